What follows belongs to an exercise in optimizing a design on an open flow for small area, a short achievable clock period and few clock cycles; a production flow would make more cautious choices.
Only simulation tests tie the RTL to the original design; equivalence was not proved.
The runs stand in the order in which they began. Some may have run side by side, so a run need not build on the results above it, and the first need not be the original design.
Not every run is shown, and edits may drop behaviour that the tests do not exercise.

[flow/run.sh]
#!/bin/bash
# synth_recipe.tcl (not shown) runs the flow's synth.tcl, then flattens the netlist and writes it again
# the make line also repeats each setting of config.mk as NAME=value (left out here)
make -C /OpenROAD-flow-scripts/flow DESIGN_CONFIG=/design/flow/config.mk WORK_HOME=/design/flow/orfs CLKGATE_MAP_FILE= SYNTH_SCRIPT=/design/flow/synth_recipe.tcl finish
[flow/config.mk]
export PLATFORM = sky130hd
export DESIGN_NAME = pagerank16
export DESIGN_NICKNAME = pagerank16
export VERILOG_FILES = /design/flow/design.v
export SDC_FILE = /design/flow/constraint.sdc
export NUM_CORES = 8
export LEC_CHECK = 0
export CAP_MARGIN = 20
export CORE_MARGIN = 2
export CORE_UTILIZATION = 30
export PLACE_DENSITY = 0.45
export SLEW_MARGIN = 20
[flow/constraint.sdc]
create_clock -name core_clock -period 23.0 [get_ports {clk}]
set_input_delay 4.6000 -clock core_clock [delete_from_list [all_inputs] [get_ports {clk}]]
set_output_delay 4.6000 -clock core_clock [all_outputs]
set_load 0.01 [all_outputs]
[flow/design.v]
module pagerank16 #(parameter N=16, WIDTH=16)
(
input clk,
input reset,
input start,
input [5:0] iters,
input [N*N-1:0] adjacency,
input [N*WIDTH-1:0] weights,
output [10*WIDTH-1:0] top_vals,
output [10*4-1:0] top_ids,
output reg done
);
localparam base = 17'h10000;
localparam d    = 16'h2666;           
localparam dn   = d/N;                
localparam db   = base-d;             
localparam n_1  = base/N;             
localparam S_IDLE = 2'd0, S_RUN = 2'd1, S_SORT = 2'd2;
reg [1:0] state;
reg [WIDTH-1:0] nodeVal [N-1:0];       
reg [WIDTH-1:0] nodeVal_next [N-1:0];  
reg [3:0] ID [N-1:0];                  
reg [3:0] page;       
reg [3:0] ref_page;   
reg [5:0] iter;       
reg [WIDTH-1:0] acc;  
reg [3:0] head, p, max;
wire [WIDTH-1:0] w_k = weights[ref_page*WIDTH +: WIDTH];
wire [WIDTH-1:0] v_k = nodeVal[ref_page];
wire [3*WIDTH-1:0] temp = db * w_k * v_k;
wire link = adjacency[{page, ref_page}];
wire [WIDTH-1:0] acc_base = (ref_page == 4'd0) ? dn[WIDTH-1:0] : acc;
wire [WIDTH-1:0] acc_new = acc_base + (link ? temp[3*WIDTH-1:2*WIDTH] : {WIDTH{1'b0}});
wire better = (nodeVal[p] > nodeVal[max]) ||
              ((nodeVal[p] == nodeVal[max]) && (ID[p] < ID[max]));
wire [3:0] max_sel = better ? p : max;
integer i;
always @(posedge clk or posedge reset) begin
	if (reset) begin
		state <= S_IDLE;
		done <= 1'b0;
		page <= 0;
		ref_page <= 0;
		iter <= 0;
		acc <= 0;
		head <= 0;
		p <= 0;
		max <= 0;
		for (i=0; i<N; i=i+1) begin
			nodeVal[i] <= n_1[WIDTH-1:0];
			nodeVal_next[i] <= 0;
			ID[i] <= i;
		end
	end
	else begin
		case (state)
		S_IDLE: begin
			if (start) begin
				done <= 1'b0;
				page <= 0;
				ref_page <= 0;
				iter <= 0;
				head <= 0;
				p <= 1;
				max <= 0;
				for (i=0; i<N; i=i+1) begin
					nodeVal[i] <= n_1[WIDTH-1:0];
					ID[i] <= i;
				end
				state <= (iters == 6'd0) ? S_SORT : S_RUN;
			end
		end
		S_RUN: begin
			acc <= acc_new;
			ref_page <= ref_page + 1'b1;
			if (ref_page == N-1) begin
				nodeVal_next[page] <= acc_new;
				page <= page + 1'b1;
				if (page == N-1) begin
					for (i=0; i<N-1; i=i+1)
						nodeVal[i] <= nodeVal_next[i];
					nodeVal[N-1] <= acc_new;
					iter <= iter + 1'b1;
					if (iter + 6'd1 == iters)
						state <= S_SORT;
				end
			end
		end
		S_SORT: begin
			if (p == N-1) begin
				nodeVal[head] <= nodeVal[max_sel];
				nodeVal[max_sel] <= nodeVal[head];
				ID[head] <= ID[max_sel];
				ID[max_sel] <= ID[head];
				if (head == 4'd9) begin
					state <= S_IDLE;
					done <= 1'b1;
				end
				else begin
					head <= head + 1'b1;
					p <= head + 4'd2;
					max <= head + 1'b1;
				end
			end
			else begin
				max <= max_sel;
				p <= p + 1'b1;
			end
		end
		default: state <= S_IDLE;
		endcase
	end
end
generate
	genvar g;
	for (g=0; g<10; g=g+1) begin : outs
		assign top_vals[g*WIDTH +: WIDTH] = nodeVal[g];
		assign top_ids[g*4 +: 4] = ID[g];
	end
endgenerate
endmodule
==> flow_summary.ini, run 1 <==
[timing]
hold_violations = 0
tightestPinTransition_ns = 1.389
timing.fmax_ghz = 0.04766
rsz0062_at_grt = no
finalMaxSlewViolations = 0
finalCriticalPeriod_ns = 20.98
fin_skew_ns = 0.05298
maxSlewHeadroom_pct = 7.404
tns_ns = 0
finalCritPeriodShare_pct = 91.22
setup_viol = 0

[critical_path]
reg2regPathDepth = 59
rrSetupSlack_ns = 5.05
crit_fanout = 16
cp_common_cell = fa_1
crit_slowest_cell = xor2_2
crit_start = weights[19]
reg2reg_to = nodeVal[15][15]$_DFFE_PP0P_
cp-end-kind = flip-flop
arrival_ns = 21.53
path_class = in2reg
cp-start-kind = input pin
worst_path_largest_cell_delay_ns = 0.71
r2r-start = ref_page[0]$_DFFE_PP0P_
worstPathRequired_ns = 23.55

[status]
outcome = complete, no violations

[finish]
syn2layout_area_growth_pct = 22.57
fin_cells = 10780
layout.cells.most_common = nand2_1
num-nets-final = 9195
postLayoutCoreUtil_pct = 37.00
drive_above_1_share_pct = 11.83
final_cell_mix = nand2_1, clkdlybuf4s50_1, o21ai_0

[routing]
drt_iter0_drc = 10870
dr.pass1.iters = 13
post-route-drc-count = 0
ant_nets = 0
wl_um = 435600
vias = 69760
vias_per_cell = 6.471
wl_per_cell_um = 40.42

[floorplan]
die_h_um = 463.4
initial_core_util_pct = 30.18
num_io_pins = 722
std_cell_rows = 168
coreArea_mm2 = 0.2098
die_w_um = 463.4
dieArea_mm2 = 0.2148

[yosys]
synth_ff_type = dfrtp_1
ys_seq_area_share_pct = 24.00
async_reset_ff_share_pct = 100.0
ys_ff_latch = 605
synth-xor-area-share_pct = 1.037
synth-simple-area-share_pct = 14.72
synthMuxAreaShare_pct = 8.097
synth_area_mm2 = 0.06332
synthCells = 7330
synthAdderAreaFrac_pct = 21.33
postSynthAreaPerCell_um2 = 8.639
synth_compound_area_share_pct = 23.20
synth-edff-count = 0
synth.distinct_cells = 92
synth_top_family_by_area = compound AO/OA/AOI/OAI gates
ys_warn_count = 4

[grt]
grt_pass1_vias = 67930
antenna_found_initial = 54
grt_pass1_wl_um = 587500
grt_start_max_net_pins = 107
gr-total-overflow = 0
track_usage_pct = 39.38

[clock_network]
path_clk_slew_ns = 0.06
cts_made_buffers = 77
post-cts-setup-buffer-count = 0
root_buffer = clkbuf_16
cts_tree = done
cts_sinks = 605
clk_latency_ns = 0.74
cts_resized = 0
ctsLongestPathBuffers = 3
h-tree-depth = 3
hold_buffers = 0

[min_path]
min_to = acc[14]$_DFFE_PP0P_
min_path_cells = 1
min-delay-start = acc[14]$_DFFE_PP0P_
hold_path.class = reg2reg

[place]
dp_hpwl_um = 314400
port_buffers = 721
place_congestion = 1.074
place_inst = 10610

[run]
cap_violations = 0
## synth_stat cells, drive strengths merged, types with 30 or more instances
master,number,share of area (%)
o22a,39,0.54
mux2i,51,0.81
a22oi,276,3.3
a21oi,186,1.5
ha,302,6.0
or2,45,0.45
nor2b,31,0.31
a221oi,123,1.7
nor3,43,0.34
a21o,36,0.43
fa,486,15
nor2,284,1.7
a22o,137,1.9
o21ai,817,6.5
xor2,32,0.44
and2,147,1.5
dfrtp,557,22
nand4,61,0.61
clkbuf,493,2.9
inv,646,3.8
buf,100,0.85
and3,83,0.84
nand2,1178,7.0
dfstp,48,2.0
o22ai,48,0.47
a31oi,273,2.7
xnor2,43,0.59
a222oi,62,0.98
nand3,139,1.1
mux4,164,5.8
a221o,41,0.65
mux2,82,1.5
nand2b,30,0.30
## metrics by stage
| step | worst slack, ns | hold slack (ns) | instance area [um2] |
|---|---|---|---|
| floorplan | 1.543 | 0.4418 | 63320 |
| global placement | 1.377 | 0.4593 | 74830 |
| detailed placement | 1.361 | 0.4621 | 74870 |
| CTS | 2.046 | 0.4752 | 77500 |
| global route | 1.111 | 0.4974 | 77560 |
| finish | 2.020 | 0.4752 | 77610 |
## cells by family after synthesis
family | count (synthesis)
AO/OA/AOI/OAI | 2236
AND/OR/NAND/NOR | 2089
buffers and inverters | 1240
adder cells (fa/ha/maj) | 788
flip-flops | 605
multiplexers | 297
XOR/XNOR | 75
## layer usage
layer | vias up | track usage (%) | routed length [um]
met5 | - | 0 | 248
met4 | 34 | 28.26 | 40390
met3 | 1695 | 14.40 | 51620
met2 | 5462 | 58.47 | 183800
met1 | 35280 | 46.88 | 159600
li1 | 27280 | - | -
## worst max path at each step
stage | depth (start not counted) | endpoint
after floorplan | 1 | ID[0][0]$_DFFE_PP0P_
after global placement | 61 | nodeVal_next[3][14]$_DFFE_PP0P_
after detailed placement | 58 | nodeVal_next[7][14]$_DFFE_PP0P_
after CTS | 58 | nodeVal_next[0][14]$_DFFE_PP0P_
after global routing | 58 | nodeVal_next[10][14]$_DFFE_PP0P_
final | 59 | nodeVal[15][15]$_DFFE_PP0P_
## area by class of cell
cell class                      instances  area (um2)
Clock inverter                         31       420.4
Clock buffer                          109        2207
Antenna cell                           27       67.56
Tap cell                             2805        3510
Multi-Input combinational cell       5485       43860
Inverter                              647        2437
Timing Repair Buffer                 1070        9898
Fill cell                           21800      132200
Sequential cell                       605       15210
## critical path: cells and delay by family
kind	cells	cell delay (ns)
adder cells (fa/ha/maj)	15	6.59
AO/OA/AOI/OAI	23	5.42
XOR/XNOR	4	1.53
multiplexers	2	1.27
buffers and inverters	10	1.11
AND/OR/NAND/NOR	5	0.98
## flip-flops by register name (all words and copies together) (netlist names)
| name | cells |
|---|---|
| ID | 64 |
| p | 4 |
| nodeVal_next | 240 |
| page | 4 |
| acc | 16 |
| iter | 6 |
| max | 4 |
| done | 1 |
| state | 2 |
| head | 4 |
| nodeVal | 256 |
| ref_page | 4 |
Testbench counts, summed over its fixed seeds: cycles 250,848.
Power of run 1 is not shown: default switching activity piles up to over one toggle a cycle in this logic, so the estimate is an artifact.
==> run 2: too many edits to list; what changed since run 1 <==
flow/design.v: 121 -> 3732 lines; modules unchanged: 0
  pagerank16: edited, 121 -> 106 lines
  pr_x3: new, 237 lines
  pr_term: new, 1158 lines, not shown
  pr_pair: new, 280 lines
  pr_row: new, 612 lines, not shown
  pr_rank: new, 1083 lines, not shown
  pr_out: new, 202 lines, shown in part
  pr_hit: new, 12 lines
  pr_cmp: new, 11 lines
  pr_fa: new, 4 lines
  pr_ha: new, 4 lines
  pr_lc15: new, 3 lines
  pr_lc16: new, 3 lines
  pr_xnor2: new, 3 lines
  pr_or2: new, 3 lines
  pr_nor2: new, 3 lines
  pr_dec4: new, 5 lines
  pr_maj: new, 3 lines
==> module pagerank16 as of run 2 <==
module pagerank16 #(parameter N=16, WIDTH=16)
(
input clk,
input reset,
input start,
input [5:0] iters,
input [N*N-1:0] adjacency,
input [N*WIDTH-1:0] weights,
output [10*WIDTH-1:0] top_vals,
output [10*4-1:0] top_ids,
output reg done
);
localparam [31:0] DB12  = 32'h0D99A000;    
localparam [33:0] DB12x3 = 34'h028CCE000;  
reg busy;         
reg first;        
reg [5:0] left;   
reg zero;         
reg [31:1] A  [0:N-1];    
reg [33:1] A3 [0:N-1];
reg [15:0] fin [0:N-1];   
reg [7:0] sel1 [0:N-1];
reg [7:0] sel2 [0:N-1];
reg [7:0] sel3 [0:N-1];
function [23:0] digits;   
	input [15:0] x;
	integer j;
	begin
		for (j=0; j<8; j=j+1) begin
			digits[j]    = x[2*j] & ~x[2*j+1];
			digits[8+j]  = ~x[2*j] & x[2*j+1];
			digits[16+j] = x[2*j] & x[2*j+1];
		end
	end
endfunction
wire go = start & ~busy;
wire [19:0] Dl [0:N-1];
wire [33:0] D3 [0:N-1];
wire [N*16-1:0] T, Xh, Yh;
wire [N-1:0] c32;
wire [8*16-1:0] Q;
wire [15:0] S [0:N-1];
genvar k;
generate
	for (k=0; k<N; k=k+1) begin : mk
		pr_term u_term (.A({A[k], 1'b0}), .A3({A3[k], 1'b0}), .s1(sel1[k]), .s2(sel2[k]), .s3(sel3[k]), .T(T[k*16 +: 16]),
			.Xh(Xh[k*16 +: 16]), .Yh(Yh[k*16 +: 16]), .c32(c32[k]), .Dl(Dl[k]));
		pr_x3 u_x3 (.a({T[k*16 +: 12], Dl[k]}), .s(D3[k]));
		pr_row u_row (.T(T), .Q(Q), .adj(adjacency[k*N +: N]), .S(S[k]));
	end
	for (k=0; k<N/2; k=k+1) begin : mp
		pr_pair u_pair (.Xa(Xh[32*k +: 16]), .Ya(Yh[32*k +: 16]), .Xb(Xh[32*k+16 +: 16]), .Yb(Yh[32*k+16 +: 16]),
			.ca(c32[2*k]), .cb(c32[2*k+1]), .Q(Q[16*k +: 16]));
	end
endgenerate
always @(posedge clk or posedge reset) begin
	if (reset) begin
		busy <= 1'b0;
		first <= 1'b0;
		left <= 6'd0;
		zero <= 1'b0;
		done <= 1'b0;
	end else if (go) begin
		busy <= 1'b1;
		first <= 1'b1;
		left <= iters;
		zero <= (iters == 6'd0);
		done <= 1'b0;
	end else if (busy) begin
		first <= 1'b0;
		left <= left - 1'b1;
		if (left <= 6'd1) begin
			busy <= 1'b0;
			done <= 1'b1;
		end
	end
end
integer i;
always @(posedge clk) begin
	for (i=0; i<N; i=i+1) begin
		if (go) begin
			A[i] <= DB12[31:1];
			A3[i] <= DB12x3[33:1];
			{sel3[i], sel2[i], sel1[i]} <= digits(iters == 6'd0 ? 16'h1000 : weights[i*WIDTH +: WIDTH]);
		end else if (busy) begin
			if (!zero)
				{sel3[i], sel2[i], sel1[i]} <= digits(S[i]);
			if (left <= 6'd1)
				fin[i] <= zero ? 16'h1000 : S[i];
			if (first) begin
				A[i] <= {T[i*16 +: 12], Dl[i][19:1]};
				A3[i] <= D3[i][33:1];
			end
		end
	end
end
wire [N*16-1:0] vals;
generate
	for (k=0; k<N; k=k+1) begin : mv
		assign vals[k*16 +: 16] = fin[k];
	end
endgenerate
wire [N*10-1:0] hit;   
pr_rank u_rank (.v(vals), .hit(hit));
pr_out u_out (.v(vals), .hit(hit), .top_vals(top_vals), .top_ids(top_ids));
endmodule
==> module pr_x3 as of run 2 <==
module pr_x3(input [31:0] a, output [33:0] s);
wire n1 = a[0] & 1'b0;
wire n2 = a[0] ^ 1'b0;
wire n3 = a[1] & a[0];
wire n4 = a[1] ^ a[0];
wire n5 = a[2] & a[1];
wire n6 = a[2] ^ a[1];
wire n7 = a[3] & a[2];
wire n8 = a[3] ^ a[2];
wire n9 = a[4] & a[3];
wire n10 = a[4] ^ a[3];
wire n11 = a[5] & a[4];
wire n12 = a[5] ^ a[4];
wire n13 = a[6] & a[5];
wire n14 = a[6] ^ a[5];
wire n15 = a[7] & a[6];
wire n16 = a[7] ^ a[6];
wire n17 = a[8] & a[7];
wire n18 = a[8] ^ a[7];
wire n19 = a[9] & a[8];
wire n20 = a[9] ^ a[8];
wire n21 = a[10] & a[9];
wire n22 = a[10] ^ a[9];
wire n23 = a[11] & a[10];
wire n24 = a[11] ^ a[10];
wire n25 = a[12] & a[11];
wire n26 = a[12] ^ a[11];
wire n27 = a[13] & a[12];
wire n28 = a[13] ^ a[12];
wire n29 = a[14] & a[13];
wire n30 = a[14] ^ a[13];
wire n31 = a[15] & a[14];
wire n32 = a[15] ^ a[14];
wire n33 = a[16] & a[15];
wire n34 = a[16] ^ a[15];
wire n35 = a[17] & a[16];
wire n36 = a[17] ^ a[16];
wire n37 = a[18] & a[17];
wire n38 = a[18] ^ a[17];
wire n39 = a[19] & a[18];
wire n40 = a[19] ^ a[18];
wire n41 = a[20] & a[19];
wire n42 = a[20] ^ a[19];
wire n43 = a[21] & a[20];
wire n44 = a[21] ^ a[20];
wire n45 = a[22] & a[21];
wire n46 = a[22] ^ a[21];
wire n47 = a[23] & a[22];
wire n48 = a[23] ^ a[22];
wire n49 = a[24] & a[23];
wire n50 = a[24] ^ a[23];
wire n51 = a[25] & a[24];
wire n52 = a[25] ^ a[24];
wire n53 = a[26] & a[25];
wire n54 = a[26] ^ a[25];
wire n55 = a[27] & a[26];
wire n56 = a[27] ^ a[26];
wire n57 = a[28] & a[27];
wire n58 = a[28] ^ a[27];
wire n59 = a[29] & a[28];
wire n60 = a[29] ^ a[28];
wire n61 = a[30] & a[29];
wire n62 = a[30] ^ a[29];
wire n63 = a[31] & a[30];
wire n64 = a[31] ^ a[30];
wire n65 = 1'b0 & a[31];
wire n66 = 1'b0 ^ a[31];
wire n67 = 1'b0 & 1'b0;
wire n68 = 1'b0 ^ 1'b0;
wire n69 = n3 | (n4 & n1);
wire n70 = n7 | (n8 & n5);
wire n71 = n8 & n6;
wire n72 = n11 | (n12 & n9);
wire n73 = n12 & n10;
wire n74 = n15 | (n16 & n13);
wire n75 = n16 & n14;
wire n76 = n19 | (n20 & n17);
wire n77 = n20 & n18;
wire n78 = n23 | (n24 & n21);
wire n79 = n24 & n22;
wire n80 = n27 | (n28 & n25);
wire n81 = n28 & n26;
wire n82 = n31 | (n32 & n29);
wire n83 = n32 & n30;
wire n84 = n35 | (n36 & n33);
wire n85 = n36 & n34;
wire n86 = n39 | (n40 & n37);
wire n87 = n40 & n38;
wire n88 = n43 | (n44 & n41);
wire n89 = n44 & n42;
wire n90 = n47 | (n48 & n45);
wire n91 = n48 & n46;
wire n92 = n51 | (n52 & n49);
wire n93 = n52 & n50;
wire n94 = n55 | (n56 & n53);
wire n95 = n56 & n54;
wire n96 = n59 | (n60 & n57);
wire n97 = n60 & n58;
wire n98 = n63 | (n64 & n61);
wire n99 = n64 & n62;
wire n100 = n67 | (n68 & n65);
wire n101 = n68 & n66;
wire n102 = n5 | (n6 & n69);
wire n103 = n70 | (n71 & n69);
wire n104 = n13 | (n14 & n72);
wire n105 = n14 & n73;
wire n106 = n74 | (n75 & n72);
wire n107 = n75 & n73;
wire n108 = n21 | (n22 & n76);
wire n109 = n22 & n77;
wire n110 = n78 | (n79 & n76);
wire n111 = n79 & n77;
wire n112 = n29 | (n30 & n80);
wire n113 = n30 & n81;
wire n114 = n82 | (n83 & n80);
wire n115 = n83 & n81;
wire n116 = n37 | (n38 & n84);
wire n117 = n38 & n85;
wire n118 = n86 | (n87 & n84);
wire n119 = n87 & n85;
wire n120 = n45 | (n46 & n88);
wire n121 = n46 & n89;
wire n122 = n90 | (n91 & n88);
wire n123 = n91 & n89;
wire n124 = n53 | (n54 & n92);
wire n125 = n54 & n93;
wire n126 = n94 | (n95 & n92);
wire n127 = n95 & n93;
wire n128 = n61 | (n62 & n96);
wire n129 = n62 & n97;
wire n130 = n98 | (n99 & n96);
wire n131 = n99 & n97;
wire n132 = n9 | (n10 & n103);
wire n133 = n72 | (n73 & n103);
wire n134 = n104 | (n105 & n103);
wire n135 = n106 | (n107 & n103);
wire n136 = n25 | (n26 & n110);
wire n137 = n26 & n111;
wire n138 = n80 | (n81 & n110);
wire n139 = n81 & n111;
wire n140 = n112 | (n113 & n110);
wire n141 = n113 & n111;
wire n142 = n114 | (n115 & n110);
wire n143 = n115 & n111;
wire n144 = n41 | (n42 & n118);
wire n145 = n42 & n119;
wire n146 = n88 | (n89 & n118);
wire n147 = n89 & n119;
wire n148 = n120 | (n121 & n118);
wire n149 = n121 & n119;
wire n150 = n122 | (n123 & n118);
wire n151 = n123 & n119;
wire n152 = n57 | (n58 & n126);
wire n153 = n58 & n127;
wire n154 = n96 | (n97 & n126);
wire n155 = n97 & n127;
wire n156 = n128 | (n129 & n126);
wire n157 = n129 & n127;
wire n158 = n130 | (n131 & n126);
wire n159 = n131 & n127;
wire n160 = n17 | (n18 & n135);
wire n161 = n76 | (n77 & n135);
wire n162 = n108 | (n109 & n135);
wire n163 = n110 | (n111 & n135);
wire n164 = n136 | (n137 & n135);
wire n165 = n138 | (n139 & n135);
wire n166 = n140 | (n141 & n135);
wire n167 = n142 | (n143 & n135);
wire n168 = n49 | (n50 & n150);
wire n169 = n50 & n151;
wire n170 = n92 | (n93 & n150);
wire n171 = n93 & n151;
wire n172 = n124 | (n125 & n150);
wire n173 = n125 & n151;
wire n174 = n126 | (n127 & n150);
wire n175 = n127 & n151;
wire n176 = n152 | (n153 & n150);
wire n177 = n153 & n151;
wire n178 = n154 | (n155 & n150);
wire n179 = n155 & n151;
wire n180 = n156 | (n157 & n150);
wire n181 = n157 & n151;
wire n182 = n158 | (n159 & n150);
wire n183 = n159 & n151;
wire n184 = n33 | (n34 & n167);
wire n185 = n84 | (n85 & n167);
wire n186 = n116 | (n117 & n167);
wire n187 = n118 | (n119 & n167);
wire n188 = n144 | (n145 & n167);
wire n189 = n146 | (n147 & n167);
wire n190 = n148 | (n149 & n167);
wire n191 = n150 | (n151 & n167);
wire n192 = n168 | (n169 & n167);
wire n193 = n170 | (n171 & n167);
wire n194 = n172 | (n173 & n167);
wire n195 = n174 | (n175 & n167);
wire n196 = n176 | (n177 & n167);
wire n197 = n178 | (n179 & n167);
wire n198 = n180 | (n181 & n167);
wire n199 = n182 | (n183 & n167);
wire n200 = n65 | (n66 & n199);
wire n201 = n100 | (n101 & n199);
assign s[0] = a[0];
assign s[1] = n4 ^ n1;
assign s[2] = n6 ^ n69;
assign s[3] = n8 ^ n102;
assign s[4] = n10 ^ n103;
assign s[5] = n12 ^ n132;
assign s[6] = n14 ^ n133;
assign s[7] = n16 ^ n134;
assign s[8] = n18 ^ n135;
assign s[9] = n20 ^ n160;
assign s[10] = n22 ^ n161;
assign s[11] = n24 ^ n162;
assign s[12] = n26 ^ n163;
assign s[13] = n28 ^ n164;
assign s[14] = n30 ^ n165;
assign s[15] = n32 ^ n166;
assign s[16] = n34 ^ n167;
assign s[17] = n36 ^ n184;
assign s[18] = n38 ^ n185;
assign s[19] = n40 ^ n186;
assign s[20] = n42 ^ n187;
assign s[21] = n44 ^ n188;
assign s[22] = n46 ^ n189;
assign s[23] = n48 ^ n190;
assign s[24] = n50 ^ n191;
assign s[25] = n52 ^ n192;
assign s[26] = n54 ^ n193;
assign s[27] = n56 ^ n194;
assign s[28] = n58 ^ n195;
assign s[29] = n60 ^ n196;
assign s[30] = n62 ^ n197;
assign s[31] = n64 ^ n198;
assign s[32] = n66 ^ n199;
assign s[33] = n68 ^ n200;
endmodule
==> module pr_pair as of run 2 <==
module pr_pair(input [15:0] Xa, input [15:0] Ya, input [15:0] Xb, input [15:0] Yb, input ca, input cb, output [15:0] Q);
wire n1;
wire n2;
pr_fa f1 (.a(Xa[0]), .b(Ya[0]), .c(Xb[0]), .s(n1), .co(n2));
wire n3;
wire n4;
pr_fa f2 (.a(n1), .b(Yb[0]), .c(1'b1), .s(n3), .co(n4));
wire n5;
wire n6;
pr_fa f3 (.a(Xa[1]), .b(Ya[1]), .c(Xb[1]), .s(n5), .co(n6));
wire n7;
wire n8;
pr_xnor2 x4 (.a(Xa[2]), .b(Ya[2]), .y(n7));
pr_or2 o4 (.a(Xa[2]), .b(Ya[2]), .y(n8));
wire n9;
wire n10;
pr_xnor2 x5 (.a(Xa[3]), .b(Ya[3]), .y(n9));
pr_or2 o5 (.a(Xa[3]), .b(Ya[3]), .y(n10));
wire n11;
wire n12;
pr_xnor2 x6 (.a(Xa[4]), .b(Ya[4]), .y(n11));
pr_or2 o6 (.a(Xa[4]), .b(Ya[4]), .y(n12));
wire n13;
wire n14;
pr_xnor2 x7 (.a(Xa[5]), .b(Ya[5]), .y(n13));
pr_or2 o7 (.a(Xa[5]), .b(Ya[5]), .y(n14));
wire n15;
wire n16;
pr_xnor2 x8 (.a(Xa[6]), .b(Ya[6]), .y(n15));
pr_or2 o8 (.a(Xa[6]), .b(Ya[6]), .y(n16));
wire n17;
wire n18;
pr_xnor2 x9 (.a(Xa[7]), .b(Ya[7]), .y(n17));
pr_or2 o9 (.a(Xa[7]), .b(Ya[7]), .y(n18));
wire n19;
wire n20;
pr_xnor2 x10 (.a(Xa[8]), .b(Ya[8]), .y(n19));
pr_or2 o10 (.a(Xa[8]), .b(Ya[8]), .y(n20));
wire n21;
wire n22;
pr_xnor2 x11 (.a(Xa[9]), .b(Ya[9]), .y(n21));
pr_or2 o11 (.a(Xa[9]), .b(Ya[9]), .y(n22));
wire n23;
wire n24;
pr_xnor2 x12 (.a(Xa[10]), .b(Ya[10]), .y(n23));
pr_or2 o12 (.a(Xa[10]), .b(Ya[10]), .y(n24));
wire n25;
wire n26;
pr_xnor2 x13 (.a(Xa[11]), .b(Ya[11]), .y(n25));
pr_or2 o13 (.a(Xa[11]), .b(Ya[11]), .y(n26));
wire n27;
wire n28;
pr_xnor2 x14 (.a(Xa[12]), .b(Ya[12]), .y(n27));
pr_or2 o14 (.a(Xa[12]), .b(Ya[12]), .y(n28));
wire n29;
wire n30;
pr_xnor2 x15 (.a(Xa[13]), .b(Ya[13]), .y(n29));
pr_or2 o15 (.a(Xa[13]), .b(Ya[13]), .y(n30));
wire n31;
wire n32;
pr_xnor2 x16 (.a(Xa[14]), .b(Ya[14]), .y(n31));
pr_or2 o16 (.a(Xa[14]), .b(Ya[14]), .y(n32));
wire n33;
wire n34;
pr_xnor2 x17 (.a(Xa[15]), .b(Ya[15]), .y(n33));
pr_or2 o17 (.a(Xa[15]), .b(Ya[15]), .y(n34));
wire n35;
wire n36;
pr_xnor2 x18 (.a(Yb[1]), .b(n2), .y(n35));
pr_or2 o18 (.a(Yb[1]), .b(n2), .y(n36));
wire n37;
wire n38;
pr_fa f19 (.a(Xb[2]), .b(Yb[2]), .c(n7), .s(n37), .co(n38));
wire n39;
wire n40;
pr_fa f20 (.a(Xb[3]), .b(Yb[3]), .c(n9), .s(n39), .co(n40));
wire n41;
wire n42;
pr_fa f21 (.a(Xb[4]), .b(Yb[4]), .c(n11), .s(n41), .co(n42));
wire n43;
wire n44;
pr_fa f22 (.a(Xb[5]), .b(Yb[5]), .c(n13), .s(n43), .co(n44));
wire n45;
wire n46;
pr_fa f23 (.a(Xb[6]), .b(Yb[6]), .c(n15), .s(n45), .co(n46));
wire n47;
wire n48;
pr_fa f24 (.a(Xb[7]), .b(Yb[7]), .c(n17), .s(n47), .co(n48));
wire n49;
wire n50;
pr_fa f25 (.a(Xb[8]), .b(Yb[8]), .c(n19), .s(n49), .co(n50));
wire n51;
wire n52;
pr_fa f26 (.a(Xb[9]), .b(Yb[9]), .c(n21), .s(n51), .co(n52));
wire n53;
wire n54;
pr_fa f27 (.a(Xb[10]), .b(Yb[10]), .c(n23), .s(n53), .co(n54));
wire n55;
wire n56;
pr_fa f28 (.a(Xb[11]), .b(Yb[11]), .c(n25), .s(n55), .co(n56));
wire n57;
wire n58;
pr_fa f29 (.a(Xb[12]), .b(Yb[12]), .c(n27), .s(n57), .co(n58));
wire n59;
wire n60;
pr_fa f30 (.a(Xb[13]), .b(Yb[13]), .c(n29), .s(n59), .co(n60));
wire n61;
wire n62;
pr_fa f31 (.a(Xb[14]), .b(Yb[14]), .c(n31), .s(n61), .co(n62));
wire n63;
wire n64;
pr_fa f32 (.a(Xb[15]), .b(Yb[15]), .c(n33), .s(n63), .co(n64));
wire n65;
wire n66;
pr_xnor2 x33 (.a(n4), .b(n5), .y(n65));
pr_or2 o33 (.a(n4), .b(n5), .y(n66));
wire n67;
wire n68;
pr_fa f34 (.a(n6), .b(n37), .c(n36), .s(n67), .co(n68));
wire n69;
wire n70;
pr_fa f35 (.a(n8), .b(n39), .c(n38), .s(n69), .co(n70));
wire n71;
wire n72;
pr_fa f36 (.a(n10), .b(n41), .c(n40), .s(n71), .co(n72));
wire n73;
wire n74;
pr_fa f37 (.a(n12), .b(n43), .c(n42), .s(n73), .co(n74));
wire n75;
wire n76;
pr_fa f38 (.a(n14), .b(n45), .c(n44), .s(n75), .co(n76));
wire n77;
wire n78;
pr_fa f39 (.a(n16), .b(n47), .c(n46), .s(n77), .co(n78));
wire n79;
wire n80;
pr_fa f40 (.a(n18), .b(n49), .c(n48), .s(n79), .co(n80));
wire n81;
wire n82;
pr_fa f41 (.a(n20), .b(n51), .c(n50), .s(n81), .co(n82));
wire n83;
wire n84;
pr_fa f42 (.a(n22), .b(n53), .c(n52), .s(n83), .co(n84));
wire n85;
wire n86;
pr_fa f43 (.a(n24), .b(n55), .c(n54), .s(n85), .co(n86));
wire n87;
wire n88;
pr_fa f44 (.a(n26), .b(n57), .c(n56), .s(n87), .co(n88));
wire n89;
wire n90;
pr_fa f45 (.a(n28), .b(n59), .c(n58), .s(n89), .co(n90));
wire n91;
wire n92;
pr_fa f46 (.a(n30), .b(n61), .c(n60), .s(n91), .co(n92));
wire n93;
wire n94;
pr_fa f47 (.a(n32), .b(n63), .c(n62), .s(n93), .co(n94));
wire n95 = ~n3;
assign Q[0] = n95 ^ ca ^ cb;
wire n97 = (n95 & ca) | (n95 & cb) | (ca & cb);
wire n98;
pr_nor2 g98 (.a(n35), .b(n65), .y(n98));
wire n99 = n35 ^ n65;
wire n100;
pr_nor2 g100 (.a(n67), .b(n66), .y(n100));
wire n101 = n67 ^ n66;
wire n102;
pr_nor2 g102 (.a(n69), .b(n68), .y(n102));
wire n103 = n69 ^ n68;
wire n104;
pr_nor2 g104 (.a(n71), .b(n70), .y(n104));
wire n105 = n71 ^ n70;
wire n106;
pr_nor2 g106 (.a(n73), .b(n72), .y(n106));
wire n107 = n73 ^ n72;
wire n108;
pr_nor2 g108 (.a(n75), .b(n74), .y(n108));
wire n109 = n75 ^ n74;
wire n110;
pr_nor2 g110 (.a(n77), .b(n76), .y(n110));
wire n111 = n77 ^ n76;
wire n112;
pr_nor2 g112 (.a(n79), .b(n78), .y(n112));
wire n113 = n79 ^ n78;
wire n114;
pr_nor2 g114 (.a(n81), .b(n80), .y(n114));
wire n115 = n81 ^ n80;
wire n116;
pr_nor2 g116 (.a(n83), .b(n82), .y(n116));
wire n117 = n83 ^ n82;
wire n118;
pr_nor2 g118 (.a(n85), .b(n84), .y(n118));
wire n119 = n85 ^ n84;
wire n120;
pr_nor2 g120 (.a(n87), .b(n86), .y(n120));
wire n121 = n87 ^ n86;
wire n122;
pr_nor2 g122 (.a(n89), .b(n88), .y(n122));
wire n123 = n89 ^ n88;
wire n124;
pr_nor2 g124 (.a(n91), .b(n90), .y(n124));
wire n125 = n91 ^ n90;
wire n126;
pr_nor2 g126 (.a(n93), .b(n92), .y(n126));
wire n127 = n93 ^ n92;
wire n128 = n100 | (n101 & n98);
wire n129 = n101 & n99;
wire n130 = n104 | (n105 & n102);
wire n131 = n105 & n103;
wire n132 = n108 | (n109 & n106);
wire n133 = n109 & n107;
wire n134 = n112 | (n113 & n110);
wire n135 = n113 & n111;
wire n136 = n116 | (n117 & n114);
wire n137 = n117 & n115;
wire n138 = n120 | (n121 & n118);
wire n139 = n121 & n119;
wire n140 = n124 | (n125 & n122);
wire n141 = n125 & n123;
wire n142 = n102 | (n103 & n128);
wire n143 = n103 & n129;
wire n144 = n130 | (n131 & n128);
wire n145 = n131 & n129;
wire n146 = n110 | (n111 & n132);
wire n147 = n111 & n133;
wire n148 = n134 | (n135 & n132);
wire n149 = n135 & n133;
wire n150 = n118 | (n119 & n136);
wire n151 = n119 & n137;
wire n152 = n138 | (n139 & n136);
wire n153 = n139 & n137;
wire n154 = n126 | (n127 & n140);
wire n155 = n127 & n141;
wire n156 = n106 | (n107 & n144);
wire n157 = n107 & n145;
wire n158 = n132 | (n133 & n144);
wire n159 = n133 & n145;
wire n160 = n146 | (n147 & n144);
wire n161 = n147 & n145;
wire n162 = n148 | (n149 & n144);
wire n163 = n149 & n145;
wire n164 = n122 | (n123 & n152);
wire n165 = n123 & n153;
wire n166 = n140 | (n141 & n152);
wire n167 = n141 & n153;
wire n168 = n154 | (n155 & n152);
wire n169 = n155 & n153;
wire n170 = n114 | (n115 & n162);
wire n171 = n115 & n163;
wire n172 = n136 | (n137 & n162);
wire n173 = n137 & n163;
wire n174 = n150 | (n151 & n162);
wire n175 = n151 & n163;
wire n176 = n152 | (n153 & n162);
wire n177 = n153 & n163;
wire n178 = n164 | (n165 & n162);
wire n179 = n165 & n163;
wire n180 = n166 | (n167 & n162);
wire n181 = n167 & n163;
wire n182 = n168 | (n169 & n162);
wire n183 = n169 & n163;
wire [14:0] n184;
pr_lc15 lc (.p({n127, n125, n123, n121, n119, n117, n115, n113, n111, n109, n107, n105, n103, n101, n99}), .G({n180, n178, n176, n174, n172, n170, n162, n160, n158, n156, n144, n142, n128, n98}), .P({n181, n179, n177, n175, n173, n171, n163, n161, n159, n157, n145, n143, n129, n99}), .ci(n97), .s(n184));
assign Q[1] = n184[0];
assign Q[2] = n184[1];
assign Q[3] = n184[2];
assign Q[4] = n184[3];
assign Q[5] = n184[4];
assign Q[6] = n184[5];
assign Q[7] = n184[6];
assign Q[8] = n184[7];
assign Q[9] = n184[8];
assign Q[10] = n184[9];
assign Q[11] = n184[10];
assign Q[12] = n184[11];
assign Q[13] = n184[12];
assign Q[14] = n184[13];
assign Q[15] = n184[14];
endmodule
==> module pr_out as of run 2, first 5 of 202 lines <==
module pr_out(input [255:0] v, input [159:0] hit, output [159:0] top_vals, output [39:0] top_ids);
assign top_vals[0] = (hit[0] & v[0]) | (hit[10] & v[16]) | (hit[20] & v[32]) | (hit[30] & v[48]) | (hit[40] & v[64]) | (hit[50] & v[80]) | (hit[60] & v[96]) | (hit[70] & v[112]) | (hit[80] & v[128]) | (hit[90] & v[144]) | (hit[100] & v[160]) | (hit[110] & v[176]) | (hit[120] & v[192]) | (hit[130] & v[208]) | (hit[140] & v[224]) | (hit[150] & v[240]);
assign top_vals[1] = (hit[0] & v[1]) | (hit[10] & v[17]) | (hit[20] & v[33]) | (hit[30] & v[49]) | (hit[40] & v[65]) | (hit[50] & v[81]) | (hit[60] & v[97]) | (hit[70] & v[113]) | (hit[80] & v[129]) | (hit[90] & v[145]) | (hit[100] & v[161]) | (hit[110] & v[177]) | (hit[120] & v[193]) | (hit[130] & v[209]) | (hit[140] & v[225]) | (hit[150] & v[241]);
assign top_vals[2] = (hit[0] & v[2]) | (hit[10] & v[18]) | (hit[20] & v[34]) | (hit[30] & v[50]) | (hit[40] & v[66]) | (hit[50] & v[82]) | (hit[60] & v[98]) | (hit[70] & v[114]) | (hit[80] & v[130]) | (hit[90] & v[146]) | (hit[100] & v[162]) | (hit[110] & v[178]) | (hit[120] & v[194]) | (hit[130] & v[210]) | (hit[140] & v[226]) | (hit[150] & v[242]);
assign top_vals[3] = (hit[0] & v[3]) | (hit[10] & v[19]) | (hit[20] & v[35]) | (hit[30] & v[51]) | (hit[40] & v[67]) | (hit[50] & v[83]) | (hit[60] & v[99]) | (hit[70] & v[115]) | (hit[80] & v[131]) | (hit[90] & v[147]) | (hit[100] & v[163]) | (hit[110] & v[179]) | (hit[120] & v[195]) | (hit[130] & v[211]) | (hit[140] & v[227]) | (hit[150] & v[243]);
==> module pr_hit as of run 2 <==
module pr_hit(input [3:0] a, input [3:0] b, output [9:0] h);
genvar k, j;
generate
	for (k=0; k<10; k=k+1) begin : gk
		wire [k:0] t;
		for (j=0; j<=k; j=j+1) begin : gj
			assign t[j] = (a == j) & (b == k-j);
		end
		assign h[k] = |t;
	end
endgenerate
endmodule
==> module pr_cmp as of run 2 <==
module pr_cmp(input [15:0] a, input [15:0] nb, output y);
wire [16:0] c;
assign c[0] = 1'b1;
genvar i;
generate
	for (i=0; i<16; i=i+1) begin : g
		assign c[i+1] = (a[i] & nb[i]) | (a[i] & c[i]) | (nb[i] & c[i]);
	end
endgenerate
assign y = c[16];
endmodule
==> module pr_fa as of run 2 <==
module pr_fa(input a, input b, input c, output s, output co);
assign s = a ^ b ^ c;
assign co = (a & b) | (a & c) | (b & c);
endmodule
==> module pr_ha as of run 2 <==
module pr_ha(input a, input b, output s, output co);
assign s = a ^ b;
assign co = a & b;
endmodule
==> module pr_lc15 as of run 2 <==
module pr_lc15(input [14:0] p, input [13:0] G, input [13:0] P, input ci, output [14:0] s);
assign s = p ^ {G | (P & {14{ci}}), ci};
endmodule
==> module pr_lc16 as of run 2 <==
module pr_lc16(input [15:0] p, input [14:0] G, input [14:0] P, input ci, output [15:0] s);
assign s = p ^ {G | (P & {15{ci}}), ci};
endmodule
==> module pr_xnor2 as of run 2 <==
module pr_xnor2(input a, input b, output y);
assign y = ~(a ^ b);
endmodule
==> module pr_or2 as of run 2 <==
module pr_or2(input a, input b, output y);
assign y = a | b;
endmodule
==> module pr_nor2 as of run 2 <==
module pr_nor2(input a, input b, output y);
assign y = ~(a | b);
endmodule
==> module pr_dec4 as of run 2 <==
module pr_dec4(input [1:0] v, output s1, output s2, output s3);
assign s1 = v[0] & ~v[1];
assign s2 = ~v[0] & v[1];
assign s3 = v[0] & v[1];
endmodule
==> module pr_maj as of run 2 <==
module pr_maj(input a, input b, input c, output y);
assign y = (a & b) | (a & c) | (b & c);
endmodule
--- a/flow/config.mk
+++ b/flow/config.mk
@@ -6,7 +6,10 @@
 export NUM_CORES = 8
 export LEC_CHECK = 0
 export CAP_MARGIN = 20
+export CELL_PAD_IN_SITES_DETAIL_PLACEMENT = 2
+export CELL_PAD_IN_SITES_GLOBAL_PLACEMENT = 2
 export CORE_MARGIN = 2
-export CORE_UTILIZATION = 30
-export PLACE_DENSITY = 0.45
+export CORE_UTILIZATION = 20
+export PLACE_DENSITY = 0.3
 export SLEW_MARGIN = 20
+export SYNTH_HIERARCHICAL = 1
==> run 2 against run 1 <==
  * The layout now fails its checks (antenna violations, max-capacitance violations, max-slew violations)
  * Routed wire length rose to 7.5 times the previous value
  * Clock-buffer cell count rose by 313
  * Critical path type is now reg2out
  * Final cell count increased to 5.7 times the previous value
  * Highest routed layer unchanged
  * Critical endpoint is now top_vals[96]
  * Clock skew is 0.12 ns higher
  * Largest cell class unchanged
  * Utilization down 14 points
  * Fmax is 38% higher
  * Flip-flop and latch count grew 1069
  * Register-to-register slack improved by 2.8 ns
==> flow_summary.ini, run 2 <==
[timing]
hold_violations = 0
rsz0062_at_grt = no
finalCritPeriodShare_pct = 66.22
tns_ns = 0
setup_viol = 0
whs_ns = 0.4648
maxSlewHeadroom_pct = -1.551
finalCriticalPeriod_ns = 15.23
tightestPinTransition_ns = 1.523
timing.fmax_ghz = 0.06565
fin_skew_ns = 0.1778
finalMaxSlewViolations = 2

[yosys]
synthCells = 37390
synth_area_mm2 = 0.3552
ys_warn_count = 19
postSynthAreaPerCell_um2 = 9.500

[routing]
ant_nets = 5
wl_um = 3251000
drt_iter0_drc = 83910
dr.pass1.iters = 21
post-route-drc-count = 0
wl_per_cell_um = 52.72
vias_per_cell = 6.663
vias = 410800

[clock_network]
h-tree-depth = 5
path_clk_slew_ns = 0.06
ctsLongestPathBuffers = 5
cts_sinks = 1674
clk_latency_ns = 1.24
cts_made_buffers = 305
cts_tree = done
post-cts-setup-buffer-count = 0
hold_buffers = 0
root_buffer = clkbuf_16
cts_resized = 0

[floorplan]
std_cell_rows = 489
coreArea_mm2 = 1.772
die_w_um = 1337
num_io_pins = 722
initial_core_util_pct = 20.05
dieArea_mm2 = 1.787
die_h_um = 1337

[place]
dp_hpwl_um = 2368000
port_buffers = 721
place_congestion = 1.062

[critical_path]
cp_common_cell = fa_1
crit_slowest_cell = a22oi_1
path_cells = buf_4 > buf_4 > o21ai_0 > a21oi_1 > o21ai_0 > a22oi_1 > fa_1 > fa_1 > fa_1 > ha_1 > ha_1 > xor2_1 > nand4b_1 > a2111oi_0 > a311o_2 > a22o_1 > a221oi_1 > nand4_1 > clkdlybuf4s50_1
path_class = reg2out
worst_path_largest_cell_delay_ns = 0.90
cp-end-kind = primary output
arrival_ns = 10.63
worstPathRequired_ns = 18.40
crit_fanout = 20
cp-start-kind = flip-flop

[finish]
reg_top3 = A3 x528, A x496, fin x256
drive_above_1_share_pct = 12.30
largest_register = A3
num-nets-final = 42900
syn2layout_area_growth_pct = 15.66
layout.cells.most_common = a222oi_1
largest_reg_flops = 528
final_cell_mix = a222oi_1, fa_1, nor2_1

[grt]
busiest_layer = met2
antenna_found_initial = 695
grt_pass1_wl_um = 4219000
gr-total-overflow = 0
use_met1_pct = 43.26
track_usage_pct = 34.83
grt_use_met2_pct = 51.26
grt_use_met3_pct = 12.07
grt_pass1_vias = 410300
grt_start_max_net_pins = 116

[run]
cap_violations = 1

[status]
violations = antenna violations, max-capacitance violations, max-slew violations
outcome = failed layout checks

[min_path]
hold_path.class = reg2reg
==> run 2: per-stage QoR <==
step / instances / area (um2) / setup slack, ns / utilization, %
global route: 61040 / 409300 / 7.643 / 23.10
finish: 61650 / 410900 / 7.769 / 23.19
floorplan: 37490 / 355600 / 3.364 / -
detailed placement: 60250 / 398300 / 8.137 / 22.48
CTS: 60800 / 408300 / 7.938 / 23.04
global placement: 60220 / 397900 / 7.706 / 22.46
==> run 2: final timing paths <==
| check | start | endpoint | slack [ns] | cells after the start |
|---|---|---|---|---|
| max | fin[0][1]$_SDFFCE_PP0P_ | top_vals[96] | 7.77 | 19 |
| max reg2reg | sel2[4][0]$_DFFE_PP_ | fin[14][11]$_SDFFCE_PP0P_ | 7.88 | 30 |
| max in group asynchronous | reset | zero$_DFFE_PP0P_ | 18.70 | 3 |
| min in group asynchronous | reset | left[1]$_DFFE_PP0P_ | 3.91 | 3 |
| min reg2reg | A[4][15]$_SDFFE_PP1P_ | A[4][15]$_SDFFE_PP1P_ | 0.46 | 1 |
| min | A[4][15]$_SDFFE_PP1P_ | A[4][15]$_SDFFE_PP1P_ | 0.46 | 1 |
==> run 2: layout make-up <==
type,count,area [um2]
Antenna cell,824,2062
Clock buffer,422,8730
Clock inverter,126,1277
Fill cell,198000,1361000
Inverter,1102,4136
Multi-Input combinational cell,30850,299300
Sequential cell,1674,39970
Tap cell,23570,29490
Timing Repair Buffer,3091,25870
==> run 2: critical path, delay by kind of cell (launching register included) <==
| family | cells | cell delay (ns) |
|---|---|---|
| XOR/XNOR | 1 | 0.25 |
| adder cells (fa/ha/maj) | 5 | 2.59 |
| AO/OA/AOI/OAI | 8 | 3.42 |
| AND/OR/NAND/NOR | 2 | 0.58 |
| buffers and inverters | 3 | 1.54 |
| flip-flops | 1 | 0.89 |
==> run 2: per-layer routing <==
layer / share of wire [%] / up-vias / routed length, um
met3: 10 / 7886 / 332700
met4: 7.3 / 250 / 236600
met5: 0.12 / - / 3793
li1: - / 152500 / -
met2: 42 / 28710 / 1379000
met1: 40 / 221500 / 1299000
Testbench counts for the RTL of run 2, summed over its fixed seeds: cycles 1,008.
Power of run 2 is left out for the same reason.
==> run 3: changes to the inputs <==
==> flow/design.v (replaced) <==
module pagerank16 #(parameter N=16, WIDTH=16)
(
input clk,
input reset,
input start,
input [5:0] iters,
input [N*N-1:0] adjacency,
input [N*WIDTH-1:0] weights,
output [10*WIDTH-1:0] top_vals,
output [10*4-1:0] top_ids,
output reg done
);
localparam [15:0] DN = 16'h0266;
localparam [16:0] DB = 17'h0D99A;
reg busy;
reg init;             
reg [5:0] left;       
reg zero;             
reg [4:0] cnt;        
reg par;              
reg [15:0] val [0:N-1];
reg [15:0] TA [0:N-1];
reg [15:0] TB [0:N-1];
reg m1v;
reg [3:0] m1k;
reg [15:0] wk, vk;
reg m1b;              
reg r1v;
reg [3:0] r1k;
reg [15:0] adj_r;
reg [15:0] lv [0:9];  
reg [3:0] li [0:9];
reg [9:0] lvalid;
wire go = start & ~busy;
wire last = (left == 6'd0);
wire [63:0] prod = {47'd0, DB} * {48'd0, wk} * {48'd0, vk};
wire [15:0] tk = prod[47:32];
reg [15:0] s;
integer k;
always @* begin
	s = DN;
	for (k=0; k<N; k=k+1)
		s = s + (adj_r[k] ? (par ? TB[k] : TA[k]) : 16'd0);
end
wire [15:0] newv = zero ? 16'h1000 : s;
reg [9:0] gt;
always @* begin
	for (k=0; k<10; k=k+1)
		gt[k] = ~lvalid[k] | (newv > lv[k]);
end
wire issue_row = busy & ~init & (cnt < 5'd16);
wire issue_init_mul = busy & init & (cnt < 5'd16);
wire phase_end = busy & (init ? (cnt == 5'd15) : (cnt == 5'd16));
integer i;
always @(posedge clk or posedge reset) begin
	if (reset) begin
		busy <= 1'b0;
		init <= 1'b0;
		left <= 6'd0;
		zero <= 1'b0;
		cnt <= 5'd0;
		par <= 1'b0;
		done <= 1'b0;
		lvalid <= 10'd0;
		r1v <= 1'b0;
		m1v <= 1'b0;
	end else begin
		r1v <= issue_row;
		m1v <= issue_init_mul | (r1v & ~last);
		if (go) begin
			busy <= 1'b1;
			done <= 1'b0;
			zero <= (iters == 6'd0);
			init <= (iters != 6'd0);
			left <= (iters == 6'd0) ? 6'd0 : iters - 6'd1;
			cnt <= 5'd0;
			par <= 1'b0;
			lvalid <= 10'd0;
		end else if (busy) begin
			cnt <= cnt + 1'b1;
			if (r1v && last)
				for (i=0; i<10; i=i+1)
					if (i > 0 && gt[i-1])
						lvalid[i] <= lvalid[i-1];
					else if (gt[i])
						lvalid[i] <= 1'b1;
			if (phase_end) begin
				cnt <= 5'd0;
				if (init) begin
					init <= 1'b0;
				end else if (last) begin
					busy <= 1'b0;
					done <= 1'b1;
				end else begin
					left <= left - 1'b1;
					par <= ~par;
				end
			end
		end
	end
end
always @(posedge clk) begin
	if (go)
		for (i=0; i<N; i=i+1)
			val[i] <= 16'h1000;
	if (issue_row) begin
		adj_r <= adjacency[cnt[3:0]*N +: N];
		r1k <= cnt[3:0];
	end
	if (issue_init_mul) begin
		wk <= weights[cnt[3:0]*WIDTH +: WIDTH];
		vk <= val[cnt[3:0]];
		m1k <= cnt[3:0];
		m1b <= 1'b0;
	end else if (r1v) begin
		wk <= weights[r1k*WIDTH +: WIDTH];
		vk <= newv;
		m1k <= r1k;
		m1b <= ~par;
	end
	if (m1v) begin
		if (m1b) TB[m1k] <= tk;
		else TA[m1k] <= tk;
	end
	if (r1v) begin
		val[r1k] <= newv;
		if (last) begin
			for (i=0; i<10; i=i+1) begin
				if (i > 0 && gt[i-1]) begin
					lv[i] <= lv[i-1];
					li[i] <= li[i-1];
				end else if (gt[i]) begin
					lv[i] <= newv;
					li[i] <= r1k;
				end
			end
		end
	end
end
genvar g;
generate
	for (g=0; g<10; g=g+1) begin : outs
		assign top_vals[g*WIDTH +: WIDTH] = lv[g];
		assign top_ids[g*4 +: 4] = li[g];
	end
endgenerate
endmodule
==> flow/config.mk (replaced) <==
export PLATFORM = sky130hd
export DESIGN_NAME = pagerank16
export DESIGN_NICKNAME = pagerank16
export VERILOG_FILES = /design/flow/design.v
export SDC_FILE = /design/flow/constraint.sdc
export NUM_CORES = 8
export LEC_CHECK = 0
export CAP_MARGIN = 20
export CORE_MARGIN = 2
export CORE_UTILIZATION = 30
export PLACE_DENSITY = 0.45
export SLEW_MARGIN = 20
==> run 3 against run 2 <==
  * The run now finishes clean
  * Clock-buffer cell count shrank 255
  * Synthesized cell count shrank 83%
  * Setup slack gained 2.0 ns
  * Global-route usage shrank 13 points
  * Area after synthesis shrank 79%
  * Register-to-register slack gained 1.9 ns
  * Flip-flop and latch count shrank 621
  * Die area shrank 86%
  * Final cell count shrank 83%
  * Design area shrank 78%
  * Hold slack gained 0.050 ns
  * Via count shrank 87%
  * Critical path type is now reg2reg
==> flow_summary.ini, run 3 <==
[grt]
grt_pass1_wl_um = 409600
grt_start_max_net_pins = 93
grt_pass1_vias = 54810
antenna_found_initial = 30
gr-total-overflow = 0
track_usage_pct = 22.14

[finish]
final_cell_mix = edfxtp_1, nand2_1, inv_1
drive_above_1_share_pct = 10.42
seq_area_mm2 = 0.03149
fillCellCount = 24680
multi_input_area_mm2 = 0.03972
layout.cells.most_common = edfxtp_1
syn2layout_area_growth_pct = 20.67
num-nets-final = 8837
reg_top3 = TA x256, TB x256, val x256

[timing]
fin_skew_ns = 0.05528
finalCritPeriodShare_pct = 57.43
timing.fmax_ghz = 0.07570
tightestPinTransition_ns = 1.099
rsz0062_at_grt = no
hold_violations = 0
maxSlewHeadroom_pct = 26.75
finalCriticalPeriod_ns = 13.21
tns_ns = 0
finalMaxSlewViolations = 0
setup_viol = 0

[critical_path]
reg2reg_to = TB[1][13]$_DFFE_PP_
cp-end-kind = flip-flop
cp_common_cell = fa_1
crit_slowest_cell = xor2_4
cp-start-kind = flip-flop
crit_fanout = 32
reg2regPathDepth = 40
worstPathRequired_ns = 23.39
arrival_ns = 13.60
r2r-start = wk[5]$_DFFE_PP_
rrSetupSlack_ns = 9.79
worst_path_largest_cell_delay_ns = 0.80
path_class = reg2reg

[routing]
vias = 52630
drt_iter0_drc = 4113
wl_per_cell_um = 26.76
vias_per_cell = 4.923
dr.pass1.iters = 6
ant_nets = 0
post-route-drc-count = 0
wl_um = 286000

[yosys]
synth_common_cells = edfxtp_1, nand2_1, inv_1, fa_1, ha_1
ys_seq_area_share_pct = 41.72
synth.distinct_cells = 85
yosysMostFrequentCell = edfxtp_1
synthCells = 6503
synth-edff-count = 1024
yosys-top-cells-area = edfxtp_1, fa_1, ha_1
postSynthAreaPerCell_um2 = 11.60
synth_ff_type = edfxtp_1
yosysTopAreaCellShare_pct = 40.77
synth_area_leader_cell = edfxtp_1
ys_warn_count = 6
ys_ff_latch = 1053
async_reset_ff_share_pct = 2.659
synth_area_mm2 = 0.07543

[clock_network]
path_clk_slew_ns = 0.07
root_buffer = clkbuf_16
cts_tree = done
hold_buffers = 0
ctsLongestPathBuffers = 3
clk_latency_ns = 0.79
cts_resized = 0
cts_sinks = 1053
cts_made_buffers = 120
h-tree-depth = 3
post-cts-setup-buffer-count = 0

[floorplan]
initial_core_util_pct = 30.09
coreArea_mm2 = 0.2507
dieArea_mm2 = 0.2554
num_io_pins = 722
die_h_um = 505.4
std_cell_rows = 184
die_w_um = 505.4

[run]
cap_violations = 0

[min_path]
min_path_cells = 2
min_to = done$_DFFE_PP0P_
min-delay-start = done$_DFFE_PP0P_
hold_path.class = reg2reg

[status]
outcome = complete, no violations

[place]
dp_hpwl_um = 213300
place_congestion = 0.9180
port_buffers = 721
[run 3: changes by cell type in the layout (fill, tap and decap cells not counted), sizes merged, moves of 1023 or more]
cell,before,now
a222oi,5872,0
fa,4720,679
buf,2375,169
nor2,2342,375
xnor2,1720,56
a22o,1376,5
a22oi,1233,11
a21oi,1273,109
xor2,1176,29
dfxtp,1024,1
[run 3: worst max-delay path, delay by kind of cell (launching register included)]
kind            cells  cell delay [ns]
simple gates        7             0.90
compound gates     10             3.70
xor+xnor            2             0.97
flops               1             0.51
buf+inv             6             0.32
fa+ha+maj          14             6.19
mux                 1             0.18
[run 3: how the worst max path moves through the flow]
stage / startpoint / slack [ns] / depth (start not counted) / to
after floorplan: wk[8]$_DFFE_PP_ / 11.27 / 37 / TA[0][9]$_DFFE_PP_
after global placement: wk[5]$_DFFE_PP_ / 9.66 / 40 / TA[11][13]$_DFFE_PP_
after detailed placement: wk[5]$_DFFE_PP_ / 9.77 / 40 / TA[10][13]$_DFFE_PP_
after CTS: wk[5]$_DFFE_PP_ / 9.67 / 40 / TB[1][13]$_DFFE_PP_
after global routing: wk[5]$_DFFE_PP_ / 8.86 / 41 / TA[7][12]$_DFFE_PP_
final: wk[5]$_DFFE_PP_ / 9.79 / 40 / TB[1][13]$_DFFE_PP_
[run 3: final cells by class]
type | count | area share [%]
antenna | 57 | 0.1567
clock buffer | 167 | 3.538
clock inverter | 55 | 0.4825
inverter | 886 | 3.657
multi-input combinational | 4234 | 43.63
sequential | 1053 | 34.59
tap | 3348 | 4.602
timing repair buffer | 890 | 9.336
[run 3: layer usage]
layer | part of all wire, % | GRT usage [%] | vias up
met2 | 48 | 36.33 | 1538
li1 | - | - | 23380
met1 | 43 | 29.89 | 27370
met4 | 3.0 | 6.583 | 14
met5 | 0.034 | 0 | -
met3 | 5.8 | 3.756 | 321
[run 3: cells by family after synthesis]
kind of cell | Yosys count | synth area share (%)
mux | 495 | 9.293
flops | 1053 | 41.72
buf+inv | 1216 | 6.118
compound gates | 570 | 4.865
simple gates | 1952 | 11.47
xor+xnor | 86 | 1.017
fa+ha+maj | 1131 | 25.52
[run 3: stage by stage]
stage	std cells	hold WS (ns)	setup WS, ns	utilization, %	instance area (um2)
after floorplan	6503	0.4231	11.27	-	75430
after global placement	10410	0.4923	9.664	34.78	87200
after detailed placement	10410	0.4952	9.765	34.79	87220
after CTS	10630	0.5200	9.668	36.25	90880
after global routing	10680	0.5608	8.861	36.29	90990
final	10690	0.5147	9.790	36.31	91020
Testbench counts for the RTL of run 3, summed over its fixed seeds: cycles 17,136.
Power of run 3 is left out for the same reason.
==> run 4: changes to the inputs <==
==> flow/design.v (replaced) <==
module pagerank16 #(parameter N=16, WIDTH=16)
(
input clk,
input reset,
input start,
input [5:0] iters,
input [N*N-1:0] adjacency,
input [N*WIDTH-1:0] weights,
output [10*WIDTH-1:0] top_vals,
output [10*4-1:0] top_ids,
output reg done
);
localparam [15:0] DN = 16'h0266;
localparam [16:0] DB = 17'h0D99A;
reg busy;
reg init;             
reg [5:0] left;       
reg zero;             
reg [3:0] cnt;        
reg par;              
reg [15:0] val [0:N-1];
reg [15:0] TA [0:N-1];
reg [15:0] TB [0:N-1];
reg m1v;
reg [2:0] m1c;        
reg [15:0] wa, va, wb, vb;
reg m1b;
reg r1v;
reg [2:0] r1c;
reg [15:0] adja, adjb;
reg [15:0] lv [0:9];  
reg [3:0] li [0:9];
reg [9:0] lvalid;
wire go = start & ~busy;
wire last = (left == 6'd0);
wire [63:0] proda = {47'd0, DB} * {48'd0, wa} * {48'd0, va};
wire [63:0] prodb = {47'd0, DB} * {48'd0, wb} * {48'd0, vb};
wire [15:0] ta = proda[47:32];
wire [15:0] tb = prodb[47:32];
reg [15:0] sa, sb;
integer k;
always @* begin
	sa = DN;
	sb = DN;
	for (k=0; k<N; k=k+1) begin
		sa = sa + (adja[k] ? (par ? TB[k] : TA[k]) : 16'd0);
		sb = sb + (adjb[k] ? (par ? TB[k] : TA[k]) : 16'd0);
	end
end
wire [15:0] newa = zero ? 16'h1000 : sa;
wire [15:0] newb = zero ? 16'h1000 : sb;
wire [3:0] ida = {r1c, 1'b0};
wire [3:0] idb = {r1c, 1'b1};
reg [15:0] v1 [0:9];
reg [3:0] i1 [0:9];
reg [9:0] ok1;
reg [15:0] v2 [0:9];
reg [3:0] i2 [0:9];
reg [9:0] ok2;
reg [9:0] g1, g2;
integer i;
always @* begin
	for (i=0; i<10; i=i+1)
		g1[i] = ~lvalid[i] | (newa > lv[i]);
	for (i=0; i<10; i=i+1) begin
		if (i > 0 && g1[i-1]) begin
			v1[i] = lv[i-1]; i1[i] = li[i-1]; ok1[i] = lvalid[i-1];
		end else if (g1[i]) begin
			v1[i] = newa; i1[i] = ida; ok1[i] = 1'b1;
		end else begin
			v1[i] = lv[i]; i1[i] = li[i]; ok1[i] = lvalid[i];
		end
	end
	for (i=0; i<10; i=i+1)
		g2[i] = ~ok1[i] | (newb > v1[i]);
	for (i=0; i<10; i=i+1) begin
		if (i > 0 && g2[i-1]) begin
			v2[i] = v1[i-1]; i2[i] = i1[i-1]; ok2[i] = ok1[i-1];
		end else if (g2[i]) begin
			v2[i] = newb; i2[i] = idb; ok2[i] = 1'b1;
		end else begin
			v2[i] = v1[i]; i2[i] = i1[i]; ok2[i] = ok1[i];
		end
	end
end
wire issue_row = busy & ~init & (cnt < 4'd8);
wire issue_init_mul = busy & init & (cnt < 4'd8);
wire phase_end = busy & (init ? (cnt == 4'd7) : (cnt == 4'd8));
always @(posedge clk or posedge reset) begin
	if (reset) begin
		busy <= 1'b0;
		init <= 1'b0;
		left <= 6'd0;
		zero <= 1'b0;
		cnt <= 4'd0;
		par <= 1'b0;
		done <= 1'b0;
		lvalid <= 10'd0;
		r1v <= 1'b0;
		m1v <= 1'b0;
	end else begin
		r1v <= issue_row;
		m1v <= issue_init_mul | (r1v & ~last);
		if (go) begin
			busy <= 1'b1;
			done <= 1'b0;
			zero <= (iters == 6'd0);
			init <= (iters != 6'd0);
			left <= (iters == 6'd0) ? 6'd0 : iters - 6'd1;
			cnt <= 4'd0;
			par <= 1'b0;
			lvalid <= 10'd0;
		end else if (busy) begin
			cnt <= cnt + 1'b1;
			if (r1v && last)
				lvalid <= ok2;
			if (phase_end) begin
				cnt <= 4'd0;
				if (init) begin
					init <= 1'b0;
				end else if (last) begin
					busy <= 1'b0;
					done <= 1'b1;
				end else begin
					left <= left - 1'b1;
					par <= ~par;
				end
			end
		end
	end
end
always @(posedge clk) begin
	if (go)
		for (i=0; i<N; i=i+1)
			val[i] <= 16'h1000;
	if (issue_row) begin
		adja <= adjacency[{cnt[2:0], 1'b0}*N +: N];
		adjb <= adjacency[{cnt[2:0], 1'b1}*N +: N];
		r1c <= cnt[2:0];
	end
	if (issue_init_mul) begin
		wa <= weights[{cnt[2:0], 1'b0}*WIDTH +: WIDTH];
		wb <= weights[{cnt[2:0], 1'b1}*WIDTH +: WIDTH];
		va <= val[{cnt[2:0], 1'b0}];
		vb <= val[{cnt[2:0], 1'b1}];
		m1c <= cnt[2:0];
		m1b <= 1'b0;
	end else if (r1v) begin
		wa <= weights[ida*WIDTH +: WIDTH];
		wb <= weights[idb*WIDTH +: WIDTH];
		va <= newa;
		vb <= newb;
		m1c <= r1c;
		m1b <= ~par;
	end
	if (m1v) begin
		if (m1b) begin
			TB[{m1c, 1'b0}] <= ta;
			TB[{m1c, 1'b1}] <= tb;
		end else begin
			TA[{m1c, 1'b0}] <= ta;
			TA[{m1c, 1'b1}] <= tb;
		end
	end
	if (r1v) begin
		val[ida] <= newa;
		val[idb] <= newb;
		if (last)
			for (i=0; i<10; i=i+1) begin
				lv[i] <= v2[i];
				li[i] <= i2[i];
			end
	end
end
genvar g;
generate
	for (g=0; g<10; g=g+1) begin : outs
		assign top_vals[g*WIDTH +: WIDTH] = lv[g];
		assign top_ids[g*4 +: 4] = li[g];
	end
endgenerate
endmodule
==> run 4 against run 3 <==
  * Largest cell class unchanged
  * Utilization down 1.2 points
  * Die area up 49%
  * Fmax down 8.0%
  * Design area up 45%
  * Synthesized cell count up 70%
  * Clock skew up 0.022 ns
  * First-iteration DRC count up 79%
  * Final cell count up 57%
  * Via count up 63%
  * Flip-flop and latch count up 45
==> flow_summary.ini, run 4 <==
[status]
outcome = complete, no violations

[routing]
vias = 85730
dr.pass1.iters = 6
wl_um = 431900
wl_per_cell_um = 25.69
ant_nets = 0
post-route-drc-count = 0
drt_iter0_drc = 7359
vias_per_cell = 5.100

[critical_path]
reg2reg_to = li[8][1]$_DFFE_PP_
crit_fanout = 68
cp-start-kind = flip-flop
arrival_ns = 14.92
reg2regPathDepth = 44
cp-end-kind = flip-flop
worstPathRequired_ns = 23.57
crit_slowest_cell = dfrtp_4
rrSetupSlack_ns = 8.65
cp_common_cell = fa_1
r2r-start = par$_DFFE_PP0P_
path_class = reg2reg
worst_path_largest_cell_delay_ns = 0.75

[floorplan]
num_io_pins = 722
coreArea_mm2 = 0.3753
die_h_um = 617.8
dieArea_mm2 = 0.3817
std_cell_rows = 225
initial_core_util_pct = 30.12
die_w_um = 617.8

[place]
dp_hpwl_um = 317900
port_buffers = 721
place_congestion = 0.9125

[grt]
track_usage_pct = 22.39
grt_pass1_vias = 91230
antenna_found_initial = 31
grt_start_max_net_pins = 143
grt_pass1_wl_um = 629200
gr-total-overflow = 0

[clock_network]
post-cts-setup-buffer-count = 0
cts_made_buffers = 143
h-tree-depth = 4
hold_buffers = 0
ctsLongestPathBuffers = 4
root_buffer = clkbuf_16
clk_latency_ns = 0.86
path_clk_slew_ns = 0.06
cts_sinks = 1098
cts_resized = 0
cts_tree = done

[timing]
maxSlewHeadroom_pct = 17.80
rsz0062_at_grt = no
tightestPinTransition_ns = 1.233
finalMaxSlewViolations = 0
timing.fmax_ghz = 0.06967
hold_violations = 0
fin_skew_ns = 0.07759
tns_ns = 0
finalCritPeriodShare_pct = 62.41
setup_viol = 0
finalCriticalPeriod_ns = 14.35

[yosys]
synth_ff_type = edfxtp_1
ys_ff_latch = 1098
synthCells = 11090
synth.distinct_cells = 84
synth_common_cells = inv_1, nand2_1, fa_1, edfxtp_1, ha_1
yosys-top-cells-area = edfxtp_1, fa_1, ha_1
postSynthAreaPerCell_um2 = 10.20
ys_warn_count = 11
ys_seq_area_share_pct = 29.04
synth_area_leader_cell = edfxtp_1
synth-edff-count = 1070
synth_area_mm2 = 0.1130
async_reset_ff_share_pct = 2.459
yosysMostFrequentCell = inv_1
yosysTopAreaCellShare_pct = 28.42

[min_path]
min_to = done$_DFFE_PP0P_
min-delay-start = done$_DFFE_PP0P_
min_path_cells = 1
hold_path.class = reg2reg

[finish]
drive_above_1_share_pct = 8.422
syn2layout_area_growth_pct = 16.45
fillCellCount = 37660
final_cell_mix = inv_1, nand2_1, fa_1
reg_top3 = TA x256, TB x256, val x256
num-nets-final = 14450
layout.cells.most_common = inv_1

[run]
cap_violations = 0
-- run 4: final cells by class --
cell class | count | area [um2] | share of cell area (%)
Multi-Input combinational cell | 7670 | 71960 | 54.67
Sequential cell | 1098 | 32840 | 24.95
Inverter | 1751 | 6575 | 4.995
Antenna cell | 37 | 92.59 | 0.07034
Clock inverter | 72 | 635.6 | 0.4829
Tap cell | 4994 | 6248 | 4.747
Timing Repair Buffer | 1010 | 9412 | 7.150
Clock buffer | 177 | 3864 | 2.935
-- run 4: logic make-up (layout without fill, tap and decap cells) --
logic type | after synthesis | in the layout | synth area share [%]
AO/OA/AOI/OAI | 1265 | 1265 | 6.866
XOR/XNOR | 162 | 162 | 1.292
adder cells (fa/ha/maj) | 2254 | 2254 | 34.05
buffers and inverters | 2319 | 3010 | 7.724
flip-flops | 1098 | 1098 | 29.04
multiplexers | 702 | 702 | 7.944
other | 0 | 37 | 0
AND/OR/NAND/NOR | 3287 | 3287 | 13.09
-- run 4: layer usage --
layer / track usage, % / wire (um) / up-vias / share of wire [%]
met3: 3.295 / 26710 / 749 / 6.2
met4: 8.697 / 19400 / 12 / 4.5
met5: 0 / 77 / - / 0.018
li1: - / - / 37720 / -
met2: 36.99 / 203600 / 2949 / 47
met1: 29.50 / 182000 / 44300 / 42
-- run 4: worst max path at each step --
stage                          startpoint             endpoint  slack [ns]  depth (start not counted)
after floorplan           par$_DFFE_PP0P_   li[9][0]$_DFFE_PP_       11.16                         49
after global placement    par$_DFFE_PP0P_  lv[3][12]$_DFFE_PP_        9.05                         42
after detailed placement  par$_DFFE_PP0P_  lv[3][12]$_DFFE_PP_        8.87                         42
after CTS                 par$_DFFE_PP0P_  lv[3][12]$_DFFE_PP_        8.81                         42
after global routing      par$_DFFE_PP0P_   li[8][2]$_DFFE_PP_        7.91                         44
final                     par$_DFFE_PP0P_   li[8][1]$_DFFE_PP_        8.65                         44
-- run 4: per-stage QoR --
step / instances / worst slack, ns / hold slack, ns / util (%) / instance area, um2
floorplan: 11090 / 11.16 / 0.4487 / - / 113000
global placement: 16520 / 9.051 / 0.4695 / 33.85 / 127000
detailed placement: 16520 / 8.866 / 0.4743 / 33.85 / 127000
CTS: 16770 / 8.807 / 0.4889 / 35.05 / 131500
global route: 16810 / 7.908 / 0.5088 / 35.08 / 131600
finish: 16810 / 8.646 / 0.4839 / 35.08 / 131600
-- run 4: critical path: cells and delay by family (launching register included) --
family | cells | cell delay, ns
adder cells (fa/ha/maj) | 8 | 3.70
AND/OR/NAND/NOR | 5 | 1.09
flip-flops | 1 | 0.75
XOR/XNOR | 7 | 1.89
buffers and inverters | 11 | 3.77
multiplexers | 4 | 0.94
AO/OA/AOI/OAI | 9 | 1.77
Testbench counts for the RTL of run 4, summed over its fixed seeds: cycles 9,072.
Power of run 4 is left out for the same reason.
==> run 5: changes to the inputs <==
--- a/flow/design.v
+++ b/flow/design.v
@@ -28,10 +28,14 @@
 reg r1v;
 reg [2:0] r1c;
 reg [15:0] adja, adjb;
+reg insv;             
+reg fin;              
+reg [15:0] qa, qb;
+reg [3:0] qida, qidb;
 reg [15:0] lv [0:9];  
 reg [3:0] li [0:9];
 reg [9:0] lvalid;
-wire go = start & ~busy;
+wire go = start & ~busy & ~fin;
 wire last = (left == 6'd0);
 wire [63:0] proda = {47'd0, DB} * {48'd0, wa} * {48'd0, va};
 wire [63:0] prodb = {47'd0, DB} * {48'd0, wb} * {48'd0, vb};
@@ -61,23 +65,23 @@
 integer i;
 always @* begin
 	for (i=0; i<10; i=i+1)
-		g1[i] = ~lvalid[i] | (newa > lv[i]);
+		g1[i] = ~lvalid[i] | (qa > lv[i]);
 	for (i=0; i<10; i=i+1) begin
 		if (i > 0 && g1[i-1]) begin
 			v1[i] = lv[i-1]; i1[i] = li[i-1]; ok1[i] = lvalid[i-1];
 		end else if (g1[i]) begin
-			v1[i] = newa; i1[i] = ida; ok1[i] = 1'b1;
+			v1[i] = qa; i1[i] = qida; ok1[i] = 1'b1;
 		end else begin
 			v1[i] = lv[i]; i1[i] = li[i]; ok1[i] = lvalid[i];
 		end
 	end
 	for (i=0; i<10; i=i+1)
-		g2[i] = ~ok1[i] | (newb > v1[i]);
+		g2[i] = ~ok1[i] | (qb > v1[i]);
 	for (i=0; i<10; i=i+1) begin
 		if (i > 0 && g2[i-1]) begin
 			v2[i] = v1[i-1]; i2[i] = i1[i-1]; ok2[i] = ok1[i-1];
 		end else if (g2[i]) begin
-			v2[i] = newb; i2[i] = idb; ok2[i] = 1'b1;
+			v2[i] = qb; i2[i] = qidb; ok2[i] = 1'b1;
 		end else begin
 			v2[i] = v1[i]; i2[i] = i1[i]; ok2[i] = ok1[i];
 		end
@@ -98,7 +102,13 @@
 		lvalid <= 10'd0;
 		r1v <= 1'b0;
 		m1v <= 1'b0;
+		insv <= 1'b0;
+		fin <= 1'b0;
 	end else begin
+		insv <= r1v & last;
+		fin <= 1'b0;
+		if (fin)
+			done <= 1'b1;
 		r1v <= issue_row;
 		m1v <= issue_init_mul | (r1v & ~last);
 		if (go) begin
@@ -112,7 +122,7 @@
 			lvalid <= 10'd0;
 		end else if (busy) begin
 			cnt <= cnt + 1'b1;
-			if (r1v && last)
+			if (insv)
 				lvalid <= ok2;
 			if (phase_end) begin
 				cnt <= 4'd0;
@@ -120,7 +130,7 @@
 					init <= 1'b0;
 				end else if (last) begin
 					busy <= 1'b0;
-					done <= 1'b1;
+					fin <= 1'b1;
 				end else begin
 					left <= left - 1'b1;
 					par <= ~par;
@@ -165,12 +175,16 @@
 	if (r1v) begin
 		val[ida] <= newa;
 		val[idb] <= newb;
-		if (last)
-			for (i=0; i<10; i=i+1) begin
-				lv[i] <= v2[i];
-				li[i] <= i2[i];
-			end
+		qa <= newa;
+		qb <= newb;
+		qida <= ida;
+		qidb <= idb;
 	end
+	if (insv)
+		for (i=0; i<10; i=i+1) begin
+			lv[i] <= v2[i];
+			li[i] <= i2[i];
+		end
 end
 genvar g;
 generate
==> run 5 against run 4 <==
  * Critical endpoint is now TA[0][15]$_DFFE_PP_
  * Flip-flop and latch count is 37 higher
  * Via count is 1.0% lower
  * Fmax is 6.0% higher
  * Critical path type unchanged
  * Final cell count is 0.51% lower
==> flow_summary.ini, run 5 <==
[routing]
post-route-drc-count = 0
wl_per_cell_um = 25.17
vias_per_cell = 5.074
vias = 84850
drt_iter0_drc = 6092
wl_um = 420900
ant_nets = 0
dr.pass1.iters = 6

[timing]
tightestPinTransition_ns = 1.205
finalMaxSlewViolations = 0
finalCritPeriodShare_pct = 58.89
timing.fmax_ghz = 0.07383
finalCriticalPeriod_ns = 13.54
hold_violations = 0
rsz0062_at_grt = no
maxSlewHeadroom_pct = 19.69
setup_viol = 0
fin_skew_ns = 0.09635
tns_ns = 0

[finish]
final_cell_mix = inv_1, nand2_1, fa_1
syn2layout_area_growth_pct = 16.59
drive_above_1_share_pct = 8.597
layout.cells.most_common = inv_1
num-nets-final = 14340
reg_top3 = TA x256, TB x256, val x256
postLayoutCoreUtil_pct = 35.06

[critical_path]
r2r-start = wa[1]$_DFFE_PP_
crit_fanout = 22
reg2regPathDepth = 38
rrSetupSlack_ns = 9.46
cp_top_family = adder cells
path_class = reg2reg
worst-path-buf-inv = 6
arrival_ns = 14.07
worstPathRequired_ns = 23.52
reg2reg_to = TA[0][15]$_DFFE_PP_
crit_cells = 38
crit_slowest_cell = edfxtp_1
cp-end-kind = flip-flop
cp_common_cell = fa_1
cp-start-kind = flip-flop
worst_path_largest_cell_delay_ns = 0.92

[status]
outcome = complete, no violations

[clock_network]
hold_buffers = 0
clk_latency_ns = 0.88
root_buffer = clkbuf_16
cts_sinks = 1135
ctsLongestPathBuffers = 4
cts_made_buffers = 152
h-tree-depth = 4
post-cts-setup-buffer-count = 0
path_clk_slew_ns = 0.06
cts_resized = 0
cts_tree = done

[yosys]
synth_top_family_by_area = adder cells
synth-edff-count = 1105
yosysTopAreaCellShare_pct = 28.91
synth-xor-area-share_pct = 1.329
synth_area_leader_cell = edfxtp_1
synth_area_mm2 = 0.1148
ys_warn_count = 11
synth.distinct_cells = 90
postSynthAreaPerCell_um2 = 10.45
synthAdderAreaFrac_pct = 33.47
synthMuxAreaShare_pct = 8.243
synthCells = 10980
yosysMostFrequentCell = inv_1
synth_ff_type = edfxtp_1
synth-simple-area-share_pct = 12.51
async_reset_ff_share_pct = 2.555
synth_common_cells = inv_1, nand2_1, fa_1, edfxtp_1, ha_1
ys_seq_area_share_pct = 29.56
yosys-top-cells-area = edfxtp_1, fa_1, ha_1
synth_compound_area_share_pct = 7.305
ys_ff_latch = 1135

[floorplan]
num_io_pins = 722
initial_core_util_pct = 30.07
coreArea_mm2 = 0.3817
die_w_um = 622.5
std_cell_rows = 227
die_h_um = 622.5
dieArea_mm2 = 0.3876

[grt]
track_usage_pct = 21.46
gr-total-overflow = 0
grt_pass1_vias = 89670
grt_pass1_wl_um = 618200
antenna_found_initial = 29
grt_start_max_net_pins = 128

[place]
port_buffers = 721
place_congestion = 0.8818
dp_hpwl_um = 310300

[min_path]
min-delay-start = fin$_DFF_PP0_
hold_path.class = reg2reg
min_to = done$_DFFE_PP0P_
min_path_cells = 2

[run]
cap_violations = 0
## run 5: cell types whose count changed in the layout (fill, tap and decap cells not counted), moves of 30 or more
cell / delta
a211oi_1: +37
a21oi_1: -84
a22oi_1: +45
and2_1: +73
diode_2: -30
edfxtp_1: +35
mux2i_1: +42
nand2_1: -133
nand2b_1: -35
nor2_1: -87
nor2b_1: +58
nor3_1: -39
o21ai_0: -163
## run 5: per-stage QoR
stage	std cells	instance area [um2]	setup slack, ns	hold WS [ns]
4_1_cts	16720	133800	9.232	0.5073
2_1_floorplan	10980	114800	11.66	0.4231
3_5_place_dp	16440	128500	9.196	0.5043
6_report	16720	133800	9.455	0.5033
3_3_place_gp	16440	128500	9.464	0.5039
5_1_grt	16720	133800	8.727	0.5511
## run 5: per-layer routing
layer | GRT usage (%) | routed length, um
met4 | 5.027 | 11040
met1 | 29.22 | 184300
met3 | 2.492 | 21680
met2 | 36.40 | 203900
met5 | 0 | 0
## run 5: final cells by class
type                    instances  area [um2]
clock buffers                 181        4018
clock inverters                92        1194
flip-flops and latches       1135       33950
multi-input cells            7550       72600
diodes                          7       17.52
fillers                     38550      247900
inverters                    1738        6526
well taps                    5038        6304
repair buffers                983        9209
## run 5: logic make-up after synthesis
group                    Yosys count
AO/OA/AOI/OAI                   1249
multiplexers                     750
adder cells (fa/ha/maj)         2254
buffers and inverters           2297
flip-flops                      1135
XOR/XNOR                         171
AND/OR/NAND/NOR                 3126
## run 5: tightest hold or removal path, stage by stage (launching register included)
cell,delay (ns)
dfrtp_1,0.35
nor2_1,0.05
nor2_1,0.07
## run 5: how the worst max path moves through the flow
| stage | start | end |
|---|---|---|
| 2_1_floorplan | wa[1]$_DFFE_PP_ | TA[0][15]$_DFFE_PP_ |
| 3_3_place_gp | wa[1]$_DFFE_PP_ | TA[5][14]$_DFFE_PP_ |
| 3_5_place_dp | wa[1]$_DFFE_PP_ | TB[6][14]$_DFFE_PP_ |
| 4_1_cts | wa[1]$_DFFE_PP_ | TA[7][14]$_DFFE_PP_ |
| 5_1_grt | wa[1]$_DFFE_PP_ | TA[0][15]$_DFFE_PP_ |
| 6_report | wa[1]$_DFFE_PP_ | TA[0][15]$_DFFE_PP_ |
Testbench counts for the RTL of run 5, summed over its fixed seeds: cycles 9,120.
Power of run 5 is left out for the same reason.
==> run 6: changes to the inputs <==
--- a/flow/design.v
+++ b/flow/design.v
@@ -23,7 +23,8 @@
 reg [15:0] TB [0:N-1];
 reg m1v;
 reg [2:0] m1c;        
-reg [15:0] wa, va, wb, vb;
+reg [31:0] wa, wb;     
+reg [15:0] va, vb;
 reg m1b;
 reg r1v;
 reg [2:0] r1c;
@@ -37,8 +38,8 @@
 reg [9:0] lvalid;
 wire go = start & ~busy & ~fin;
 wire last = (left == 6'd0);
-wire [63:0] proda = {47'd0, DB} * {48'd0, wa} * {48'd0, va};
-wire [63:0] prodb = {47'd0, DB} * {48'd0, wb} * {48'd0, vb};
+wire [47:0] proda = {16'd0, wa} * {32'd0, va};
+wire [47:0] prodb = {16'd0, wb} * {32'd0, vb};
 wire [15:0] ta = proda[47:32];
 wire [15:0] tb = prodb[47:32];
 reg [15:0] sa, sb;
@@ -149,15 +150,15 @@
 		r1c <= cnt[2:0];
 	end
 	if (issue_init_mul) begin
-		wa <= weights[{cnt[2:0], 1'b0}*WIDTH +: WIDTH];
-		wb <= weights[{cnt[2:0], 1'b1}*WIDTH +: WIDTH];
+		wa <= DB * weights[{cnt[2:0], 1'b0}*WIDTH +: WIDTH];
+		wb <= DB * weights[{cnt[2:0], 1'b1}*WIDTH +: WIDTH];
 		va <= val[{cnt[2:0], 1'b0}];
 		vb <= val[{cnt[2:0], 1'b1}];
 		m1c <= cnt[2:0];
 		m1b <= 1'b0;
 	end else if (r1v) begin
-		wa <= weights[ida*WIDTH +: WIDTH];
-		wb <= weights[idb*WIDTH +: WIDTH];
+		wa <= DB * weights[ida*WIDTH +: WIDTH];
+		wb <= DB * weights[idb*WIDTH +: WIDTH];
 		va <= newa;
 		vb <= newb;
 		m1c <= r1c;
==> run 6 against run 5 <==
  * Routed wire length rose by 14%
  * Via count rose by 7.3%
  * Synthesized cell count rose by 9.0%
  * Fmax rose by 22%
  * Die area rose by 11%
  * Design area rose by 9.8%
  * Largest cell class unchanged
  * Global-route usage rose by 0.62 points
  * Utilization fell by 0.36 points
  * Clock skew fell by 0.028 ns
  * Final cell count rose by 9.8%
==> flow_summary.ini, run 6 <==
[routing]
vias_per_cell = 4.957
vias = 91060
wl_um = 479200
ant_nets = 0
post-route-drc-count = 0
drt_iter0_drc = 6462
wl_per_cell_um = 26.09
dr.pass1.iters = 6

[timing]
setup_viol = 0
timing.fmax_ghz = 0.08976
tightestPinTransition_ns = 1.126
finalMaxSlewViolations = 0
rsz0062_at_grt = no
whs_ns = 0.5063
setup_ws_ns = 11.86
fin_skew_ns = 0.06796
tns_ns = 0
finalCriticalPeriod_ns = 11.14
maxSlewHeadroom_pct = 24.86
hold_violations = 0
finalCritPeriodShare_pct = 48.44

[finish]
syn2layout_area_growth_pct = 15.14
layout.cells.most_common = inv_1
final_cell_mix = inv_1, fa_1, nand2_1
reg_top3 = TA x256, TB x256, val x256
drive_above_1_share_pct = 9.566
num-nets-final = 15720
fillCellCount = 43150

[grt]
grt_pass1_wl_um = 694100
antenna_found_initial = 115
grt_start_max_net_pins = 98
track_usage_pct = 22.08
grt_pass1_vias = 95830
gr-total-overflow = 0

[clock_network]
cts_tree = done
cts_made_buffers = 152
h-tree-depth = 4
cts_resized = 0
hold_buffers = 0
post-cts-setup-buffer-count = 0
ctsLongestPathBuffers = 4
root_buffer = clkbuf_16
cts_sinks = 1165
clk_latency_ns = 0.89
path_clk_slew_ns = 0.06

[critical_path]
cp_common_cell = inv_1
cp-start-kind = input pin
worst-path-buf-inv = 7
cp_top_family = adder cells
worstPathRequired_ns = 23.58
rrSetupSlack_ns = 13.42
worst_path_largest_cell_delay_ns = 0.57
arrival_ns = 11.73
crit_fanout = 4
cp-end-kind = flip-flop
crit_slowest_cell = mux2i_1
path_class = in2reg
path_cells = clkdlybuf4s50_1 > mux4_2 > mux2i_1 > inv_1 > ha_1 > ha_1 > inv_1 > fa_1 > inv_1 > fa_1 > fa_1 > inv_1 > fa_1 > inv_1 > ha_1 > inv_1 > a2111oi_0 > a2bb2oi_1 > a221o_1 > o221a_2 > o31ai_1 > a41oi_1 > xor2_1 > mux2i_1

[yosys]
synth_common_cells = inv_1, fa_1, nand2_1, ha_1, edfxtp_1
yosysTopAreaCellShare_pct = 26.72
ys_seq_area_share_pct = 27.30
async_reset_ff_share_pct = 2.489
yosys-top-cells-area = edfxtp_1, fa_1, ha_1
synth_area_mm2 = 0.1276
ys_ff_latch = 1165
synth-edff-count = 1135
postSynthAreaPerCell_um2 = 10.65
synthCells = 11980
yosysMostFrequentCell = inv_1
synth.distinct_cells = 84
synth_ff_type = edfxtp_1
ys_warn_count = 11
synth_area_leader_cell = edfxtp_1

[place]
place_congestion = 1.100
pre_cts_slack_ns = 10.98
port_buffers = 721
dp_hpwl_um = 364600

[run]
cap_violations = 0

[floorplan]
die_w_um = 656.1
std_cell_rows = 239
initial_core_util_pct = 30.13
die_h_um = 656.1
num_io_pins = 722
coreArea_mm2 = 0.4234
dieArea_mm2 = 0.4305

[status]
outcome = complete, no violations

[min_path]
hold_path.class = reg2reg
-- run 6: changes by cell type in the layout (fill, tap and decap cells not counted), sizes merged, moves of 94 or more --
cell | previous run | this run
inv | 1739 | 2222
nand2 | 1494 | 1169
ha | 894 | 1140
fa | 1360 | 1538
nand3 | 248 | 88
mux4 | 128 | 256
nor2 | 453 | 547
-- run 6: kinds of logic after synthesis --
group | count (synthesis) | synth area share [%]
simple gates | 2787 | 10.18
buf+inv | 2786 | 8.257
fa+ha+maj | 2678 | 35.31
compound gates | 1427 | 7.376
flops | 1165 | 27.30
mux | 907 | 10.00
xor+xnor | 225 | 1.566
-- run 6: stage by stage --
step	util, %	std cells	cell area, um2
floorplan	-	11980	127600
global placement	33.50	18030	141900
detailed placement	33.50	18030	141900
CTS	34.64	18300	146700
global route	34.68	18350	146800
finish	34.69	18370	146900
-- run 6: path summary, 6_finish.rpt --
path | from | endpoint | depth (start not counted)
worst max-delay path | weights[158] | wb[30]$_DFFE_PP_ | 24
worst min-delay path | fin$_DFF_PP0_ | done$_DFFE_PP0P_ | 2
worst max register to register | par$_DFFE_PP0P_ | val[7][15]$_SDFFCE_PN0P_ | 22
worst min register to register | fin$_DFF_PP0_ | done$_DFFE_PP0P_ | 2
max in group asynchronous | reset | insv$_DFF_PP0_ | 2
min in group asynchronous | reset | lvalid[4]$_DFFE_PP0P_ | 2
-- run 6: metal layers --
metal	vias up	part of all wire, %	GRT usage (%)	wire (um)
met3	638	4.9	3.116	23310
met5	-	0.055	0.3324	264
met2	2472	48	37.64	230600
li1	40790	-	-	-
met4	28	3.9	7.427	18530
met1	47130	43	28.69	206500
-- run 6: cell type report --
type,instances,area [um2],area share (%)
flip-flops and latches,1165,34850,23.72
multi-input cells,8024,82540,56.19
well taps,5663,7086,4.824
clock inverters,80,725.7,0.4940
repair buffers,971,9134,6.218
diodes,67,167.7,0.1141
inverters,2209,8293,5.645
clock buffers,189,4099,2.790
-- run 6: worst min-delay path, delay by kind of cell (launching register included) --
| family | cells | cell delay [ns] |
|---|---|---|
| AND/OR/NAND/NOR | 2 | 0.12 |
| flip-flops | 1 | 0.35 |
Testbench counts for the RTL of run 6, summed over its fixed seeds: cycles 9,120.
Power of run 6 is left out for the same reason.

[static timing again, ports no longer ideal]
The flow's constraints put no driver on any port. The routed layouts listed below were extracted and timed again, unchanged, in two steps.
Step 1: set_driving_cell puts a clkbuf_16 on clk and a buf_2 on each other input, an assumption about the parent block.
Step 2 moves the port delays by t, midway between the first and last clock arrival at a register: inputs arrive t later, outputs are due t later. That takes back most of the time a late clock gives input paths.
a / b / c = ideal ports / drivers / drivers and shift; a / b = the first two.
| run | t, ns | setup slack, ns | worst hold slack (ns) | worst slew at a driven data input, ns | cell pins on the clock port's net |
|---|---|---|---|---|---|
| run 1 | 0.810 | 2.020 / 2.031 / 1.220 | 0.475 / 0.475 / 0.475 | 0.27 | 1 |
| run 2 | 1.361 | 7.769 / 7.560 / 7.879 | 0.465 / 0.465 / 0.465 | 0.62 | 1 |
| run 3 | 0.849 | 9.790 / 9.790 / 9.790 | 0.515 / 0.515 / 0.515 | 0.28 | 1 |
| run 4 | 0.919 | 8.646 / 8.646 / 8.646 | 0.484 / 0.484 / 0.484 | 0.39 | 1 |
| run 5 | 0.941 | 9.455 / 9.455 / 9.455 | 0.503 / 0.503 / 0.503 | 0.21 | 1 |
| run 6 | 0.975 | 11.859 / 11.773 / 10.798 | 0.506 / 0.506 / 0.506 | 0.41 | 1 |
For run 6, which loses most, drivers alone change the setup slack by -0.086 ns; drivers and shift together by -1.061 ns.
